From an optimization exercise on the open Yosys and OpenROAD flow, aimed at small area and few clock cycles per item; shortcuts taken in it are not production practice. Function was checked by simulation only, so behaviour that the tests miss may differ from the original. Runs are listed by start time; runs that overlapped did not see each other's results, and the first one shown may already differ from the original design. Some runs may be left out. An edit can pass the tests and still lose a function that they never use. Power and IR drop assume default switching activity.

### flow/design.v
    module MAZE(
    input clk,
    input rst_n,
	input in_valid,
	input [1:0] in,
    output reg out_valid,
    output reg [1:0] out
);
reg [1:0] graph[0:18][0:18];
parameter [1:0] ROAD = 2'b00, WALL = 2'b01, SWORD = 2'b10, MONSTER = 2'b11;
parameter [1:0] MOVE_RIGHT = 2'b00, MOVE_DOWN = 2'b01, MOVE_LEFT = 2'b10, MOVE_UP = 2'b11;
reg P_cur;
reg P_next;
parameter S_IDLE = 1'd0, S_DELETE_ROAD = 1'd1;
wire data_in_available;
reg delete_flag_counter;
wire reach_endpoint;
wire move_with_sword;
reg sword_available;
reg [4:0] counter_i_move,counter_j_move;
integer i,j;
assign data_in_available = (P_cur == S_IDLE) & in_valid;
assign reach_endpoint = (counter_i_move == 5'd17) & (counter_j_move == 5'd17);
assign move_with_sword = (sword_available);
always @(posedge clk or negedge rst_n) begin
    if(!rst_n) P_cur <= S_IDLE;
    else P_cur <= P_next;
end
always @(*) begin 
    if(!rst_n) P_next = S_IDLE;
    else begin
        case (P_cur)
        S_IDLE:
            if((counter_i_move == 5'd17) & (counter_j_move == 5'd17)) P_next = S_DELETE_ROAD;
            else if(in_valid) P_next = S_IDLE;
            else P_next = S_IDLE;
        S_DELETE_ROAD:
            if((counter_i_move == 5'd17) & (counter_j_move == 5'd17)) P_next = S_IDLE;
            else P_next = S_DELETE_ROAD;
        default: P_next = S_IDLE;
        endcase
    end
end
always @(posedge clk) begin
    if(data_in_available) begin
        graph[counter_i_move][counter_j_move] <= in;
        for(i = 0;i < 19;i = i + 1) begin
            graph[i][0] <= 2'b01;
            graph[i][18] <= 2'b01;
        end
        for(j = 1;j < 18;j = j + 1) begin
            graph[0][j] <= 2'b01;
            graph[18][j] <= 2'b01;
        end
    end
    else begin
        for(j = 2;j < 18;j = j + 1) begin
            if(!graph[1][j]) begin
                casez({graph[1][j-1], graph[1][j+1], graph[2][j]})
                    6'b0101??,6'b01??01,6'b??0101: begin
                        graph[1][j] <= 2'd1;
                    end
                    default: begin
                        graph[1][j] <= graph[1][j];
                    end
                endcase
            end
        end
        for(i = 2;i < 17;i = i + 1) begin
            if(!graph[i][1]) begin
                casez({graph[i-1][1], graph[i][2], graph[i+1][1]})
                    6'b0101??,6'b01??01,6'b??0101: begin
                        graph[i][1] <= 2'd1;
                    end
                    default: begin
                        graph[i][1] <= graph[i][1];
                    end
                endcase
            end
        end 
        for(i = 2;i < 17;i = i + 1) begin
            for(j = 2;j < 17;j = j + 1) begin
                if(!graph[i][j]) begin
                    casez({graph[i][j-1], graph[i-1][j], graph[i][j+1], graph[i+1][j]})
                        8'b010101??,8'b0101??01,8'b01??0101,8'b??010101: begin
                            graph[i][j] <= 2'd1;
                        end
                        default: begin
                            graph[i][j] <= graph[i][j];
                        end
                    endcase
                end
            end
        end
        for(i = 2;i < 17;i = i + 1) begin
            if(!graph[i][17]) begin
                casez({graph[i-1][17], graph[i][16], graph[i+1][17]})
                    6'b0101??,6'b01??01,6'b??0101: begin
                        graph[i][17] <= 2'd1;
                    end
                    default: begin
                        graph[i][17] <= graph[i][17];
                    end
                endcase
            end
        end 
        for(j = 1;j < 17;j = j + 1) begin
            if(!graph[17][j]) begin
                casez({graph[17][j-1], graph[16][j], graph[17][j+1]})
                    6'b0101??,6'b01??01,6'b??0101: begin
                        graph[17][j] <= 2'd1;
                    end
                    default: begin
                        graph[17][j] <= graph[17][j];
                    end
                endcase
            end
        end 
    end
end
always @(posedge clk or negedge rst_n) begin
    if(!rst_n) begin
        counter_i_move <= 5'd1;
        counter_j_move <= 5'd1;
        sword_available <= 1'b0;
        out <= 2'd0;
        out_valid <= 1'b0;
    end
    else if(data_in_available) begin
        if((counter_j_move == 5'd17) & (counter_i_move == 5'd17)) begin
            counter_i_move <= 5'd1;
            counter_j_move <= 5'd1;
            if(graph[1][1] == SWORD) begin
                sword_available <= 1'b1;
            end
            else begin
                sword_available <= 1'b0;
            end
        end
        else if(counter_j_move == 5'd17) begin
            counter_i_move <= counter_i_move + 1;
            counter_j_move <= 5'd1;
        end 
        else begin
            counter_i_move <= counter_i_move;
            counter_j_move <= counter_j_move + 1;
        end
    end
    else if((P_cur == S_DELETE_ROAD) & (!reach_endpoint)) begin
        if(move_with_sword) begin
            if(out == MOVE_RIGHT) begin
                if((graph[counter_i_move - 1][counter_j_move] != WALL)) begin  
                    counter_i_move <= counter_i_move - 1;
                    counter_j_move <= counter_j_move;
                    sword_available <= sword_available;
                    out <= MOVE_UP; 
                    out_valid <= 1'b1;
                end
                else if((graph[counter_i_move][counter_j_move + 1] != WALL)) begin  
                    counter_i_move <= counter_i_move;
                    counter_j_move <= counter_j_move + 1;
                    sword_available <= sword_available;
                    out <= MOVE_RIGHT; 
                    out_valid <= 1'b1;
                end
                else if((graph[counter_i_move + 1][counter_j_move] != WALL)) begin  
                    counter_i_move <= counter_i_move + 1;
                    counter_j_move <= counter_j_move;
                    sword_available <= sword_available;
                    out <= MOVE_DOWN; 
                    out_valid <= 1'b1;
                end
                else begin  
                    counter_i_move <= counter_i_move;
                    counter_j_move <= counter_j_move - 1;
                    sword_available <= sword_available;
                    out <= MOVE_LEFT; 
                    out_valid <= 1'b1;
                end
            end
            else if(out == MOVE_DOWN) begin
                if((graph[counter_i_move][counter_j_move + 1] != WALL)) begin  
                    counter_i_move <= counter_i_move;
                    counter_j_move <= counter_j_move + 1;
                    sword_available <= sword_available;
                    out <= MOVE_RIGHT; 
                    out_valid <= 1'b1;
                end
                else if((graph[counter_i_move + 1][counter_j_move] != WALL)) begin  
                    counter_i_move <= counter_i_move + 1;
                    counter_j_move <= counter_j_move;
                    sword_available <= sword_available;
                    out <= MOVE_DOWN; 
                    out_valid <= 1'b1;
                end
                else if((graph[counter_i_move][counter_j_move - 1] != WALL)) begin  
                    counter_i_move <= counter_i_move;
                    counter_j_move <= counter_j_move - 1;
                    sword_available <= sword_available;
                    out <= MOVE_LEFT; 
                    out_valid <= 1'b1;
                end
                else begin  
                    counter_i_move <= counter_i_move - 1;
                    counter_j_move <= counter_j_move;
                    sword_available <= sword_available;
                    out <= MOVE_UP; 
                    out_valid <= 1'b1;
                end
            end
            else if(out == MOVE_LEFT) begin
                if((graph[counter_i_move + 1][counter_j_move] != WALL)) begin  
                    counter_i_move <= counter_i_move + 1;
                    counter_j_move <= counter_j_move;
                    sword_available <= sword_available;
                    out <= MOVE_DOWN; 
                    out_valid <= 1'b1;
                end
                else if((graph[counter_i_move][counter_j_move - 1] != WALL)) begin  
                    counter_i_move <= counter_i_move;
                    counter_j_move <= counter_j_move - 1;
                    sword_available <= sword_available;
                    out <= MOVE_LEFT; 
                    out_valid <= 1'b1;
                end
                else if((graph[counter_i_move - 1][counter_j_move] != WALL)) begin  
                    counter_i_move <= counter_i_move - 1;
                    counter_j_move <= counter_j_move;
                    sword_available <= sword_available;
                    out <= MOVE_UP; 
                    out_valid <= 1'b1;
                end
                else begin  
                    counter_i_move <= counter_i_move;
                    counter_j_move <= counter_j_move + 1;
                    sword_available <= sword_available;
                    out <= MOVE_RIGHT; 
                    out_valid <= 1'b1;
                end
            end
            else begin  
                if((graph[counter_i_move][counter_j_move - 1] != WALL)) begin  
                    counter_i_move <= counter_i_move;
                    counter_j_move <= counter_j_move - 1;
                    sword_available <= sword_available;
                    out <= MOVE_LEFT; 
                    out_valid <= 1'b1;
                end
                else if((graph[counter_i_move - 1][counter_j_move] != WALL)) begin  
                    counter_i_move <= counter_i_move - 1;
                    counter_j_move <= counter_j_move;
                    sword_available <= sword_available;
                    out <= MOVE_UP; 
                    out_valid <= 1'b1;
                end
                else if((graph[counter_i_move][counter_j_move + 1] != WALL)) begin  
                    counter_i_move <= counter_i_move;
                    counter_j_move <= counter_j_move + 1;
                    sword_available <= sword_available;
                    out <= MOVE_RIGHT; 
                    out_valid <= 1'b1;
                end
                else begin  
                    counter_i_move <= counter_i_move + 1;
                    counter_j_move <= counter_j_move;
                    sword_available <= sword_available;
                    out <= MOVE_DOWN; 
                    out_valid <= 1'b1;
                end
            end
        end
        else begin
            if(out == MOVE_RIGHT) begin
                if((graph[counter_i_move - 1][counter_j_move] == ROAD) | (graph[counter_i_move - 1][counter_j_move] == SWORD)) begin  
                    counter_i_move <= counter_i_move - 1;
                    counter_j_move <= counter_j_move;
                    sword_available <= (graph[counter_i_move - 1][counter_j_move] == SWORD)?1'b1:sword_available;
                    out <= MOVE_UP; 
                    out_valid <= 1'b1;
                end
                else if((graph[counter_i_move][counter_j_move + 1] == ROAD) | (graph[counter_i_move][counter_j_move + 1] == SWORD)) begin  
                    counter_i_move <= counter_i_move;
                    counter_j_move <= counter_j_move + 1;
                    sword_available <= (graph[counter_i_move][counter_j_move + 1] == SWORD)?1'b1:sword_available;
                    out <= MOVE_RIGHT; 
                    out_valid <= 1'b1;
                end
                else if((graph[counter_i_move + 1][counter_j_move] == ROAD) | (graph[counter_i_move + 1][counter_j_move] == SWORD)) begin  
                    counter_i_move <= counter_i_move + 1;
                    counter_j_move <= counter_j_move;
                    sword_available <= (graph[counter_i_move + 1][counter_j_move] == SWORD)?1'b1:sword_available;
                    out <= MOVE_DOWN; 
                    out_valid <= 1'b1;
                end
                else begin  
                    counter_i_move <= counter_i_move;
                    counter_j_move <= counter_j_move - 1;
                    sword_available <= sword_available;
                    out <= MOVE_LEFT; 
                    out_valid <= 1'b1;
                end
            end
            else if(out == MOVE_DOWN) begin
                if((graph[counter_i_move][counter_j_move + 1] == ROAD) | (graph[counter_i_move][counter_j_move + 1] == SWORD)) begin  
                    counter_i_move <= counter_i_move;
                    counter_j_move <= counter_j_move + 1;
                    sword_available <= (graph[counter_i_move][counter_j_move + 1] == SWORD)?1'b1:sword_available;
                    out <= MOVE_RIGHT; 
                    out_valid <= 1'b1;
                end
                else if((graph[counter_i_move + 1][counter_j_move] == ROAD) | (graph[counter_i_move + 1][counter_j_move] == SWORD)) begin  
                    counter_i_move <= counter_i_move + 1;
                    counter_j_move <= counter_j_move;
                    sword_available <= (graph[counter_i_move + 1][counter_j_move] == SWORD)?1'b1:sword_available;
                    out <= MOVE_DOWN; 
                    out_valid <= 1'b1;
                end
                else if((graph[counter_i_move][counter_j_move - 1] == ROAD) | (graph[counter_i_move][counter_j_move - 1] == SWORD)) begin  
                    counter_i_move <= counter_i_move;
                    counter_j_move <= counter_j_move - 1;
                    sword_available <= (graph[counter_i_move][counter_j_move - 1] == SWORD)?1'b1:sword_available;
                    out <= MOVE_LEFT; 
                    out_valid <= 1'b1;
                end
                else begin  
                    counter_i_move <= counter_i_move - 1;
                    counter_j_move <= counter_j_move;
                    sword_available <= sword_available;
                    out <= MOVE_UP; 
                    out_valid <= 1'b1;
                end
            end
            else if(out == MOVE_LEFT) begin
                if((graph[counter_i_move + 1][counter_j_move] == ROAD) | (graph[counter_i_move + 1][counter_j_move] == SWORD)) begin  
                    counter_i_move <= counter_i_move + 1;
                    counter_j_move <= counter_j_move;
                    sword_available <= (graph[counter_i_move + 1][counter_j_move] == SWORD)?1'b1:sword_available;
                    out <= MOVE_DOWN; 
                    out_valid <= 1'b1;
                end
                else if((graph[counter_i_move][counter_j_move - 1] == ROAD) | (graph[counter_i_move][counter_j_move - 1] == SWORD)) begin  
                    counter_i_move <= counter_i_move;
                    counter_j_move <= counter_j_move - 1;
                    sword_available <= (graph[counter_i_move][counter_j_move - 1] == SWORD)?1'b1:sword_available;
                    out <= MOVE_LEFT; 
                    out_valid <= 1'b1;
                end
                else if((graph[counter_i_move - 1][counter_j_move] == ROAD) | (graph[counter_i_move - 1][counter_j_move] == SWORD)) begin  
                    counter_i_move <= counter_i_move - 1;
                    counter_j_move <= counter_j_move;
                    sword_available <= (graph[counter_i_move - 1][counter_j_move] == SWORD)?1'b1:sword_available;
                    out <= MOVE_UP; 
                    out_valid <= 1'b1;
                end
                else begin  
                    counter_i_move <= counter_i_move;
                    counter_j_move <= counter_j_move + 1;
                    sword_available <= sword_available;
                    out <= MOVE_RIGHT; 
                    out_valid <= 1'b1;
                end
            end
            else begin  
                if((graph[counter_i_move][counter_j_move - 1] == ROAD) | (graph[counter_i_move][counter_j_move - 1] == SWORD)) begin  
                    counter_i_move <= counter_i_move;
                    counter_j_move <= counter_j_move - 1;
                    sword_available <= (graph[counter_i_move][counter_j_move - 1] == SWORD)?1'b1:sword_available;
                    out <= MOVE_LEFT; 
                    out_valid <= 1'b1;
                end
                else if((graph[counter_i_move - 1][counter_j_move] == ROAD) | (graph[counter_i_move - 1][counter_j_move] == SWORD)) begin  
                    counter_i_move <= counter_i_move - 1;
                    counter_j_move <= counter_j_move;
                    sword_available <= (graph[counter_i_move - 1][counter_j_move] == SWORD)?1'b1:sword_available;
                    out <= MOVE_UP; 
                    out_valid <= 1'b1;
                end
                else if((graph[counter_i_move][counter_j_move + 1] == ROAD) | (graph[counter_i_move][counter_j_move + 1] == SWORD)) begin  
                    counter_i_move <= counter_i_move;
                    counter_j_move <= counter_j_move + 1;
                    sword_available <= (graph[counter_i_move][counter_j_move + 1] == SWORD)?1'b1:sword_available;
                    out <= MOVE_RIGHT; 
                    out_valid <= 1'b1;
                end
                else begin  
                    counter_i_move <= counter_i_move + 1;
                    counter_j_move <= counter_j_move;
                    sword_available <= sword_available;
                    out <= MOVE_DOWN; 
                    out_valid <= 1'b1;
                end
            end
        end
    end
    else begin
        counter_i_move <= 5'd1;
        counter_j_move <= 5'd1;
        sword_available <= 1'b0;
        out <= 2'd0;
        out_valid <= 1'b0;
    end
end
endmodule
### flow/run.sh
#!/bin/bash
# synth_recipe.tcl (not shown) runs the flow's synth.tcl, then flattens the netlist and writes it again
# the make line also repeats each setting of config.mk as NAME=value (left out here)
make -C /OpenROAD-flow-scripts/flow DESIGN_CONFIG=/design/flow/config.mk WORK_HOME=/design/flow/orfs CLKGATE_MAP_FILE= SYNTH_SCRIPT=/design/flow/synth_recipe.tcl finish
### flow/config.mk
export PLATFORM = sky130hd
export DESIGN_NAME = MAZE
export DESIGN_NICKNAME = MAZE
export VERILOG_FILES = /design/flow/design.v
export SDC_FILE = /design/flow/constraint.sdc
export NUM_CORES = 4
export LEC_CHECK = 0
export CAP_MARGIN = 20
export CORE_MARGIN = 2
export CORE_UTILIZATION = 40
export SLEW_MARGIN = 20
### flow/constraint.sdc
create_clock -name core_clock -period 15.0 [get_ports {clk}]
set_input_delay 3.0000 -clock core_clock [delete_from_list [all_inputs] [get_ports {clk}]]
set_output_delay 3.0000 -clock core_clock [all_outputs]
set_load 0.01 [all_outputs]
==> impl_metrics.toml, run 1 <==
[run_status]
run_status = "timing/DRC/antenna clean"

[global_route]
overflow = 0
grt_usage_pct = 33.4
grt_pass1_vias = 66400
grt_pass1_wl_um = 507000
grt_antenna_before_repair = 17
grt_start_max_net_pins = 170

[clock_network]
numCtsBuffers = 131
clk_path_buf_depth = 3
clkTransAtPathRegs_ps = 60
htreeDepth = 4
hold_buffers = 0
clockRootBuffer = "clkbuf_16"
cts_sinks = 1039
cts.repair.resized = 0
cts_tree = "built"
post-cts-setup-buffers = 0
insertion_delay_ps = 850

[yosys]
syn-num-nets = 7408
synth_commonest_cells = "edfxtp_1, mux4_2, nand2_1"
synthFlopType = "edfxtp_1"
synth_area_leaders = "edfxtp_1, mux4_2, nand2b_1, mux2i_1, dfxtp_1"
synth_cells = 7307
ys_ff_latch = 1039
ys.warnings.count = 1
seq_area_frac_synth_pct = 35.5
synth-async-reset-ratio_pct = 1.44
syn_area_um2 = 83500
synth_cell_types = 110
avgSynthCellArea_um2 = 11.4
yosysMostFrequentCell = "edfxtp_1"
synth_edf_count = 880
synth_top_area_share_pct = 31.6
post-synth-top-area-cell = "edfxtp_1"

[timing]
setup_viol = 0
slew_viol_final = 0
rsz0062_at_grt = "no"
holdWs_ps = 447
fin_tns_setup_ps = 0
maxSlewHeadroom_pct = 14.5
finalClockSkew_ps = 46.3
tightest_slew_ps = 1270
finalCritPeriodShare_pct = 63.2
period_minus_slack_ps = 9480
fmax_mhz = 105
finalHoldViolCount = 0

[setup_path]
regToRegStartpoint = "counter_i_move[0]"
worst_path_max_delay_cell = "or2_2"
critPathLaunchType = "register"
max_stage_delay_ps = 800
rrSetupSlack_ps = 5520
reg2reg_depth = 23
crit_top_cell = "ha_1"
cp.arrival_ps = 10220
crit_fanout = 16
worstPathRequired_ps = 15740
timing.rr.end = "counter_j_move[1]"
setup.worst_path.class = "register to register"
cp-end-kind = "register"
crit_chain = "inv_1, ha_1, xnor2_1, inv_1, ha_1, ha_1, fa_1, ha_1, or2_2, a21oi_1, or2_2, buf_4, mux4_2, mux2i_1, a221oi_1, o2111ai_1, o21ai_1, nand2b_1, nand2_1, nor4_1, a2111o_1, a211o_4, mux2_4"

[drt]
viasPerCell = 7.20
dr.pass1.iters = 9
wl_per_cell_um = 36.5
initialDrtViolationCount = 12300
ant_nets = 0
route.detailed.drc = 0
vias = 71400
drt_wl_total_um = 362000

[placement]
dp_hpwl_um = 247000
gp_congestion = 1.01
numPortBuffers = 7

[floorplan]
start_util_pct = 40.3
io-pin-count = 8
rows = 167
die_w_um = 461
die-area_um2 = 212000
core_area_um2 = 207000
dieHeight_um = 461

[cells_and_area]
drive_above_1_share_pct = 19.4
num-nets-final = 7112
area_delta_synth_final_pct = 7.49
n_fill_cell = 19300
fin_util_pct = 43.3

[hold_path]
holdPathStages = 1
hp-start = "graph[16][0]"
hold_path_end = "graph[16][0]"
worstHoldPathType = "register to register"

[run]
maxCapViolCount = 0
[layout make-up]
class	count	area, µm²	share of cell area, %
clock buffers	174	3590	4.00
well taps	2788	3490	3.89
clock inverters	68	618	0.689
diodes	16	40.0	0.0446
repair buffers	151	1330	1.48
inverters	99	374	0.417
multi-input cells	5589	50600	56.4
flip-flops and latches	1039	29700	33.1
[per-layer routing]
metal | vias to the layer above | global-route usage (%) | part of all wire [%]
met5 | - | 0.115 | 0.056
met4 | 24 | 20.3 | 7.2
met3 | 1299 | 11.0 | 15
met2 | 6053 | 47.7 | 42
met1 | 35900 | 43.9 | 36
li1 | 28100 | - | -
[critical path, delay by kind of cell, from the launching register on]
family,cells,cell delay [ps]
simple gates,5,1690
xor+xnor,1,440
fa+ha+maj,5,1890
buf+inv,3,960
compound gates,6,2430
flops,1,690
mux,3,1230
[how the worst max path moves through the flow]
stage                 startpoint  depth (start not counted)           endpoint
4_1_cts        counter_i_move[0]                         23  counter_j_move[2]
3_5_place_dp   counter_i_move[0]                         23  counter_j_move[1]
5_1_grt        counter_i_move[0]                         23  counter_j_move[2]
6_report       counter_i_move[0]                         23  counter_j_move[1]
3_3_place_gp   counter_i_move[0]                         23  counter_j_move[2]
2_1_floorplan  counter_i_move[0]                         23  counter_j_move[1]
[cells in the final DEF (no fill, tap or decap), drive strengths merged, types with 31 or more instances in the layout]
cell,netlist,layout
edfxtp,880,880
mux4,851,851
nand2,525,525
nand2b,485,485
and2,428,428
nor2,396,396
o22ai,306,306
mux2i,304,304
or3,293,293
nor2b,264,264
a21oi,254,254
maj3,177,177
o21ai,177,177
clkbuf,315,175
buf,265,145
dfxtp,144,144
a22oi,131,131
inv,99,109
mux2,109,109
nand3,94,94
and3,84,84
ha,81,81
nor3,64,64
a31oi,57,57
a211oi,54,54
clkinv,0,48
o211ai,46,46
xnor2,38,38
nand4,31,31
[through the flow]
step	instances	area [µm²]	setup WS, ps
final	9924	89800	5520
after global routing	9908	89700	5460
after CTS	9906	89700	5870
after detailed placement	9664	85500	5920
after global placement	9663	85400	5960
after floorplan	7307	83500	8270
[logic make-up (layout without fill, tap and decap cells)]
group	Yosys count	after routing	synth area share (%)
AOI/OAI and AO/OA	1283	1283	10.2
xor gates and xnor gates	62	62	0.677
adders and majority gates	273	273	3.69
buffers and inverters	679	492	4.33
DFF	1039	1039	35.5
muxes	1264	1264	28.2
other	0	16	0
and+or+nand+nor	2707	2707	17.4
[registers in the layout, indices dropped and copies added, names as in the netlist]
register	cells
graph	1024
out	2
counter_j_move	5
P_cur	1
counter_i_move	5
sword_available	1
out_valid	1
Testbench counts, summed over its fixed seeds: cycles 32,700, items 96.
Power of run 1 is left out: the tool's default activity adds up to more than one toggle a clock period on the data nets, which glitch-free logic cannot reach.
==> run 2: changes to the inputs <==
==> flow/design.v (replaced) <==
module MAZE(
    input clk,
    input rst_n,
    input in_valid,
    input [1:0] in,
    output reg out_valid,
    output reg [1:0] out
);
reg        walk;           
reg  [4:0] r, c;           
reg  [1:0] hd;             
reg        sw;             
reg  [1:0] ch [0:143];     
reg  [1:0] nd [0:8];       
wire load = in_valid & ~walk;
wire r_odd = r[0];
wire c_odd = c[0];
wire is_node  = load & ~r_odd & ~c_odd;
wire is_hedge = load & ~r_odd &  c_odd;
wire is_vedge = load &  r_odd & ~c_odd;
wire push = is_hedge | is_vedge;
wire at_node = ~r[0] & ~c[0];
wire last_in = load & (r == 5'd16) & (c == 5'd16);
function [1:0] fold_raw;
    input [1:0] e;
    input [1:0] n;
    begin
        case (e)
            2'd1: fold_raw = 2'b00;
            2'd2: fold_raw = 2'b11;
            2'd3: fold_raw = 2'b01;
            default: fold_raw = (n == 2'd2) ? 2'b11 : (n == 2'd3) ? 2'b01 : 2'b10;
        endcase
    end
endfunction
function [1:0] fold_st;
    input [1:0] x;
    input [1:0] n;
    begin
        fold_st = (x == 2'b10) ? ((n == 2'd2) ? 2'b11 : (n == 2'd3) ? 2'b01 : 2'b10) : x;
    end
endfunction
wire [1:0] push_val = fold_raw(in, c_odd ? nd[0] : nd[8]);
wire [1:0] H [0:8][0:9];    
wire [1:0] V [0:9][0:8];    
genvar gi, gj;
generate
    for (gi = 0; gi < 9; gi = gi + 1) begin : g_h
        assign H[gi][0] = 2'b00;
        assign H[gi][9] = 2'b00;
        for (gj = 0; gj < 8; gj = gj + 1) begin : g_hc
            assign H[gi][gj+1] = ch[143 - 17*gi - gj];
        end
    end
    for (gj = 0; gj < 9; gj = gj + 1) begin : g_v
        assign V[0][gj] = 2'b00;
        assign V[9][gj] = 2'b00;
        for (gi = 0; gi < 8; gi = gi + 1) begin : g_vr
            assign V[gi+1][gj] = ch[135 - 17*gi - gj];
        end
    end
endgenerate
wire [8:0] rowm, colm;
generate
    for (gi = 0; gi < 9; gi = gi + 1) begin : g_m
        assign rowm[gi] = ~walk | (r == 2*gi) | (r == 2*gi + 1) | (r == 2*gi - 1) |
                          (at_node & ((r == 2*gi + 2) | (r == 2*gi - 2)));
        assign colm[gi] = ~walk | (c == 2*gi) | (c == 2*gi + 1) | (c == 2*gi - 1) |
                          (at_node & ((c == 2*gi + 2) | (c == 2*gi - 2)));
    end
endgenerate
wire dead [0:8][0:8];
generate
    for (gi = 0; gi < 9; gi = gi + 1) begin : g_dr
        for (gj = 0; gj < 9; gj = gj + 1) begin : g_dc
            if ((gi == 0 && gj == 0) || (gi == 8 && gj == 8)) begin : g_keep
                assign dead[gi][gj] = 1'b0;
            end else begin : g_fill
                wire [1:0] e0 = H[gi][gj+1];
                wire [1:0] e1 = V[gi+1][gj];
                wire [1:0] e2 = H[gi][gj];
                wire [1:0] e3 = V[gi][gj];
                wire o0 = |e0, o1 = |e1, o2 = |e2, o3 = |e3;
                wire s = (&e0) | (&e1) | (&e2) | (&e3);
                wire many = (o0 & o1) | (o0 & o2) | (o0 & o3) | (o1 & o2) | (o1 & o3) | (o2 & o3);
                assign dead[gi][gj] = ~many & ~s & ~(rowm[gi] & colm[gj]);
            end
        end
    end
endgenerate
wire clr [0:143];
generate
    for (gi = 0; gi < 9; gi = gi + 1) begin : g_ch
        for (gj = 0; gj < 8; gj = gj + 1) begin : g_chc
            assign clr[143 - 17*gi - gj] = dead[gi][gj] | dead[gi][gj+1];
        end
    end
    for (gi = 0; gi < 8; gi = gi + 1) begin : g_cv
        for (gj = 0; gj < 9; gj = gj + 1) begin : g_cvc
            assign clr[135 - 17*gi - gj] = dead[gi][gj] | dead[gi+1][gj];
        end
    end
endgenerate
integer k;
always @(posedge clk) begin
    if (push) begin
        ch[0] <= push_val;
        for (k = 1; k < 144; k = k + 1) ch[k] <= ch[k-1];
    end else begin
        for (k = 0; k < 144; k = k + 1)
            if (clr[k]) ch[k] <= 2'b00;
        if (is_node & (c != 5'd0)) ch[0] <= fold_st(ch[0], in);
        if (is_node & (r != 5'd0)) ch[8] <= fold_st(ch[8], in);
    end
end
always @(posedge clk) begin
    if (load & ~c_odd) begin
        nd[0] <= in;
        for (k = 1; k < 9; k = k + 1) nd[k] <= nd[k-1];
    end
end
wire [3:0] R = r[4:1];
wire [3:0] C = c[4:1];
wire [179:0] Hf;    
wire [179:0] Vf;    
generate
    for (gi = 0; gi < 9; gi = gi + 1) begin : g_hf
        for (gj = 0; gj < 10; gj = gj + 1) begin : g_hfc
            assign Hf[(gi*10+gj)*2 +: 2] = H[gi][gj];
        end
    end
    for (gi = 0; gi < 10; gi = gi + 1) begin : g_vf
        for (gj = 0; gj < 9; gj = gj + 1) begin : g_vfc
            assign Vf[(gi*9+gj)*2 +: 2] = V[gi][gj];
        end
    end
endgenerate
wire [7:0] hidx = R*10 + C;
wire [7:0] vidx = R*9 + C;
wire [1:0] eg [0:3];
assign eg[0] = Hf[(hidx+1)*2 +: 2];
assign eg[1] = Vf[(vidx+9)*2 +: 2];
assign eg[2] = Hf[hidx*2 +: 2];
assign eg[3] = Vf[vidx*2 +: 2];
wire [3:0] pass;
assign pass[0] = eg[0][1] | (eg[0][0] & sw);
assign pass[1] = eg[1][1] | (eg[1][0] & sw);
assign pass[2] = eg[2][1] | (eg[2][0] & sw);
assign pass[3] = eg[3][1] | (eg[3][0] & sw);
wire [1:0] hl = hd + 2'd3;
wire [1:0] hr = hd + 2'd1;
wire [1:0] hb = hd + 2'd2;
wire [1:0] dn = ~at_node ? hd :
                pass[hl] ? hl :
                pass[hd] ? hd :
                pass[hr] ? hr : hb;
wire got = at_node & (&eg[dn]);
wire [1:0] e00 = ch[143];
wire sw0 = sw;
wire d0 = ~(e00[1] | (e00[0] & sw0));    
wire at_end = (r == 5'd16) & (c == 5'd16);
always @(posedge clk or negedge rst_n) begin
    if (!rst_n) begin
        walk <= 1'b0;
        r <= 5'd0;
        c <= 5'd0;
        out_valid <= 1'b0;
        out <= 2'd0;
    end else if (walk) begin
        if (at_end) begin
            walk <= 1'b0;
            r <= 5'd0;
            c <= 5'd0;
            out_valid <= 1'b0;
            out <= 2'd0;
        end else begin
            out_valid <= 1'b1;
            out <= dn;
            case (dn)
                2'd0: c <= c + 5'd1;
                2'd1: r <= r + 5'd1;
                2'd2: c <= c - 5'd1;
                default: r <= r - 5'd1;
            endcase
        end
    end else if (load) begin
        if (last_in) begin
            walk <= 1'b1;
            out_valid <= 1'b1;
            out <= {1'b0, d0};
            r <= {4'd0, d0};
            c <= {4'd0, ~d0};
        end else if (c == 5'd16) begin
            c <= 5'd0;
            r <= r + 5'd1;
        end else begin
            c <= c + 5'd1;
        end
    end
end
always @(posedge clk) begin
    if (walk) begin
        hd <= dn;
        if (got) sw <= 1'b1;
    end else if (load) begin
        if (last_in) begin
            hd <= {1'b0, d0};
            if (d0 ? (&ch[135]) : (&ch[143])) sw <= 1'b1;
        end
        if ((r == 5'd0) & (c == 5'd0)) sw <= (in == 2'd2);
    end
end
endmodule
==> run 2 against run 1 <==
  * Clock skew is 27 ps lower
  * Wire length shrank 75%
  * Worst hold slack got worse by 27 ps
  * Global-route usage is 5.0 points lower
  * Synthesized area shrank 71%
  * Final cell count shrank 68%
  * Highest routed layer unchanged
==> impl_metrics.toml, run 2 <==
[yosys]
ys_ff_latch = 323
synth_area_leaders = "edfxtp_1, mux4_2, and3_1, nand2_1, nor2_1"
ys.warnings.count = 3
muxShareOfSynthArea_pct = 14.4
synthSimpleGateAreaFrac_pct = 24.0
synth-async-reset-ratio_pct = 4.33
post-synth-top-area-cell = "edfxtp_1"
avgSynthCellArea_um2 = 9.87
yosysMostFrequentCell = "nand2_1"
synth_commonest_cells = "nand2_1, edfxtp_1, and3_1"
synth_edf_count = 309
synth_top_family_by_area = "simple AND/OR/NAND/NOR gates"
syn-num-nets = 2490
synth_fa_ha_area_share_pct = 4.54
synthFlopType = "edfxtp_1"
synth_top_area_share_pct = 38.4
syn_area_um2 = 24200
seq_area_frac_synth_pct = 39.8
synth_compound_area_share_pct = 13.0
synth_cell_types = 96
synth_cells = 2451
synth_xor_area_share_pct = 0.486

[hold_path]
holdPathStages = 0
hold_path_end = "nd[6][1]"
worstHoldPathType = "register to register"
hp-start = "nd[5][1]"

[floorplan]
dieHeight_um = 250
die-area_um2 = 62400
start_util_pct = 40.3
die_w_um = 250
rows = 90
core_area_um2 = 60000
io-pin-count = 8

[setup_path]
setup.worst_path.class = "register to register"
worstPathRequired_ps = 15490
reg2reg_depth = 12
worst_path_max_delay_cell = "dfrtp_4"
regToRegStartpoint = "c[1]"
timing.rr.end = "c[4]"
crit_fanout = 45
cp-end-kind = "register"
crit_chain = "ha_4, buf_4, mux4_1, mux4_2, o22a_1, o311ai_2, a32oi_1, o22ai_2, and2_2, nand2_1, o32a_1, o2bb2ai_1"
rrSetupSlack_ps = 8960
critPathLaunchType = "register"
max_stage_delay_ps = 720
cp.arrival_ps = 6530

[placement]
numPortBuffers = 7
pre_cts_ws_ps = 8600
gp_congestion = 0.951
dp_hpwl_um = 65400

[clock_network]
cts_sinks = 323
clockRootBuffer = "clkbuf_16"
htreeDepth = 2
post-cts-setup-buffers = 0
clk_path_buf_depth = 3
cts_tree = "built"
hold_buffers = 0
insertion_delay_ps = 570
cts.repair.resized = 0
clkTransAtPathRegs_ps = 60
numCtsBuffers = 39

[drt]
vias = 21900
dr.pass1.iters = 5
initialDrtViolationCount = 3450
ant_nets = 0
wl_per_cell_um = 28.4
route.detailed.drc = 0
viasPerCell = 6.86
drt_wl_total_um = 90600

[timing]
tightest_slew_ps = 1240
setup_viol = 0
fin_tns_setup_ps = 0
finalCritPeriodShare_pct = 40.3
slew_viol_final = 0
fmax_mhz = 165
rsz0062_at_grt = "no"
setup_ws_ps = 8960
finalClockSkew_ps = 19.0
maxSlewHeadroom_pct = 17.3
holdWs_ps = 421
finalHoldViolCount = 0
period_minus_slack_ps = 6040

[cells_and_area]
layout.cells.most_common = "nand2_1"
drive_above_1_share_pct = 9.77
reg_top3 = "ch: 288 flops, nd: 18 flops"
mostFrequentLayoutCells = "nand2_1, edfxtp_1, and3_1"
num-nets-final = 2415
largest_reg_flops = 288
n_fill_cell = 5721
area_delta_synth_final_pct = 7.93
largest_register = "ch"

[global_route]
grt_pass1_wl_um = 134000
grt_pass1_vias = 20400
grt_usage_pct = 28.4
grt_antenna_before_repair = 3
grt_start_max_net_pins = 141
overflow = 0

[run_status]
run_status = "timing/DRC/antenna clean"

[run]
maxCapViolCount = 0
## run 2: worst max-delay path by stage
stage                  start        end  slack, ps
global route            c[1]       c[1]       8680
floorplan           in_valid  ch[35][0]      10210
CTS                     c[1]       c[4]       9060
finish                  c[1]       c[4]       8960
detailed placement  in_valid   ch[0][1]       8600
global placement    in_valid   ch[0][1]       8650
## run 2: metal layers
metal  global-route usage (%)  wire (µm)
met4                     13.2       4320
met3                     6.03      10400
met1                     39.5      36100
met5                        0         32
met2                     42.4      39700
## run 2: final cells by class
cell class                 count  area, µm²  share of cell area (%)
multi-input combinational   1935      13700                    52.6
inverter                      39        146                   0.561
tap                          782        978                    3.75
antenna                        5       12.5                  0.0479
clock buffer                  48       1050                    4.03
clock inverter                22        210                   0.805
sequential                   323       9630                    36.9
timing repair buffer          38        330                    1.27
## run 2: critical path: cells and delay by family (launching register included)
kind,cells,cell delay (ps)
multiplexers,2,1210
AND/OR/NAND/NOR,2,440
AO/OA/AOI/OAI,6,2080
flip-flops,1,720
adder cells (fa/ha/maj),1,720
buffers and inverters,1,690
## run 2: cell families (layout without fill, tap and decap cells)
group,Yosys count,count (layout)
mux,189,189
flops,323,323
other cells,0,5
compound gates,435,435
buf+inv,193,147
fa+ha+maj,99,99
simple gates,1201,1201
xor+xnor,11,11
## run 2: per-stage QoR
stage          area, µm²  util, %  std cells
2_1_floorplan      24200        -       2451
5_1_grt            26100     43.5       3190
6_report           26100     43.5       3192
4_1_cts            26100     43.4       3186
3_3_place_gp       24800     41.3       3116
3_5_place_dp       24800     41.3       3116
Testbench counts for the RTL of run 2, summed over its fixed seeds: cycles 32,192, items 96.
Power of run 2 is not shown: the default activity estimate is doubtful for this run.
==> run 3: changes to the inputs <==
==> flow/design.v (replaced) <==
module MAZE(
    input clk,
    input rst_n,
    input in_valid,
    input [1:0] in,
    output reg out_valid,
    output reg [1:0] out
);
reg        walk;           
reg  [4:0] r, c;           
reg  [1:0] hd;             
reg        sw;             
reg  [1:0] ch [0:143];     
reg  [1:0] nd [0:8];       
wire load = in_valid & ~walk;
wire at_node = ~r[0] & ~c[0];
wire is_node = load & at_node;
wire push = load & (r[0] ^ c[0]);
wire last_in = load & (r == 5'd16) & (c == 5'd16);
function [1:0] fold_raw;
    input [1:0] e;
    input [1:0] n;
    begin
        case (e)
            2'd1: fold_raw = 2'b00;
            2'd2: fold_raw = 2'b11;
            2'd3: fold_raw = 2'b01;
            default: fold_raw = (n == 2'd2) ? 2'b11 : (n == 2'd3) ? 2'b01 : 2'b10;
        endcase
    end
endfunction
function [1:0] fold_st;
    input [1:0] x;
    input [1:0] n;
    begin
        fold_st = (x == 2'b10) ? ((n == 2'd2) ? 2'b11 : (n == 2'd3) ? 2'b01 : 2'b10) : x;
    end
endfunction
wire [1:0] push_val = fold_raw(in, c[0] ? nd[0] : nd[8]);
wire [1:0] H [0:8][0:9];    
wire [1:0] V [0:9][0:8];    
genvar gi, gj;
generate
    for (gi = 0; gi < 9; gi = gi + 1) begin : g_h
        assign H[gi][0] = 2'b00;
        assign H[gi][9] = 2'b00;
        for (gj = 0; gj < 8; gj = gj + 1) begin : g_hc
            assign H[gi][gj+1] = ch[143 - 17*gi - gj];
        end
    end
    for (gj = 0; gj < 9; gj = gj + 1) begin : g_v
        assign V[0][gj] = 2'b00;
        assign V[9][gj] = 2'b00;
        for (gi = 0; gi < 8; gi = gi + 1) begin : g_vr
            assign V[gi+1][gj] = ch[135 - 17*gi - gj];
        end
    end
endgenerate
wire [8:0] rh, chh;         
wire [8:0] rowm, colm;      
generate
    for (gi = 0; gi < 9; gi = gi + 1) begin : g_dec
        assign rh[gi]  = (r[4:1] == gi);
        assign chh[gi] = (c[4:1] == gi);
    end
    for (gi = 0; gi < 9; gi = gi + 1) begin : g_m
        if (gi == 0) begin : g_m0
            assign rowm[gi] = ~walk | rh[0] | rh[1];
            assign colm[gi] = ~walk | chh[0] | chh[1];
        end else if (gi == 8) begin : g_m8
            assign rowm[gi] = ~walk | rh[7] | rh[8];
            assign colm[gi] = ~walk | chh[7] | chh[8];
        end else begin : g_mm
            assign rowm[gi] = ~walk | rh[gi-1] | rh[gi] | rh[gi+1];
            assign colm[gi] = ~walk | chh[gi-1] | chh[gi] | chh[gi+1];
        end
    end
endgenerate
wire dead [0:8][0:8];
generate
    for (gi = 0; gi < 9; gi = gi + 1) begin : g_dr
        for (gj = 0; gj < 9; gj = gj + 1) begin : g_dc
            if ((gi == 0 && gj == 0) || (gi == 8 && gj == 8)) begin : g_keep
                assign dead[gi][gj] = 1'b0;
            end else begin : g_fill
                wire [7:0] b = {H[gi][gj+1], V[gi+1][gj], H[gi][gj], V[gi][gj]};
                wire o0 = b[7] | b[6], o1 = b[5] | b[4], o2 = b[3] | b[2], o3 = b[1] | b[0];
                wire le1 = ~((o0 | o1) & (o2 | o3)) & ~(o0 & o1) & ~(o2 & o3);
                assign dead[gi][gj] = le1 & ~(rowm[gi] & colm[gj]);
            end
        end
    end
endgenerate
wire keep [0:143];
generate
    for (gi = 0; gi < 9; gi = gi + 1) begin : g_kh
        for (gj = 0; gj < 8; gj = gj + 1) begin : g_khc
            assign keep[143 - 17*gi - gj] = ~push & (~(dead[gi][gj] | dead[gi][gj+1]) | (&ch[143 - 17*gi - gj]));
        end
    end
    for (gi = 0; gi < 8; gi = gi + 1) begin : g_kv
        for (gj = 0; gj < 9; gj = gj + 1) begin : g_kvc
            assign keep[135 - 17*gi - gj] = ~push & (~(dead[gi][gj] | dead[gi+1][gj]) | (&ch[135 - 17*gi - gj]));
        end
    end
endgenerate
wire [1:0] ch_d [0:143];
wire tap0 = is_node & (c != 5'd0);
wire tap8 = is_node & (r != 5'd0);
generate
    for (gi = 0; gi < 144; gi = gi + 1) begin : g_cd
        if (gi == 0) begin : g_c0
            assign ch_d[gi] = push ? push_val : tap0 ? fold_st(ch[0], in) : ({2{keep[gi]}} & ch[gi]);
        end else if (gi == 8) begin : g_c8
            assign ch_d[gi] = push ? ch[gi-1] : tap8 ? fold_st(ch[8], in) : ({2{keep[gi]}} & ch[gi]);
        end else begin : g_cn
            assign ch_d[gi] = ({2{push}} & ch[gi-1]) | ({2{keep[gi]}} & ch[gi]);
        end
    end
endgenerate
integer k;
always @(posedge clk) begin
    for (k = 0; k < 144; k = k + 1) ch[k] <= ch_d[k];
end
always @(posedge clk) begin
    if (load & ~c[0]) begin
        nd[0] <= in;
        for (k = 1; k < 9; k = k + 1) nd[k] <= nd[k-1];
    end
end
reg [19:0] hrow;
reg [19:0] vcol;
integer a, b2;
always @(*) begin
    hrow = 20'd0;
    vcol = 20'd0;
    for (a = 0; a < 9; a = a + 1)
        for (b2 = 0; b2 < 10; b2 = b2 + 1) begin
            hrow[2*b2 +: 2] = hrow[2*b2 +: 2] | ({2{rh[a]}} & H[a][b2]);
            vcol[2*b2 +: 2] = vcol[2*b2 +: 2] | ({2{chh[a]}} & V[b2][a]);
        end
end
reg [1:0] eg0, eg1, eg2, eg3;
always @(*) begin
    eg0 = 2'd0; eg1 = 2'd0; eg2 = 2'd0; eg3 = 2'd0;
    for (a = 0; a < 9; a = a + 1) begin
        eg0 = eg0 | ({2{chh[a]}} & hrow[2*a+2 +: 2]);
        eg2 = eg2 | ({2{chh[a]}} & hrow[2*a +: 2]);
        eg1 = eg1 | ({2{rh[a]}} & vcol[2*a+2 +: 2]);
        eg3 = eg3 | ({2{rh[a]}} & vcol[2*a +: 2]);
    end
end
wire [1:0] eg [0:3];
assign eg[0] = eg0;
assign eg[1] = eg1;
assign eg[2] = eg2;
assign eg[3] = eg3;
wire [3:0] pass;
assign pass[0] = eg0[1] | (eg0[0] & sw);
assign pass[1] = eg1[1] | (eg1[0] & sw);
assign pass[2] = eg2[1] | (eg2[0] & sw);
assign pass[3] = eg3[1] | (eg3[0] & sw);
wire [1:0] hl = hd + 2'd3;
wire [1:0] hr = hd + 2'd1;
wire [1:0] hb = hd + 2'd2;
wire [1:0] dn = ~at_node ? hd :
                pass[hl] ? hl :
                pass[hd] ? hd :
                pass[hr] ? hr : hb;
wire got = at_node & (&eg[dn]);
wire [1:0] e00 = ch[143];
wire d0 = ~(e00[1] | (e00[0] & sw));    
wire at_end = (r == 5'd16) & (c == 5'd16);
always @(posedge clk or negedge rst_n) begin
    if (!rst_n) begin
        walk <= 1'b0;
        r <= 5'd0;
        c <= 5'd0;
        out_valid <= 1'b0;
        out <= 2'd0;
    end else if (walk) begin
        if (at_end) begin
            walk <= 1'b0;
            r <= 5'd0;
            c <= 5'd0;
            out_valid <= 1'b0;
            out <= 2'd0;
        end else begin
            out_valid <= 1'b1;
            out <= dn;
            case (dn)
                2'd0: c <= c + 5'd1;
                2'd1: r <= r + 5'd1;
                2'd2: c <= c - 5'd1;
                default: r <= r - 5'd1;
            endcase
        end
    end else if (load) begin
        if (last_in) begin
            walk <= 1'b1;
            out_valid <= 1'b1;
            out <= {1'b0, d0};
            r <= {4'd0, d0};
            c <= {4'd0, ~d0};
        end else if (c == 5'd16) begin
            c <= 5'd0;
            r <= r + 5'd1;
        end else begin
            c <= c + 5'd1;
        end
    end
end
always @(posedge clk) begin
    if (walk) begin
        hd <= dn;
        if (got) sw <= 1'b1;
    end else if (load) begin
        if (last_in) begin
            hd <= {1'b0, d0};
            if (d0 ? (&ch[135]) : (&ch[143])) sw <= 1'b1;
        end
        if ((r == 5'd0) & (c == 5'd0)) sw <= (in == 2'd2);
    end
end
endmodule
==> run 3 against run 2 <==
  * Final cell count shrank 12%
  * Final area shrank 22%
  * Fmax shrank 8.0%
  * Register-to-register slack gained 100 ps
  * Sequential share of layout area shrank 3.6 points
  * Wire length shrank 15%
  * Still clean
==> impl_metrics.toml, run 3 <==
[cells_and_area]
mostFrequentLayoutCells = "nor2_1, dfxtp_1, a22o_1"
n_fill_cell = 4651
stdcell_count = 2823
layout.cells.most_common = "nor2_1"
regArea_um2 = 6790
multiInputGateArea_um2 = 11300
drive_above_1_share_pct = 7.76
num-nets-final = 2203
diodes = 0
design_area_um2 = 20400
area_delta_synth_final_pct = 8.49
largest_reg_flops = 288
reg_top3 = "ch: 288 flops, nd: 18 flops"
largest_register = "ch"

[drt]
wl_per_cell_um = 27.2
vias = 18800
dr.pass1.iters = 8
viasPerCell = 6.64
drt_wl_total_um = 76700
route.detailed.drc = 0
ant_nets = 0
initialDrtViolationCount = 2890

[pwr]
intPower_mw = 1.56
vdd_drop_max_v = 0.000102
power.switching_uw = 699
pwr-share-clk_pct = 41.2
seq_power_share_pct = 40.2
p_comb_share_pct = 18.7
netSwitchingFraction_pct = 31.0
cellLeakagePower_nw = 7.44
powerDensity_nw_per_um2 = 111

[hold_path]
worstHoldPathType = "register to register"

[timing]
finalClockSkew_ps = 19.3
setup_viol = 0
maxSlewHeadroom_pct = 18.9
fin_tns_setup_ps = 0
tightest_slew_ps = 1210
finalHoldViolCount = 0
finalCritPeriodShare_pct = 43.8
holdWs_ps = 422
rsz0062_at_grt = "no"
slew_viol_final = 0
setup_ws_ps = 8430
period_minus_slack_ps = 6570
fmax_mhz = 152

[yosys]
seq_area_frac_synth_pct = 36.1
ys_ff_latch = 323
syn-num-nets = 2264
synth_top_area_share_pct = 30.2
synth-async-reset-ratio_pct = 4.33
ys.warnings.count = 3
synth_commonest_cells = "nor2_1, dfxtp_1, a22o_1"
synth_edf_count = 25
yosysMostFrequentCell = "nor2_1"
syn_area_um2 = 18800
synth_cell_types = 93
synth_cells = 2254
synthFlopType = "dfxtp_1"
avgSynthCellArea_um2 = 8.34
synth_area_leaders = "dfxtp_1, a22o_1, nor2_1, o21ai_0, a22oi_1"
post-synth-top-area-cell = "dfxtp_1"

[global_route]
use_met1_pct = 43.3
grt_usage_pct = 30.4
busiest_layer = "met2"
grt_util_met3_pct = 3.93
grt_start_max_net_pins = 110
grt_pass1_wl_um = 113000
grt_pass1_vias = 17100
grt_antenna_before_repair = 1
grtUsageMet2_pct = 45.4
overflow = 0

[placement]
place_inst = 2761
numPortBuffers = 7
pre_cts_ws_ps = 7990
placed_area_um2 = 19200
dp_hpwl_um = 55800
gp_congestion = 1.02

[floorplan]
die-area_um2 = 48800
core_area_um2 = 46500
die_w_um = 221
start_util_pct = 40.5
dieHeight_um = 221
io-pin-count = 8
rows = 79

[setup_path]
critPathLaunchType = "input port"
timing.rr.end = "sw"
max_stage_delay_ps = 890
crit_top_cell = "buf_4"
cp.arrival_ps = 7020
cp-end-kind = "register"
reg2reg_depth = 13
setup.worst_path.start = "in_valid"
crit_fanout = 109
rrSetupSlack_ps = 9060
crit_end = "ch[34][1]"
setup.worst_path.class = "input port to register"
regToRegStartpoint = "c[3]"
worst_path_max_delay_cell = "buf_4"
worstPathRequired_ps = 15450
crit_chain = "clkdlybuf4s50_1, nor2b_1, and2_4, buf_4, buf_4, nor2_1, a22o_1"

[clock_network]
clk_path_buf_depth = 3
cts.repair.resized = 0
htreeDepth = 2
clockRootBuffer = "clkbuf_16"
cts_tree = "built"
cts_sinks = 323
hold_buffers = 0
post-cts-setup-buffers = 0
insertion_delay_ps = 560
numCtsBuffers = 37
clkTransAtPathRegs_ps = 60

[run]
maxCapViolCount = 0

[run_status]
run_status = "timing/DRC/antenna clean"
## run 3: cell types whose count changed in the layout (fill, tap and decap cells not counted), sizes merged, moves of 38 or more
cell / previous run / this run
a22o: 7 / 233
a22oi: 4 / 108
a2bb2o: 0 / 39
and3: 280 / 16
dfxtp: 0 / 284
edfxtp: 309 / 25
mux4: 117 / 1
nand2: 384 / 180
nand3b: 3 / 41
nand4: 55 / 5
nor2: 261 / 331
o21ai: 77 / 176
## run 3: worst max-delay path, delay by kind of cell
kind | cells | cell delay (ps)
AOI/OAI and AO/OA | 1 | 230
buffers and inverters | 3 | 2390
and+or+nand+nor | 3 | 1270
## run 3: worst min-delay path by stage
stage	slack, ps	to	depth (start not counted)	from
after CTS	420	nd[8][1]	0	nd[7][1]
after detailed placement	410	nd[7][0]	0	nd[6][0]
final	420	nd[8][1]	0	nd[7][1]
after floorplan	400	nd[2][0]	0	nd[1][0]
after global placement	410	nd[7][0]	0	nd[6][0]
after global routing	430	nd[4][1]	0	nd[3][1]
## run 3: kinds of logic after synthesis
group	synth area share [%]
buffers and inverters	4.09
flip-flops	36.1
AND/OR/NAND/NOR	20.9
adder cells (fa/ha/maj)	2.89
AO/OA/AOI/OAI	32.1
multiplexers	3.93
XOR/XNOR	0.0466
## run 3: power groups by stage
stage                     combinational [mW]  sequential (mW)  clock (mW)
after global routing                   0.436            0.906       0.969
after detailed placement               0.404            0.925           0
after CTS                              0.406            0.906       0.934
final                                  0.421            0.907       0.929
after floorplan                        0.331            0.897           0
after global placement                 0.406            0.924           0
## run 3: area by class of cell
cell class | instances | share of cell area (%)
inverters | 33 | 0.607
clock inverters | 12 | 0.797
clock buffers | 50 | 5.07
multi-input cells | 1768 | 55.3
flip-flops and latches | 323 | 33.3
well taps | 607 | 3.72
repair buffers | 30 | 1.19
## run 3: routing by layer
| layer | vias up | wire length [µm] |
|---|---|---|
| li1 | 8430 | - |
| met1 | 9107 | 33400 |
| met2 | 1023 | 32900 |
| met3 | 195 | 6710 |
| met4 | 0 | 3710 |
| met5 | - | 0 |
## run 3: stage by stage
step,power (mW),util [%]
floorplan,1.23,-
global placement,1.33,41.3
detailed placement,1.33,41.3
CTS,2.25,43.9
global route,2.31,43.9
finish,2.26,43.9
Testbench counts for the RTL of run 3, summed over its fixed seeds: cycles 32,364, items 96.
==> run 4: changes to the inputs <==
--- a/flow/config.mk
+++ b/flow/config.mk
@@ -5,6 +5,7 @@
 export SDC_FILE = /design/flow/constraint.sdc
 export NUM_CORES = 4
 export LEC_CHECK = 0
+export ABC_AREA = 1
 export CAP_MARGIN = 20
 export CORE_MARGIN = 2
 export CORE_UTILIZATION = 40
==> run 4 against run 3 <==
  * Still clean on timing, DRC and antenna
  * First-iteration DRC count decreased by 29%
  * Synthesized area fell by 3.3%
  * Setup slack gained 1200 ps
  * Fmax is 23% higher
  * Non-clock buffer count unchanged
  * Sequential power up 3.1%
  * Critical path depth increased by 2
  * Final area down 1.5%
  * Critical endpoint is now ch[63][0]
  * Largest cell class unchanged
  * Highest routed layer unchanged
==> impl_metrics.toml, run 4 <==
[setup_path]
reg2reg_depth = 27
max_stage_delay_ps = 700
timing.rr.end = "sw"
crit_chain = "clkdlybuf4s50_1, inv_1, nor2_1, inv_1, nor2_1, inv_8, buf_12, nand2_1, o22ai_1"
regToRegStartpoint = "c[3]"
critPathLaunchType = "input port"
worstPathRequired_ps = 15460
setup.worst_path.class = "input port to register"
cp.arrival_ps = 5790
cp-end-kind = "register"
worst_path_max_delay_cell = "buf_12"
rrSetupSlack_ps = 10330
crit_fanout = 233

[clock_network]
insertion_delay_ps = 560
cts.repair.resized = 0
numCtsBuffers = 38
cts_tree = "built"
clk_path_buf_depth = 3
cts_sinks = 323
clockRootBuffer = "clkbuf_16"
clkTransAtPathRegs_ps = 60
htreeDepth = 2
hold_buffers = 0
post-cts-setup-buffers = 0

[cells_and_area]
drive_above_1_share_pct = 5.34
diodes = 0
multiInputGateArea_um2 = 9460
layout.cells.most_common = "nand2_1"
area_delta_synth_final_pct = 10.6
regArea_um2 = 6790
largest_reg_flops = 288
largest_register = "ch"
mostFrequentLayoutCells = "nand2_1, inv_1, o22ai_1"
reg_top3 = "ch: 288 flops, nd: 18 flops"
n_fill_cell = 4707
num-nets-final = 2697

[floorplan]
start_util_pct = 40.3
rows = 78
io-pin-count = 8
dieHeight_um = 217
core_area_um2 = 45100
die_w_um = 217
die-area_um2 = 47200

[global_route]
overflow = 0
grt_pass1_wl_um = 105000
grt_start_max_net_pins = 234
grt_antenna_before_repair = 0
grt_usage_pct = 29.0
grt_pass1_vias = 18100

[timing]
fmax_mhz = 188
finalClockSkew_ps = 17.1
tightest_slew_ps = 1180
holdWs_ps = 420
rsz0062_at_grt = "no"
finalCritPeriodShare_pct = 35.5
finalHoldViolCount = 0
fin_tns_setup_ps = 0
maxSlewHeadroom_pct = 20.9
period_minus_slack_ps = 5330
setup_viol = 0
slew_viol_final = 0

[pwr]
intPower_mw = 1.70
p_comb_share_pct = 35.3
powerDensity_nw_per_um2 = 146
seq_power_share_pct = 32.0
power.switching_mw = 1.22
vdd_drop_max_v = 0.000101
cellLeakagePower_nw = 6.93
netSwitchingFraction_pct = 41.8
pwr-share-clk_pct = 32.7

[hold_path]
holdPathStages = 0
hp-start = "nd[5][1]"
hold_path_end = "nd[6][1]"
worstHoldPathType = "register to register"

[placement]
numPortBuffers = 7
dp_hpwl_um = 51300
gp_congestion = 0.982

[yosys]
seq_area_frac_synth_pct = 37.3
avgSynthCellArea_um2 = 6.73
synthFlopType = "dfxtp_1"
post-synth-top-area-cell = "dfxtp_1"
synth_edf_count = 25
synth_commonest_cells = "nand2_1, inv_1, o22ai_1"
ys_ff_latch = 323
synth_cells = 2703
syn_area_um2 = 18200
ys.warnings.count = 3
synth_top_area_share_pct = 31.3
syn-num-nets = 2713
synth_area_leaders = "dfxtp_1, o22ai_1, nand2_1, inv_1, nor2_1"
synth-async-reset-ratio_pct = 4.33
synth_cell_types = 50
yosysMostFrequentCell = "nand2_1"

[drt]
dr.pass1.iters = 8
viasPerCell = 5.92
route.detailed.drc = 0
vias = 19600
ant_nets = 0
drt_wl_total_um = 69800
initialDrtViolationCount = 2047
wl_per_cell_um = 21.0

[run_status]
run_status = "timing/DRC/antenna clean"

[run]
maxCapViolCount = 0
## run 4: changes by cell type after synthesis, moves of 37 or more
cell and change:
nand3b_1 -40, mux2i_1 -52, o221ai_1 +48, a22oi_1 -106
a2bb2o_1 -39, nand3_1 +113, maj3_1 -37, a22o_1 -232
o211ai_1 +40, a21oi_1 -94, nand2_1 +401, o22ai_1 +348
o21ai_0 -45, inv_1 +366
## run 4: kinds of logic after synthesis
group | count (synthesis) | synth area share, %
AND/OR/NAND/NOR | 1158 | 26.5
AO/OA/AOI/OAI | 696 | 24.0
buffers and inverters | 502 | 10.9
flip-flops | 323 | 37.3
adder cells (fa/ha/maj) | 16 | 0.950
XOR/XNOR | 8 | 0.385
## run 4: critical path: cells and delay by family
family	cells	cell delay, ps
buffers and inverters	5	1970
and+or+nand+nor	3	370
AOI/OAI and AO/OA	1	190
## run 4: layout make-up
class / count / area share [%]
tap: 600 / 3.73
multi-input combinational: 1878 / 47.1
inverter: 416 / 7.82
clock inverter: 10 / 0.492
timing repair buffer: 30 / 1.27
sequential: 323 / 33.8
clock buffer: 58 / 5.87
## run 4: per-stage QoR
stage | utilization (%) | total power [mW] | worst slack (ps) | area (µm²) | instances
6_report | 44.6 | 2.93 | 9670 | 20100 | 3315
5_1_grt | 44.6 | 3.02 | 9410 | 20100 | 3315
4_1_cts | 44.6 | 2.90 | 9770 | 20100 | 3315
3_5_place_dp | 41.7 | 1.95 | 9190 | 18800 | 3247
3_3_place_gp | 41.7 | 1.94 | 9260 | 18800 | 3247
2_1_floorplan | - | 1.56 | 10660 | 18200 | 2703
## run 4: power groups by stage
stage	clock network [mW]	logic, mW	registers (mW)
5_1_grt	1.00	1.08	0.939
3_5_place_dp	0	0.999	0.953
4_1_cts	0.966	1.00	0.935
2_1_floorplan	0	0.622	0.935
3_3_place_gp	0	0.990	0.952
6_report	0.958	1.03	0.935
## run 4: how the worst max path moves through the flow
| stage | slack (ps) | from | end |
|---|---|---|---|
| 6_report | 9670 | in_valid | ch[63][0] |
| 5_1_grt | 9410 | in_valid | ch[55][1] |
| 4_1_cts | 9770 | in_valid | ch[75][0] |
| 2_1_floorplan | 10660 | in_valid | nd[0][0] |
| 3_3_place_gp | 9260 | in_valid | ch[8][0] |
| 3_5_place_dp | 9190 | in_valid | ch[75][0] |
## run 4: routing by layer
layer / GRT usage [%] / share of wire [%] / vias to the layer above
met2: 45.8 / 44 / 890
met3: 4.21 / 8.4 / 188
li1: - / - / 9249
met1: 38.7 / 43 / 9295
met5: 0 / 0 / -
met4: 14.2 / 5.2 / 0
==> run 5: changes to the inputs <==
--- a/flow/config.mk
+++ b/flow/config.mk
@@ -9,4 +9,7 @@
 export CAP_MARGIN = 20
 export CORE_MARGIN = 2
 export CORE_UTILIZATION = 40
+export CTS_BUF_LIST = sky130_fd_sc_hd__clkbuf_16
+export CTS_CLUSTER_DIAMETER = 80
+export CTS_CLUSTER_SIZE = 24
 export SLEW_MARGIN = 20
==> run 5 against run 4 <==
  * Sequential cell count stayed put
  * Wire length is 0.90% lower
  * Sequential power hardly changed
  * Critical path type unchanged
  * Fmax is 0.12% higher
  * Setup slack better by 6.3 ps
  * Synthesized cell count stayed put
==> impl_metrics.toml, run 5 <==
[run_status]
run_status = "timing/DRC/antenna clean"

[timing]
finalHoldViolCount = 0
finalCritPeriodShare_pct = 35.5
rsz0062_at_grt = "no"
tightest_slew_ps = 1210
fin_tns_setup_ps = 0
fmax_mhz = 188
finalClockSkew_ps = 23.5
period_minus_slack_ps = 5330
slew_viol_final = 0
setup_viol = 0
maxSlewHeadroom_pct = 18.5

[clock_network]
numCtsBuffers = 24
clockRootBuffer = "clkbuf_16"
clk_path_buf_depth = 3
insertion_delay_ps = 580
cts_sinks = 323
cts_tree = "built"
post-cts-setup-buffers = 0
cts.repair.resized = 0
clkTransAtPathRegs_ps = 100
htreeDepth = 1
hold_buffers = 0

[yosys]
synth_commonest_cells = "nand2_1, inv_1, o22ai_1"
avgSynthCellArea_um2 = 6.73
synth_edf_count = 25
synth_cell_types = 50
post-synth-top-area-cell = "dfxtp_1"
synth_cells = 2703
seq_area_frac_synth_pct = 37.3
yosysMostFrequentCell = "nand2_1"
muxShareOfSynthArea_pct = 0
ys_ff_latch = 323
synthFlopType = "dfxtp_1"
synth-async-reset-ratio_pct = 4.33
synth_top_area_share_pct = 31.3
ys.warnings.count = 3
synth_area_leaders = "dfxtp_1, o22ai_1, nand2_1, inv_1, nor2_1"
synthSimpleGateAreaFrac_pct = 26.5
syn-num-nets = 2713
synth_xor_area_share_pct = 0.385
synth_fa_ha_area_share_pct = 0.950
syn_area_um2 = 18200
synth_compound_area_share_pct = 24.0
synth_top_family_by_area = "simple AND/OR/NAND/NOR gates"

[hold_path]
worstHoldPathType = "register to register"
holdPathStages = 0

[placement]
numPortBuffers = 7
placed_area_um2 = 18800
dp_hpwl_um = 51300
gp_congestion = 0.982
place_inst = 3247

[floorplan]
dieHeight_um = 217
die-area_um2 = 47200
rows = 78
die_w_um = 217
core_area_um2 = 45100
start_util_pct = 40.3
io-pin-count = 8

[drt]
viasPerCell = 5.91
ant_nets = 0
initialDrtViolationCount = 2183
wl_per_cell_um = 21.0
vias = 19400
route.detailed.drc = 0
dr.pass1.iters = 5
drt_wl_total_um = 69200

[global_route]
grt_usage_pct = 28.5
grt_pass1_vias = 17800
overflow = 0
grt_antenna_before_repair = 0
grt_start_max_net_pins = 234
grt_pass1_wl_um = 103000

[setup_path]
setup.worst_path.class = "input port to register"
critPathLaunchType = "input port"
crit_fanout = 233
worstPathRequired_ps = 15480
cp.arrival_ps = 5800
reg2reg_depth = 27
cp-end-kind = "register"

[cells_and_area]
stdcell_count = 3291
num-nets-final = 2683
mostFrequentLayoutCells = "nand2_1, inv_1, o22ai_1"
layout.cells.most_common = "nand2_1"
area_delta_synth_final_pct = 8.29
reg_top3 = "ch: 288 flops, nd: 18 flops"
largest_reg_flops = 288
drive_above_1_share_pct = 4.76
largest_register = "ch"
design_area_um2 = 19700
diodes = 0

[run]
maxCapViolCount = 0

[pwr]
powerDensity_nw_per_um2 = 137
vdd_drop_max_v = 0.0000997
cellLeakagePower_nw = 6.72
run 5: cell counts after synthesis:
No cell type changed its count.
run 5: critical path, cell delays in order:
cell             delay (ps)
clkdlybuf4s50_1         430
inv_1                    70
nor2_1                   30
inv_1                   150
nor2_1                  140
inv_8                   640
buf_12                  650
nand2_1                 190
o22ai_1                 160
run 5: metal layers:
layer  wire, µm  global-route usage, %  vias up
li1           -                      -     9210
met1      29000                   38.3     9162
met2      30000                   44.7      892
met3       6200                   4.10      185
met4       3930                   14.5        0
met5          0                      0        -
run 5: logic make-up (layout without fill, tap and decap cells):
logic type | Yosys count | after routing
AND/OR/NAND/NOR | 1158 | 1158
AO/OA/AOI/OAI | 696 | 696
buffers and inverters | 502 | 490
flip-flops | 323 | 323
adder cells (fa/ha/maj) | 16 | 16
XOR/XNOR | 8 | 8
run 5: report_power, final:
part	switching, mW	internal (mW)
Sequential	0.0402	0.894
Combinational	0.801	0.232
Clock	0.385	0.346
Total	1.23	1.47
run 5: final timing paths:
kind,slack [ps],startpoint,end
min in group asynchronous,2830,rst_n,c[1]
hold / removal,410,nd[5][1],nd[6][1]
setup reg to reg,10340,c[3],sw
max in group asynchronous,11730,rst_n,r[3]
hold reg to reg,410,nd[5][1],nd[6][1]
setup / recovery,9670,in_valid,ch[75][0]
run 5: per-stage QoR:
| stage | total power, mW | hold slack (ps) | setup WS (ps) | utilization [%] |
|---|---|---|---|---|
| global route | 2.79 | 422 | 9460 | 43.7 |
| global placement | 1.94 | 406 | 9260 | 41.7 |
| finish | 2.70 | 414 | 9670 | 43.7 |
| floorplan | 1.56 | 400 | 10660 | - |
| CTS | 2.67 | 416 | 9780 | 43.7 |
| detailed placement | 1.95 | 407 | 9190 | 41.7 |
run 5: cell type report:
type | count | area (µm²)
clock inverter | 19 | 240
timing repair buffer | 30 | 255
inverter | 416 | 1570
tap | 600 | 751
multi-input combinational | 1878 | 9460
clock buffer | 25 | 626
fill | 4749 | 25400
sequential | 323 | 6790
==> run 6: changes to the inputs <==
--- a/flow/config.mk
+++ b/flow/config.mk
@@ -12,4 +12,6 @@
 export CTS_BUF_LIST = sky130_fd_sc_hd__clkbuf_16
 export CTS_CLUSTER_DIAMETER = 80
 export CTS_CLUSTER_SIZE = 24
+export GPL_ROUTABILITY_DRIVEN = 0
+export GPL_TIMING_DRIVEN = 0
 export SLEW_MARGIN = 20
==> run 6 against run 5 <==
  * Clock power decreased by 11%
  * Wire length increased by 11%
  * First-iteration DRC count increased by 33%
  * Critical path depth increased by 1
  * Register-to-register slack improved by 140 ps
  * Setup slack improved by 290 ps
  * Sequential share of layout area decreased by 0.32 points
  * Final cell count increased by 2.1%
  * Count of clock-buffer cells in the layout decreased by 4
  * Die area unchanged
  * Via count increased by 4.8%
  * Synthesized cell count unchanged
  * Critical path type unchanged
  * Critical endpoint is now ch[116][0]
  * Largest power group unchanged
==> impl_metrics.toml, run 6 <==
[cells_and_area]
reg_top3 = "ch: 288 flops, nd: 18 flops"
area_delta_synth_final_pct = 9.30
fin_util_pct = 44.1
largest_reg_flops = 288
largest_register = "ch"
layout.cells.most_common = "nand2_1"
n_fill_cell = 4699
num-nets-final = 2758
design_area_um2 = 19900
drive_above_1_share_pct = 5.47
mostFrequentLayoutCells = "nand2_1, inv_1, o22ai_1"

[timing]
finalHoldViolCount = 0
fin_tns_setup_ps = 0
finalCritPeriodShare_pct = 33.6
maxSlewHeadroom_pct = 33.0
finalClockSkew_ps = 27.5
setup_viol = 0
holdWs_ps = 428
rsz0062_at_grt = "no"
fmax_mhz = 199
period_minus_slack_ps = 5030
tightest_slew_ps = 1000
slew_viol_final = 0

[placement]
placed_area_um2 = 19200
dp_hpwl_um = 59000
numPortBuffers = 7

[floorplan]
die-area_um2 = 47200
die_w_um = 217
io-pin-count = 8
core_area_um2 = 45100
start_util_pct = 40.3
rows = 78
dieHeight_um = 217

[hold_path]
worstHoldPathType = "register to register"
hp-start = "nd[3][0]"

[global_route]
grt_antenna_before_repair = 0
overflow = 0
grt_pass1_vias = 18400
grt_pass1_wl_um = 113000
grt_usage_pct = 31.5
grt_start_max_net_pins = 26

[drt]
drt_wl_total_um = 76700
ant_nets = 0
viasPerCell = 6.06
initialDrtViolationCount = 2894
vias = 20400
dr.pass1.iters = 9
route.detailed.drc = 0
wl_per_cell_um = 22.8

[yosys]
synth-async-reset-ratio_pct = 4.33
avgSynthCellArea_um2 = 6.73
synth_top_area_share_pct = 31.3
synth_commonest_cells = "nand2_1, inv_1, o22ai_1"
synth_cell_types = 50
ys_ff_latch = 323
ys.warnings.count = 3
yosysMostFrequentCell = "nand2_1"
seq_area_frac_synth_pct = 37.3
synthFlopType = "dfxtp_1"
synth_cells = 2703
post-synth-top-area-cell = "dfxtp_1"
synth_edf_count = 25
syn_area_um2 = 18200
syn-num-nets = 2713
synth_area_leaders = "dfxtp_1, o22ai_1, nand2_1, inv_1, nor2_1"

[setup_path]
cp_num_buf_inv = 6
setup.worst_path.start = "in_valid"
crit_chain = "clkdlybuf4s50_1, inv_1, nor2_1, inv_1, nor2_1, inv_2, clkbuf_1, buf_1, nand2_1, o22ai_1"
crit_end = "ch[116][0]"
critPathLaunchType = "input port"
setup.worst_path.class = "input port to register"
cp.depth = 10
crit_fanout = 10
regToRegStartpoint = "c[1]"
worst_path_max_delay_cell = "clkbuf_1"
rrSetupSlack_ps = 10480
worstPathRequired_ps = 15470
critPathTopFamily = "buffers and inverters"
timing.rr.end = "sw"
cp.arrival_ps = 5510
reg2reg_depth = 26
max_stage_delay_ps = 730
cp-end-kind = "register"

[pwr]
powerDensity_nw_per_um2 = 137
cellLeakagePower_nw = 6.83
vdd_drop_max_v = 0.000112

[clock_network]
post-cts-setup-buffers = 0
cts_sinks = 323
htreeDepth = 1
clkTransAtPathRegs_ps = 100
numCtsBuffers = 21
clockRootBuffer = "clkbuf_16"
hold_buffers = 0
cts_tree = "built"
insertion_delay_ps = 570
cts.repair.resized = 0
clk_path_buf_depth = 3

[run_status]
run_status = "timing/DRC/antenna clean"

[run]
maxCapViolCount = 0
[run 6: cell counts after synthesis]
No cell type changed its count.
[run 6: through the flow]
stage | setup WS [ps] | power (mW) | instances
after floorplan | 10660 | 1.56 | 2703
after global placement | 7920 | 1.98 | 3310
after detailed placement | 9460 | 2.03 | 3324
after CTS | 10020 | 2.66 | 3359
after global routing | 9850 | 2.79 | 3360
final | 9970 | 2.72 | 3361
[run 6: cell families (layout without fill, tap and decap cells)]
group	after synthesis	count (layout)	share of synthesized area (%)
other cells	0	1	0
xor+xnor	8	8	0.385
buf+inv	502	559	10.9
simple gates	1158	1158	26.5
flops	323	323	37.3
compound gates	696	696	24.0
fa+ha+maj	16	16	0.950
[run 6: worst min-delay path by stage]
stage                           to  slack, ps  depth (start not counted)
final                     nd[4][0]        430                          0
after global routing      nd[4][0]        430                          0
after CTS                 nd[4][0]        430                          0
after detailed placement  nd[4][0]        410                          0
after global placement    nd[2][0]        400                          0
after floorplan           nd[2][0]        400                          0
[run 6: final cells by class]
class | instances | area, µm² | area share, %
multi-input cells | 1878 | 9490 | 47.7
inverters | 416 | 1560 | 7.87
clock inverters | 14 | 163 | 0.818
clock buffers | 21 | 526 | 2.64
diodes | 1 | 2.50 | 0.0126
repair buffers | 22 | 179 | 0.900
flip-flops and latches | 323 | 6790 | 34.1
plain buffers | 86 | 414 | 2.08
well taps | 600 | 751 | 3.78
[run 6: metal layers]
metal | vias to the layer above | global-route usage [%] | part of all wire, % | wire [µm]
met5 | - | 0 | 0 | 0
met4 | 0 | 14.5 | 5.7 | 4340
met3 | 255 | 6.82 | 11 | 8720
met2 | 1250 | 49.4 | 43 | 33300
met1 | 9517 | 41.3 | 40 | 30400
li1 | 9360 | - | - | -
[run 6: where the power goes]
| part | total [mW] | switching, mW | internal (mW) |
|---|---|---|---|
| clock | 0.648 | 0.358 | 0.289 |
| sequential | 0.922 | 0.0279 | 0.894 |
| combinational | 1.15 | 0.884 | 0.270 |
==> run 7: changes to the inputs <==
--- a/flow/config.mk
+++ b/flow/config.mk
@@ -8,10 +8,8 @@
 export ABC_AREA = 1
 export CAP_MARGIN = 20
 export CORE_MARGIN = 2
-export CORE_UTILIZATION = 40
+export CORE_UTILIZATION = 60
 export CTS_BUF_LIST = sky130_fd_sc_hd__clkbuf_16
 export CTS_CLUSTER_DIAMETER = 80
 export CTS_CLUSTER_SIZE = 24
-export GPL_ROUTABILITY_DRIVEN = 0
-export GPL_TIMING_DRIVEN = 0
 export SLEW_MARGIN = 20
==> run 7 against run 6 <==
  * Combinational power shrank 9.6%
  * Total power shrank 6.3%
  * Clock skew shrank 13 ps
  * Clock power shrank about 10%
  * Register-to-register slack lost 370 ps
  * Final cell count shrank 8.7%
  * Worst hold slack gained 8.3 ps
  * Non-clock buffer count shrank 77
  * Setup slack lost 1400 ps
  * Global-route usage grew 10 points
  * Critical path depth is the same
  * Core utilization grew 20 points
==> impl_metrics.toml, run 7 <==
[yosys]
seq_area_frac_synth_pct = 37.3
syn_area_um2 = 18200
synth_cells = 2703
ys_ff_latch = 323
synth-async-reset-ratio_pct = 4.33
synth_cell_types = 50
ys.warnings.count = 3
synthFlopType = "dfxtp_1"
avgSynthCellArea_um2 = 6.73
post-synth-top-area-cell = "dfxtp_1"
synth_commonest_cells = "nand2_1, inv_1, o22ai_1"
synth_top_area_share_pct = 31.3
synth_edf_count = 25
synth_area_leaders = "dfxtp_1, o22ai_1, nand2_1, inv_1, nor2_1"
syn-num-nets = 2713
yosysMostFrequentCell = "nand2_1"

[setup_path]
rrSetupSlack_ps = 10110
worstPathRequired_ps = 15440
worst_path_max_delay_cell = "buf_4"
setup.worst_path.class = "input port to register"
regToRegStartpoint = "c[2]"
cp-end-kind = "register"
cp.arrival_ps = 6870
crit_chain = "clkdlybuf4s50_1, inv_1, nor2_1, inv_1, nor2_1, inv_8, buf_6, buf_4, nand2_1, o22ai_1"
setup.worst_path.start = "in_valid"
max_stage_delay_ps = 950
critPathLaunchType = "input port"
timing.rr.end = "sw"
crit_end = "ch[36][1]"
crit_fanout = 208
reg2reg_depth = 26

[global_route]
overflow = 0
grt_start_max_net_pins = 209
grt_usage_pct = 41.7
grt_pass1_vias = 17900
grt_pass1_wl_um = 101000
grt_antenna_before_repair = 0

[clock_network]
hold_buffers = 0
cts_sinks = 323
clk_path_buf_depth = 3
clockRootBuffer = "clkbuf_16"
htreeDepth = 1
insertion_delay_ps = 550
cts.repair.resized = 0
post-cts-setup-buffers = 0
cts_tree = "built"
numCtsBuffers = 18
clkTransAtPathRegs_ps = 90

[cells_and_area]
design_area_um2 = 19200
num-nets-final = 2678
largest_register = "ch"
mostFrequentLayoutCells = "nand2_1, inv_1, o22ai_1"
drive_above_1_share_pct = 4.22
area_delta_synth_final_pct = 5.40
diodes = 0
reg_top3 = "ch: 288 flops, nd: 18 flops"
largest_reg_flops = 288
layout.cells.most_common = "nand2_1"

[hold_path]
worstHoldPathType = "register to register"
holdPathStages = 0

[pwr]
vdd_drop_max_v = 0.0000927
cellLeakagePower_nw = 6.61
powerDensity_nw_per_um2 = 133

[floorplan]
die-area_um2 = 31700
start_util_pct = 61.2
die_w_um = 178
rows = 63
core_area_um2 = 29700
io-pin-count = 8
dieHeight_um = 178

[drt]
dr.pass1.iters = 6
ant_nets = 0
drt_wl_total_um = 66900
vias = 19700
route.detailed.drc = 0
initialDrtViolationCount = 2672
viasPerCell = 6.43
wl_per_cell_um = 21.8

[timing]
tightest_slew_ps = 1350
finalClockSkew_ps = 14.9
fin_tns_setup_ps = 0
slew_viol_final = 0
maxSlewHeadroom_pct = 9.88
fmax_mhz = 156
finalHoldViolCount = 0
finalCritPeriodShare_pct = 42.8
rsz0062_at_grt = "no"
period_minus_slack_ps = 6420
setup_viol = 0

[placement]
placed_area_um2 = 18600
numPortBuffers = 7
dp_hpwl_um = 49300
gp_congestion = 1.04

[run_status]
run_status = "timing/DRC/antenna clean"

[run]
maxCapViolCount = 0
[run 7: cell counts after synthesis]
No cell type changed its count.
[run 7: how the worst min path moves through the flow]
stage | startpoint | endpoint | slack [ps]
floorplan | nd[1][0] | nd[2][0] | 400
finish | nd[3][0] | nd[4][0] | 440
global placement | nd[5][1] | nd[6][1] | 400
detailed placement | nd[4][0] | nd[5][0] | 410
global route | nd[6][0] | nd[7][0] | 440
CTS | nd[6][0] | nd[7][0] | 430
[run 7: layer usage]
layer / track usage, % / vias to the layer above / wire length [µm]
met5: 0 / - / 0
met4: 24.3 / 0 / 4690
met3: 7.42 / 252 / 7290
met2: 65.7 / 1153 / 29300
met1: 53.9 / 9122 / 25600
li1: - / 9181 / -
[run 7: cells by family after synthesis]
| logic type | count (synthesis) | synth area share (%) |
|---|---|---|
| buffers and inverters | 502 | 10.9 |
| DFF | 323 | 37.3 |
| xor gates and xnor gates | 8 | 0.385 |
| AOI/OAI and AO/OA | 696 | 24.0 |
| adders and majority gates | 16 | 0.950 |
| and+or+nand+nor | 1158 | 26.5 |
[run 7: critical path, delay by kind of cell]
kind | cells | cell delay (ps)
simple gates | 3 | 400
compound gates | 1 | 190
buf+inv | 6 | 3030
[run 7: cell type report]
type	instances	area, µm²
Clock buffer	19	475
Clock inverter	10	109
Fill cell	2776	10600
Inverter	416	1570
Multi-Input combinational cell	1878	9480
Sequential cell	323	6790
Tap cell	390	488
Timing Repair Buffer	31	254
[run 7: stage by stage]
stage | worst slack [ps] | power [mW] | cells | utilization, % | hold slack (ps)
2_1_floorplan | 10660 | 1.56 | 2703 | - | 400
3_3_place_gp | 8150 | 1.92 | 3038 | 62.5 | 403
3_5_place_dp | 8000 | 1.94 | 3038 | 62.5 | 407
4_1_cts | 8550 | 2.50 | 3067 | 64.5 | 429
5_1_grt | 8340 | 2.62 | 3067 | 64.5 | 438
6_report | 8580 | 2.55 | 3067 | 64.5 | 436
[run 7: report_power, final]
| group | internal [mW] | total, mW | leakage, nW | switching, mW |
|---|---|---|---|---|
| logic | 0.235 | 1.04 | 3.63 | 0.801 |
| registers | 0.894 | 0.934 | 2.68 | 0.0398 |
| clock network | 0.269 | 0.583 | 0.301 | 0.314 |
| total | 1.40 | 2.55 | 6.61 | 1.16 |
==> run 8: changes to the inputs <==
--- a/flow/config.mk
+++ b/flow/config.mk
@@ -8,7 +8,7 @@
 export ABC_AREA = 1
 export CAP_MARGIN = 20
 export CORE_MARGIN = 2
-export CORE_UTILIZATION = 60
+export CORE_UTILIZATION = 80
 export CTS_BUF_LIST = sky130_fd_sc_hd__clkbuf_16
 export CTS_CLUSTER_DIAMETER = 80
 export CTS_CLUSTER_SIZE = 24
==> run 8 against run 7 <==
  * Still clean on timing, DRC and antenna
  * Count of clock-buffer cells in the layout decreased by 2
  * Total power decreased by 2.5%
  * Wire length decreased by 1.3%
  * Fmax increased by 17%
  * Largest cell class unchanged
  * Highest routed layer is now met5
==> impl_metrics.toml, run 8 <==
[global_route]
grt_usage_pct = 53.6
grt_pass1_wl_um = 100000
overflow = 0
grt_start_max_net_pins = 216
grt_antenna_before_repair = 2
grt_pass1_vias = 19000

[yosys]
synth_commonest_cells = "nand2_1, inv_1, o22ai_1"
synth-async-reset-ratio_pct = 4.33
seq_area_frac_synth_pct = 37.3
synth_cells = 2703
syn-num-nets = 2713
ys.warnings.count = 3
yosysMostFrequentCell = "nand2_1"
syn_area_um2 = 18200
synth_top_area_share_pct = 31.3
ys_ff_latch = 323
synthFlopType = "dfxtp_1"
avgSynthCellArea_um2 = 6.73
synth_cell_types = 50
synth_area_leaders = "dfxtp_1, o22ai_1, nand2_1, inv_1, nor2_1"
synth_edf_count = 25
post-synth-top-area-cell = "dfxtp_1"

[timing]
rsz0062_at_grt = "no"
fmax_mhz = 182
slew_viol_final = 0
tightest_slew_ps = 1230
finalCritPeriodShare_pct = 36.6
finalHoldViolCount = 0
period_minus_slack_ps = 5490
maxSlewHeadroom_pct = 17.4
fin_tns_setup_ps = 0
setup_viol = 0
finalClockSkew_ps = 28.1

[drt]
vias = 20900
wl_per_cell_um = 22.3
ant_nets = 0
route.detailed.drc = 0
drt_wl_total_um = 66000
dr.pass1.iters = 14
initialDrtViolationCount = 4067
viasPerCell = 7.07

[setup_path]
critPathLaunchType = "input port"
cp-end-kind = "register"
timing.rr.end = "sw"
setup.worst_path.class = "input port to register"
crit_chain = "clkdlybuf4s50_1, inv_1, nor2_1, inv_1, nor2_1, inv_8, buf_16, buf_6, nand2_1, o22ai_1"
cp.arrival_ps = 5940
setup.worst_path.start = "in_valid"
rrSetupSlack_ps = 10020
worstPathRequired_ps = 15450
crit_fanout = 132
worst_path_max_delay_cell = "buf_6"
reg2reg_depth = 26
max_stage_delay_ps = 760
regToRegStartpoint = "c[2]"
crit_end = "ch[97][0]"

[floorplan]
start_util_pct = 80.8
die_w_um = 155
die-area_um2 = 24000
core_area_um2 = 22500
io-pin-count = 8
rows = 55
dieHeight_um = 155

[pwr]
powerDensity_nw_per_um2 = 132
cellLeakagePower_nw = 6.55
vdd_drop_max_v = 0.000101

[run_status]
run_status = "timing/DRC/antenna clean"

[clock_network]
numCtsBuffers = 17
cts.repair.resized = 0
cts_sinks = 323
clockRootBuffer = "clkbuf_16"
cts_tree = "built"
insertion_delay_ps = 550
post-cts-setup-buffers = 0
clkTransAtPathRegs_ps = 90
hold_buffers = 0
htreeDepth = 1
clk_path_buf_depth = 3

[run]
maxCapViolCount = 0

[cells_and_area]
n_fill_cell = 1515
drive_above_1_share_pct = 3.86
reg_top3 = "ch: 288 flops, nd: 18 flops"
stdcell_count = 2955
largest_reg_flops = 288
num-nets-final = 2674
area_delta_synth_final_pct = 4.06
mostFrequentLayoutCells = "nand2_1, inv_1, o22ai_1"
layout.cells.most_common = "nand2_1"
multiInputGateArea_um2 = 9480
largest_register = "ch"
regArea_um2 = 6790

[placement]
dp_hpwl_um = 46400
place_inst = 2928
gp_congestion = 1.07
numPortBuffers = 7

[hold_path]
worstHoldPathType = "register to register"
[run 8: stage by stage]
stage	cell area [µm²]	hold WS (ps)	util (%)	worst slack [ps]	total power, mW
6_report	18900	436	84.1	9510	2.49
5_1_grt	18900	451	84.1	9380	2.53
4_1_cts	18900	440	83.8	9360	2.37
3_5_place_dp	18400	408	81.7	8870	1.89
3_3_place_gp	18400	404	81.7	9050	1.87
2_1_floorplan	18200	400	-	10660	1.56
[run 8: layout make-up]
type	count	area share, %
clock buffer	17	2.25
antenna	2	0.0265
tap	285	1.88
inverter	416	8.31
multi-input combinational	1878	50.1
timing repair buffer	28	1.35
clock inverter	6	0.212
sequential	323	35.9
[run 8: cell families after synthesis]
group                      after synthesis  synth area share (%)
adders and majority gates               16                 0.950
DFF                                    323                  37.3
xor gates and xnor gates                 8                 0.385
and+or+nand+nor                       1158                  26.5
AOI/OAI and AO/OA                      696                  24.0
buffers and inverters                  502                  10.9
[run 8: critical path, delay by kind of cell]
kind	cells	cell delay, ps
compound gates	1	220
buf+inv	6	2220
simple gates	3	390
[run 8: power by group]
part           switching, mW  leakage, nW  total [mW]  internal (mW)
Sequential            0.0392         2.68       0.933          0.894
Combinational          0.816         3.62        1.05          0.231
Clock                  0.299        0.242       0.508          0.209
[run 8: layer usage]
metal  global-route usage (%)  wire (µm)  up-vias
li1                         -          -     9185
met4                     43.3       6680        4
met2                     79.4      27200     1862
met3                     16.1      10600      554
met1                     64.2      21400     9299
met5                     5.59        157        -
[run 8: worst min-delay path by stage]
| stage | end | depth (start not counted) | startpoint |
|---|---|---|---|
| 6_report | nd[2][1] | 0 | nd[1][1] |
| 3_3_place_gp | nd[5][1] | 0 | nd[4][1] |
| 4_1_cts | nd[4][0] | 0 | nd[3][0] |
| 3_5_place_dp | nd[2][1] | 0 | nd[1][1] |
| 5_1_grt | nd[6][1] | 0 | nd[5][1] |
| 2_1_floorplan | nd[2][0] | 0 | nd[1][0] |
==> run 9: changes to the inputs <==
--- a/flow/config.mk
+++ b/flow/config.mk
@@ -8,7 +8,7 @@
 export ABC_AREA = 1
 export CAP_MARGIN = 20
 export CORE_MARGIN = 2
-export CORE_UTILIZATION = 80
+export CORE_UTILIZATION = 70
 export CTS_BUF_LIST = sky130_fd_sc_hd__clkbuf_16
 export CTS_CLUSTER_DIAMETER = 80
 export CTS_CLUSTER_SIZE = 24
==> run 9 against run 8 <==
  * Worst hold slack about the same
  * Clock power increased by 1%
  * Count of clock-buffer cells in the layout rose by 1
  * Total power about the same
  * Combinational power about the same
  * Synthesized cell count did not move
  * Synthesized area did not move
==> impl_metrics.toml, run 9 <==
[run_status]
run_status = "timing/DRC/antenna clean"

[yosys]
synth_cell_types = 50
synth_area_leaders = "dfxtp_1, o22ai_1, nand2_1, inv_1, nor2_1"
synth-async-reset-ratio_pct = 4.33
synth_edf_count = 25
synth_commonest_cells = "nand2_1, inv_1, o22ai_1"
seq_area_frac_synth_pct = 37.3
avgSynthCellArea_um2 = 6.73
synthFlopType = "dfxtp_1"
ys.warnings.count = 3
synth_cells = 2703
post-synth-top-area-cell = "dfxtp_1"
syn_area_um2 = 18200
syn-num-nets = 2713
ys_ff_latch = 323
synth_top_area_share_pct = 31.3
yosysMostFrequentCell = "nand2_1"

[cells_and_area]
reg_top3 = "ch: 288 flops, nd: 18 flops"
num-nets-final = 2673
fin_util_pct = 74.9
largest_register = "ch"
stdcell_count = 2997
largest_reg_flops = 288
mostFrequentLayoutCells = "nand2_1, inv_1, o22ai_1"
area_delta_synth_final_pct = 4.28
layout.cells.most_common = "nand2_1"
n_fill_cell = 2077
drive_above_1_share_pct = 3.94

[timing]
finalCritPeriodShare_pct = 37.2
rsz0062_at_grt = "no"
finalHoldViolCount = 0
maxSlewHeadroom_pct = 19.4
finalClockSkew_ps = 24.4
fin_tns_setup_ps = 0
period_minus_slack_ps = 5580
setup_viol = 0
slew_viol_final = 0
tightest_slew_ps = 1210
fmax_mhz = 179

[clock_network]
clkTransAtPathRegs_ps = 100
cts_sinks = 323
cts.repair.resized = 0
numCtsBuffers = 17
cts_tree = "built"
insertion_delay_ps = 540
clk_path_buf_depth = 3
htreeDepth = 1
post-cts-setup-buffers = 0
clockRootBuffer = "clkbuf_16"
hold_buffers = 0

[floorplan]
dieHeight_um = 165
die_w_um = 165
start_util_pct = 71.8
die-area_um2 = 27300
io-pin-count = 8
core_area_um2 = 25300
rows = 58

[drt]
dr.pass1.iters = 13
ant_nets = 0
drt_wl_total_um = 66200
initialDrtViolationCount = 3193
vias = 20100
wl_per_cell_um = 22.1
route.detailed.drc = 0
viasPerCell = 6.72

[setup_path]
reg2reg_depth = 26
cp.arrival_ps = 5950
max_stage_delay_ps = 690
crit_fanout = 221
critPathLaunchType = "input port"
regToRegStartpoint = "c[2]"
crit_chain = "clkdlybuf4s50_1, inv_1, nor2_1, inv_1, nor2_1, clkinv_8, buf_4, nand2_1, o22ai_1"
worstPathRequired_ps = 15380
cp-end-kind = "register"
rrSetupSlack_ps = 9980
setup.worst_path.class = "input port to register"
worst_path_max_delay_cell = "clkinv_8"
timing.rr.end = "sw"

[global_route]
grt_util_met3_pct = 15.0
grt_pass1_vias = 18300
overflow = 0
grtUsageMet2_pct = 71.7
grt_pass1_wl_um = 99500
grt_antenna_before_repair = 2
grt_usage_pct = 47.8
grt_start_max_net_pins = 222
use_met1_pct = 57.5
busiest_layer = "met2"

[hold_path]
holdPathStages = 0
hp-start = "nd[3][1]"
worstHoldPathType = "register to register"
hold_path_end = "nd[4][1]"

[placement]
dp_hpwl_um = 47300
numPortBuffers = 7
gp_congestion = 1.07
place_inst = 2974

[pwr]
powerDensity_nw_per_um2 = 131
power.switching_mw = 1.15
pwr-share-clk_pct = 20.7
finalPower_mw = 2.49
cellLeakagePower_nw = 6.53
intPower_mw = 1.34
netSwitchingFraction_pct = 46.1
vdd_drop_max_v = 0.000164
p_comb_share_pct = 41.7
seq_power_share_pct = 37.6

[run]
maxCapViolCount = 0
-- run 9: power by group through the flow --
| stage | clock network (mW) | logic (mW) | registers [mW] |
|---|---|---|---|
| 2_1_floorplan | 0 | 0.622 | 0.935 |
| 3_3_place_gp | 0 | 0.935 | 0.951 |
| 3_5_place_dp | 0 | 0.958 | 0.952 |
| 4_1_cts | 0.503 | 0.963 | 0.933 |
| 5_1_grt | 0.530 | 1.07 | 0.937 |
| 6_report | 0.515 | 1.04 | 0.934 |
-- run 9: cells by family after synthesis --
| family | count (synthesis) | share of synthesized area (%) |
|---|---|---|
| simple gates | 1158 | 26.5 |
| buf+inv | 502 | 10.9 |
| xor+xnor | 8 | 0.385 |
| fa+ha+maj | 16 | 0.950 |
| flops | 323 | 37.3 |
| compound gates | 696 | 24.0 |
-- run 9: how the worst max path moves through the flow --
| stage | startpoint | slack [ps] | cells after the start | end |
|---|---|---|---|---|
| 6_report | in_valid | 9420 | 9 | ch[52][1] |
| 5_1_grt | in_valid | 9260 | 9 | ch[52][1] |
| 4_1_cts | in_valid | 9390 | 9 | ch[93][0] |
| 3_5_place_dp | in_valid | 8910 | 9 | ch[119][0] |
| 3_3_place_gp | in_valid | 9020 | 9 | ch[121][0] |
| 2_1_floorplan | in_valid | 10660 | 4 | nd[0][0] |
-- run 9: area by class of cell --
cell class | instances | area [µm²] | share of cell area, %
Antenna cell | 1 | 2.50 | 0.0132
Sequential cell | 323 | 6790 | 35.8
Tap cell | 330 | 413 | 2.18
Multi-Input combinational cell | 1878 | 9480 | 50.0
Timing Repair Buffer | 27 | 231 | 1.22
Inverter | 416 | 1580 | 8.31
Clock buffer | 18 | 450 | 2.38
Clock inverter | 4 | 20.0 | 0.106
-- run 9: critical path, delay by kind of cell --
kind | cells | cell delay (ps)
buf+inv | 5 | 1940
simple gates | 3 | 700
compound gates | 1 | 110
-- run 9: metrics by stage --
| stage | setup slack (ps) | hold slack [ps] | cell area, µm² |
|---|---|---|---|
| 2_1_floorplan | 10660 | 400 | 18200 |
| 3_3_place_gp | 9020 | 402 | 18500 |
| 3_5_place_dp | 8910 | 412 | 18500 |
| 4_1_cts | 9390 | 438 | 18900 |
| 5_1_grt | 9260 | 443 | 19000 |
| 6_report | 9420 | 435 | 19000 |
-- run 9: routing by layer --
layer | share of wire (%) | vias up
met5 | 0.16 | -
met4 | 8.7 | 4
met3 | 14 | 392
met2 | 42 | 1496
met1 | 35 | 9066
li1 | - | 9191
==> run 10: changes to the inputs <==
--- a/flow/design.v
+++ b/flow/design.v
@@ -58,6 +58,7 @@
 endgenerate
 wire [8:0] rh, chh;         
 wire [8:0] rowm, colm;      
+wire fill_on = walk | last_in;
 generate
     for (gi = 0; gi < 9; gi = gi + 1) begin : g_dec
         assign rh[gi]  = (r[4:1] == gi);
@@ -65,14 +66,14 @@
     end
     for (gi = 0; gi < 9; gi = gi + 1) begin : g_m
         if (gi == 0) begin : g_m0
-            assign rowm[gi] = ~walk | rh[0] | rh[1];
-            assign colm[gi] = ~walk | chh[0] | chh[1];
+            assign rowm[gi] = ~fill_on | rh[0] | rh[1];
+            assign colm[gi] = ~fill_on | chh[0] | chh[1];
         end else if (gi == 8) begin : g_m8
-            assign rowm[gi] = ~walk | rh[7] | rh[8];
-            assign colm[gi] = ~walk | chh[7] | chh[8];
+            assign rowm[gi] = ~fill_on | rh[7] | rh[8];
+            assign colm[gi] = ~fill_on | chh[7] | chh[8];
         end else begin : g_mm
-            assign rowm[gi] = ~walk | rh[gi-1] | rh[gi] | rh[gi+1];
-            assign colm[gi] = ~walk | chh[gi-1] | chh[gi] | chh[gi+1];
+            assign rowm[gi] = ~fill_on | rh[gi-1] | rh[gi] | rh[gi+1];
+            assign colm[gi] = ~fill_on | chh[gi-1] | chh[gi] | chh[gi+1];
         end
     end
 endgenerate
@@ -95,12 +96,12 @@
 generate
     for (gi = 0; gi < 9; gi = gi + 1) begin : g_kh
         for (gj = 0; gj < 8; gj = gj + 1) begin : g_khc
-            assign keep[143 - 17*gi - gj] = ~push & (~(dead[gi][gj] | dead[gi][gj+1]) | (&ch[143 - 17*gi - gj]));
+            assign keep[143 - 17*gi - gj] = ~push & (~(dead[gi][gj] | dead[gi][gj+1]) | ch[143 - 17*gi - gj][0]);
         end
     end
     for (gi = 0; gi < 8; gi = gi + 1) begin : g_kv
         for (gj = 0; gj < 9; gj = gj + 1) begin : g_kvc
-            assign keep[135 - 17*gi - gj] = ~push & (~(dead[gi][gj] | dead[gi+1][gj]) | (&ch[135 - 17*gi - gj]));
+            assign keep[135 - 17*gi - gj] = ~push & (~(dead[gi][gj] | dead[gi+1][gj]) | ch[135 - 17*gi - gj][0]);
         end
     end
 endgenerate
==> run 10 against run 9 <==
  * Highest routed layer is now met4
  * Non-clock buffer count increased by 8
  * Core utilization is 0.34 points lower
  * Largest cell class unchanged
  * Sequential power increased by 34%
  * Synthesized cell count down 12%
  * Total power grew 31%
  * Synthesized area decreased by 2.3%
  * Largest power group unchanged
  * Die area is 2.3% lower
  * Final cell count down 10%
==> impl_metrics.toml, run 10 <==
[pwr]
seq_power_share_pct = 38.2
pwr-share-clk_pct = 15.8
vdd_drop_max_v = 0.000156
p_comb_share_pct = 45.9
intPower_mw = 1.66
finalPower_mw = 3.26
cellLeakagePower_nw = 7.46
netSwitchingFraction_pct = 49.1
power.switching_mw = 1.60
powerDensity_nw_per_um2 = 175

[hold_path]
hp-start = "nd[5][1]"
holdPathStages = 0
worstHoldPathType = "register to register"
hold_path_end = "nd[6][1]"

[clock_network]
cts_sinks = 323
clk_path_buf_depth = 3
cts_tree = "built"
cts.repair.resized = 0
clkTransAtPathRegs_ps = 90
insertion_delay_ps = 540
clockRootBuffer = "clkbuf_16"
hold_buffers = 0
post-cts-setup-buffers = 0
numCtsBuffers = 17
htreeDepth = 1

[setup_path]
timing.rr.end = "sw"
worstPathRequired_ps = 15280
cp-end-kind = "register"
cp.arrival_ps = 6670
max_stage_delay_ps = 900
critPathTopFamily = "simple AND/OR/NAND/NOR gates"
regToRegStartpoint = "c[2]"
crit_chain = "clkdlybuf4s50_1, inv_1, nor2_1, clkinv_1, nor3_1, nor2_1, buf_4, nor4_2, buf_4, o221ai_1, o211ai_1, inv_1, o21ai_0, nand2_1"
critPathLaunchType = "input port"
reg2reg_depth = 28
cp_num_buf_inv = 6
rrSetupSlack_ps = 9750
worst_path_max_delay_cell = "nor4_2"
setup.worst_path.class = "input port to register"
crit_fanout = 15

[placement]
placed_area_um2 = 18200
dp_hpwl_um = 46800
gp_congestion = 1.07
numPortBuffers = 7

[yosys]
syn-num-nets = 2376
synth_area_leaders = "edfxtp_1, dfxtp_1, nand2_1, nor2_1, nand3_1"
synth_commonest_cells = "nand2_1, nor2_1, nand3_1"
synth_edf_count = 167
synthFlopType = "edfxtp_1"
avgSynthCellArea_um2 = 7.51
ys_ff_latch = 323
syn_area_um2 = 17800
seq_area_frac_synth_pct = 46.2
yosysMostFrequentCell = "nand2_1"
ys.warnings.count = 3
post-synth-top-area-cell = "edfxtp_1"
synth-async-reset-ratio_pct = 4.33
synth_cell_types = 44
synth_top_area_share_pct = 28.2
synth_cells = 2366

[cells_and_area]
multiInputGateArea_um2 = 8340
fin_util_pct = 74.5
design_area_um2 = 18700
n_fill_cell = 1910
mostFrequentLayoutCells = "nand2_1, nor2_1, inv_1"
drive_above_1_share_pct = 4.08
area_delta_synth_final_pct = 5.04
regArea_um2 = 8210
layout.cells.most_common = "nand2_1"
num-nets-final = 2353

[timing]
finalCritPeriodShare_pct = 42.7
setup_viol = 0
tightest_slew_ps = 1300
period_minus_slack_ps = 6400
slew_viol_final = 0
holdWs_ps = 428
fin_tns_setup_ps = 0
rsz0062_at_grt = "no"
maxSlewHeadroom_pct = 13.1
fmax_mhz = 156
finalClockSkew_ps = 22.2
finalHoldViolCount = 0

[global_route]
grt_antenna_before_repair = 1
grt_usage_pct = 48.8
grt_pass1_vias = 16900
overflow = 0
use_met1_pct = 60.0
grt_pass1_wl_um = 97400
grt_util_met3_pct = 15.9
grtUsageMet2_pct = 74.2
busiest_layer = "met2"
grt_start_max_net_pins = 100

[floorplan]
dieHeight_um = 163
core_area_um2 = 25000
io-pin-count = 8
die-area_um2 = 26700
rows = 58
die_w_um = 163
start_util_pct = 70.9

[drt]
wl_per_cell_um = 24.6
viasPerCell = 6.89
initialDrtViolationCount = 3649
drt_wl_total_um = 66100
route.detailed.drc = 0
dr.pass1.iters = 7
ant_nets = 0
vias = 18500

[run_status]
run_status = "timing/DRC/antenna clean"

[run]
maxCapViolCount = 0
## run 10: worst max path at each step
stage / from / to / cells after the start
CTS: in_valid / ch[0][1] / 14
finish: in_valid / ch[0][1] / 14
detailed placement: in_valid / ch[0][1] / 14
global route: in_valid / ch[53][1] / 9
global placement: in_valid / register / 7
floorplan: in_valid / register / 5
## run 10: final cells by class
cell class	count	area share (%)
clock inverter	11	0.295
clock buffer	17	2.28
antenna	3	0.0402
multi-input combinational	1720	44.7
inverter	246	4.96
timing repair buffer	35	1.50
tap	330	2.21
sequential	323	44.0
## run 10: worst register-to-register path: cells and delay by family, from the launching register on
family	cells	cell delay, ps
AO/OA/AOI/OAI	1	150
flip-flops	1	520
buffers and inverters	4	1160
AND/OR/NAND/NOR	23	3140
## run 10: logic make-up (layout without fill, tap and decap cells)
group                    after synthesis  count (layout)  synth area share [%]
flip-flops                           323             323                  46.2
XOR/XNOR                               8               8                 0.394
multiplexers                           1               1                0.0564
buffers and inverters                323             309                  7.21
AO/OA/AOI/OAI                        509             509                  17.4
AND/OR/NAND/NOR                     1179            1179                  27.3
adder cells (fa/ha/maj)               23              23                  1.37
other                                  0               3                     0
## run 10: per-stage QoR
stage | setup WS, ps | std cells
floorplan | 6770 | 2366
global placement | 8430 | 2654
detailed placement | 8250 | 2654
CTS | 8800 | 2682
global route | 8510 | 2682
finish | 8600 | 2685
## run 10: power by group through the flow
stage          Clock (mW)  Combinational [mW]  Sequential [mW]
2_1_floorplan           0               0.945             1.20
3_3_place_gp            0                1.34             1.25
3_5_place_dp            0                1.38             1.25
4_1_cts             0.504                1.39             1.23
5_1_grt             0.530                1.56             1.25
6_report            0.516                1.50             1.25
## run 10: layer usage
layer,vias up,share of wire [%]
li1,8080,-
met2,1741,42
met5,-,0
met3,453,16
met1,8239,33
met4,0,8.8
Testbench counts for the RTL of run 10, summed over its fixed seeds: cycles 32,408, items 96.
==> run 11: changes to the inputs <==
--- a/flow/config.mk
+++ b/flow/config.mk
@@ -11,5 +11,5 @@
 export CORE_UTILIZATION = 70
 export CTS_BUF_LIST = sky130_fd_sc_hd__clkbuf_16
 export CTS_CLUSTER_DIAMETER = 80
-export CTS_CLUSTER_SIZE = 24
+export CTS_CLUSTER_SIZE = 28
 export SLEW_MARGIN = 20
==> run 11 against run 10 <==
  * Core utilization up 0.070 points
  * Clock power rose by 2%
  * Global-route usage decreased by 0.15 points
  * Via count about the same
  * Synthesized area is the same
  * Count of clock-buffer cells in the layout unchanged
  * Largest cell class unchanged
  * Largest power group unchanged
  * Highest routed layer is now met5
==> impl_metrics.toml, run 11 <==
[timing]
holdWs_ps = 432
rsz0062_at_grt = "no"
finalClockSkew_ps = 31.7
fin_tns_setup_ps = 0
period_minus_slack_ps = 6500
fmax_mhz = 154
tightest_slew_ps = 1250
finalHoldViolCount = 0
finalCritPeriodShare_pct = 43.4
setup_viol = 0
slew_viol_final = 0
maxSlewHeadroom_pct = 16.8

[cells_and_area]
layout.cells.most_common = "nand2_1"
area_delta_synth_final_pct = 5.14
fin_util_pct = 74.6
mostFrequentLayoutCells = "nand2_1, nor2_1, inv_1"
n_fill_cell = 1899
num-nets-final = 2352
drive_above_1_share_pct = 4.12

[clock_network]
cts.repair.resized = 0
htreeDepth = 1
cts_tree = "built"
numCtsBuffers = 16
clkTransAtPathRegs_ps = 110
cts_sinks = 323
clockRootBuffer = "clkbuf_16"
post-cts-setup-buffers = 0
hold_buffers = 0
insertion_delay_ps = 550
clk_path_buf_depth = 3

[drt]
dr.pass1.iters = 9
drt_wl_total_um = 66100
route.detailed.drc = 0
initialDrtViolationCount = 3653
vias = 18500
ant_nets = 0
viasPerCell = 6.90
wl_per_cell_um = 24.6

[yosys]
synth_edf_count = 167
synth_area_leaders = "edfxtp_1, dfxtp_1, nand2_1, nor2_1, nand3_1"
synth_cell_types = 44
synthFlopType = "edfxtp_1"
ys_ff_latch = 323
ys.warnings.count = 3
syn-num-nets = 2376
post-synth-top-area-cell = "edfxtp_1"
syn_area_um2 = 17800
synth-async-reset-ratio_pct = 4.33
synth_cells = 2366
synth_commonest_cells = "nand2_1, nor2_1, nand3_1"
seq_area_frac_synth_pct = 46.2
yosysMostFrequentCell = "nand2_1"
synth_top_area_share_pct = 28.2
avgSynthCellArea_um2 = 7.51

[setup_path]
worstPathRequired_ps = 15270
cp-end-kind = "register"
crit_fanout = 15
setup.worst_path.class = "input port to register"
cp_num_buf_inv = 6
critPathLaunchType = "input port"
crit_chain = "clkdlybuf4s50_1, inv_1, nor2_1, clkinv_1, nor3_1, nor2_1, buf_4, nor4_2, buf_4, o221ai_1, o211ai_1, inv_1, o21ai_0, nand2_1"
max_stage_delay_ps = 920
cp.arrival_ps = 6770
worst_path_max_delay_cell = "nor4_2"
critPathTopFamily = "simple AND/OR/NAND/NOR gates"

[placement]
dp_hpwl_um = 46800
gp_congestion = 1.07
numPortBuffers = 7

[run_status]
run_status = "timing/DRC/antenna clean"

[global_route]
grt_pass1_vias = 16900
grt_antenna_before_repair = 1
grt_pass1_wl_um = 97100
overflow = 0
grt_start_max_net_pins = 100
grt_usage_pct = 48.7

[floorplan]
die-area_um2 = 26700
dieHeight_um = 163
io-pin-count = 8
die_w_um = 163
start_util_pct = 70.9
core_area_um2 = 25000
rows = 58

[pwr]
vdd_drop_max_v = 0.000145
powerDensity_nw_per_um2 = 175
finalPower_mw = 3.27
cellLeakagePower_nw = 7.46

[hold_path]
worstHoldPathType = "register to register"

[run]
maxCapViolCount = 0
-- run 11: changes by cell type in the layout (fill, tap and decap cells not counted) --
cell and delta:
inv_12 +2, inv_1 -1, inv_8 -1
-- run 11: logic make-up after synthesis --
| kind of cell | synth area share, % |
|---|---|
| buffers and inverters | 7.21 |
| xor gates and xnor gates | 0.394 |
| muxes | 0.0564 |
| DFF | 46.2 |
| adders and majority gates | 1.37 |
| AOI/OAI and AO/OA | 17.4 |
| and+or+nand+nor | 27.3 |
-- run 11: report_power, final --
group | internal, mW | switching, mW | total [mW]
Sequential | 1.09 | 0.155 | 1.24
Combinational | 0.358 | 1.14 | 1.50
Clock | 0.215 | 0.310 | 0.526
-- run 11: area by class of cell --
type                       instances  area [µm²]  area share, %
clock inverter                    11        72.6          0.389
tap                              330         413           2.21
timing repair buffer              35         280           1.50
clock buffer                      17         425           2.28
multi-input combinational       1720        8340           44.7
inverter                         246         926           4.96
sequential                       323        8210           44.0
antenna                            3        7.51         0.0402
-- run 11: through the flow --
step	worst slack, ps	cell area (µm²)	instances
6_report	8500	18700	2685
5_1_grt	8440	18700	2683
4_1_cts	8810	18700	2682
3_5_place_dp	8250	18200	2654
3_3_place_gp	8430	18200	2654
2_1_floorplan	6770	17800	2366
-- run 11: final timing paths --
| path | startpoint | end | slack, ps | cells after the start |
|---|---|---|---|---|
| max | in_valid | ch[0][1] | 8500 | 14 |
| min | nd[2][1] | nd[3][1] | 430 | 0 |
| max reg2reg | c[2] | sw | 9780 | 28 |
| min reg2reg | nd[2][1] | nd[3][1] | 430 | 0 |
| max in group asynchronous | rst_n | r[4] | 11660 | 1 |
| min in group asynchronous | rst_n | c[1] | 2890 | 1 |
-- run 11: routing by layer --
metal  vias up  track usage (%)  part of all wire, %
li1       8091                -                    -
met1      8295             59.7                   34
met2      1711             73.2                   42
met3       423             16.6                   16
met4         2             31.7                  8.3
met5         -             1.52                0.083

static timing again, ports no longer ideal:
How much do the figures lean on ideal ports? The routed layouts below were timed once more, with nothing changed but the port constraints.
Step 1, drivers: a clkbuf_16 drives clk and a buf_2 each remaining input, both assumed.
Step 2, shift: input delay + t, output delay - t, t = (earliest + latest rising clock arrival at the registers) / 2. This alone moves slack from input paths to output paths.
a / b / c = ideal / step 1 / step 2; a / b = the first two.
| run | shift t [ns] | setup WS [ns] | clock arrival spread, ns |
|---|---|---|---|
| run 1 | 0.929 | 5.516 / 5.516 / 5.516 | 0.071 / 0.071 |
| run 2 | 0.628 | 8.957 / 8.957 / 8.838 | 0.019 / 0.020 |
| run 3 | 0.610 | 8.431 / 8.466 / 7.856 | 0.020 / 0.020 |
| run 4 | 0.613 | 9.668 / 9.705 / 9.092 | 0.018 / 0.018 |
| run 5 | 0.627 | 9.674 / 9.708 / 9.081 | 0.026 / 0.026 |
| run 6 | 0.613 | 9.967 / 9.997 / 9.383 | 0.033 / 0.033 |
| run 7 | 0.593 | 8.579 / 8.614 / 8.021 | 0.020 / 0.020 |
| run 8 | 0.585 | 9.509 / 9.540 / 8.956 | 0.030 / 0.031 |
| run 9 | 0.577 | 9.424 / 9.450 / 8.873 | 0.025 / 0.025 |
| run 10 | 0.582 | 8.602 / 8.617 / 8.035 | 0.024 / 0.024 |
| run 11 | 0.585 | 8.497 / 8.515 / 7.930 | 0.044 / 0.044 |
After both steps setup and hold are still met in every run listed. For run 5, which loses most, drivers alone change the setup slack by +0.034 ns; drivers and shift together by -0.593 ns.
